This is an optimization exercise on Yosys and OpenROAD, whose aim is small area, not a production implementation.
RTL that was checked went through simulation tests only; none was proved equivalent to the original.
Runs are listed by start time; runs that overlapped did not see each other's results, and the first one shown may already differ from the original design.
Not every run is shown, and edits may drop behaviour that the tests do not exercise.
Function not checked in runs 1 and 3 to 9: the RTL went through the layout flow alone.
In runs 18 and 19 the design's own scripts or RTL, not TritonCTS, make the clock network.
The clock input has no modelled driver; a real chip could not lean on it and would need a root buffer or a full tree.

--- design.v ---
`timescale 1ns / 1ps
module bin2bcd(CLK,RESET,ENABLE,  BIN ,BCD_o);
parameter INPUT_SIZE = 32 ;  
parameter OUTPUT_SIZE = 10 ;  
parameter COUNT_SIZE = 6   ; 
integer k ;
output	reg	[OUTPUT_SIZE * 4 -1:0]  BCD_o ;
input					CLK;
input		[INPUT_SIZE-1:0]	BIN;
input   				ENABLE;
input   				RESET;
	reg	[OUTPUT_SIZE * 4 -1:0]  BCD ;
	reg	[COUNT_SIZE:0]		CNT ;
	reg	[3:0]			BCD_t ; 
	reg	[INPUT_SIZE-1:0]	BIN_INPUT;
function       [3:0]   CORRECT;
input   [3:0]   DECADE;
begin
	CORRECT = (DECADE >= 5)?(DECADE+3):(DECADE);
end
endfunction
always @ (posedge CLK or posedge RESET) begin
	if(RESET) begin 
		CNT = INPUT_SIZE+1;
		BCD = 0 ;
		BIN_INPUT = 0 ;
	end else begin 
		if(ENABLE) begin
			if(CNT == INPUT_SIZE + 1 ) begin
				BIN_INPUT = BIN;
				CNT = CNT -1;
			end else begin
				if (CNT == 0) begin
					BCD_o = BCD ;	
				end else begin
					for(k = 1 ; k <= OUTPUT_SIZE ; k = k + 1) begin
						BCD_t[0] = BCD[(k-1)* 4] ;
						BCD_t[1] = BCD[(k-1)* 4 + 1];
						BCD_t[2] = BCD[(k-1)* 4 + 2] ;
						BCD_t[3] = BCD[(k-1)* 4 + 3] ;
						BCD_t[3:0] = CORRECT(BCD_t[3:0]) ;
						BCD[(k-1)* 4]  = BCD_t[0];    				
                                        	BCD[(k-1)* 4 + 1] = BCD_t[1]	;
						BCD[(k-1)* 4 + 2] = BCD_t[2]	;
						BCD[(k-1)* 4 + 3] = BCD_t[3]	;
					end 
					CNT = CNT -1; 
					BCD = (BCD<<1); 
					BCD[0] = BIN_INPUT[INPUT_SIZE - 1]; 
					BIN_INPUT = BIN_INPUT<<1; 
				end
			end
		end
	end
end
endmodule
--- run.sh ---
#!/bin/bash
# synth_recipe.tcl (not shown) runs the flow's synth.tcl, then flattens the netlist and writes it again
# the make line also repeats each setting of config.mk as NAME=value (left out here)
make -C /OpenROAD-flow-scripts/flow DESIGN_CONFIG=/design/flow/config.mk WORK_HOME=/design/flow/orfs CLKGATE_MAP_FILE= SYNTH_SCRIPT=/design/flow/synth_recipe.tcl finish
--- config.mk ---
export PLATFORM = sky130hd
export DESIGN_NAME = bin2bcd
export DESIGN_NICKNAME = bin2bcd
export VERILOG_FILES = /design/flow/design.v
export SDC_FILE = /design/flow/constraint.sdc
export NUM_CORES = 4
export LEC_CHECK = 0
export CAP_MARGIN = 20
export CORE_MARGIN = 2
export CORE_UTILIZATION = 40
export SLEW_MARGIN = 20
--- constraint.sdc ---
create_clock -name core_clock -period 10.0 [get_ports {CLK}]
set_input_delay 2.0000 -clock core_clock [delete_from_list [all_inputs] [get_ports {CLK}]]
set_output_delay 2.0000 -clock core_clock [all_outputs]
set_load 0.01 [all_outputs]
==> results of run 1 <==
==> flip-flops by register name, summed over array words and instances, names as in the netlist <==
name	count
BCD	40
BIN_INPUT	32
BCD_o	40
CNT	7
==> synth_stat cells (4+ instances only) <==
cell type	number	share of area, %
o21ai_0	106	9.8
dfrtp_1	77	36
nand2_1	43	3.0
edfxtp_1	40	22
mux2i_1	32	5.9
inv_1	25	1.7
ha_1	23	5.3
a21oi_1	19	1.8
nor2_1	14	0.97
clkbuf_1	11	0.76
xnor2_1	11	1.8
mux2_2	10	2.1
nand2b_1	10	1.2
o31ai_1	10	1.4
nor3b_1	9	1.2
buf_2	5	0.46
buf_4	4	0.56
xor2_1	4	0.65
==> area by class of cell <==
cell class | count | area, um2
sequential | 119 | 3180
timing repair buffer | 78 | 782
clock inverter | 12 | 86.3
tap | 176 | 220
fill | 1166 | 6410
multi-input combinational | 304 | 2020
clock buffer | 20 | 447
inverter | 25 | 95.1
==> kinds of logic (layout without fill, tap and decap cells) <==
logic type | count (synthesis) | in the layout | synth area share (%)
buf+inv | 48 | 135 | 3.79
fa+ha+maj | 23 | 23 | 5.32
flops | 119 | 119 | 58.8
mux | 44 | 44 | 8.42
compound gates | 138 | 138 | 13.7
xor+xnor | 15 | 15 | 2.43
simple gates | 84 | 84 | 7.49
==> path summary, 6_finish.rpt <==
| kind | slack (ps) | to | cells after the start |
|---|---|---|---|
| worst min register to register | 470 | CNT[4] | 1 |
| max in group asynchronous | 7420 | BCD[7] | 3 |
| worst max-delay path | 5930 | BCD_o[38] | 4 |
| min in group asynchronous | 2110 | BIN_INPUT[0] | 3 |
| worst min-delay path | 470 | CNT[4] | 1 |
| worst max register to register | 7450 | BCD[0] | 4 |
==> stage by stage <==
step / util, % / area, um2 / worst slack (ps)
detailed placement: 47.4 / 6280 / 5160
global route: 51.6 / 6840 / 5700
global placement: 47.4 / 6280 / 5200
floorplan: - / 5410 / 4650
CTS: 51.5 / 6820 / 5610
finish: 51.6 / 6840 / 5930
==> worst max-delay path, stage by stage <==
cell,delay [ps]
clkdlybuf4s50_1,410
clkinv_2,50
buf_6,560
and4_2,1050
==> per-layer routing <==
layer | track usage, % | share of wire (%) | up-vias | wire [um]
li1 | - | - | 1808 | -
met1 | 18.7 | 47 | 1691 | 4620
met2 | 22.1 | 44 | 75 | 4340
met3 | 5.47 | 5.7 | 19 | 554
met4 | 7.92 | 2.5 | 0 | 248
met5 | 0 | 0 | - | 0
==> summary.txt, run 1 <==
Floorplan
  – Die Y: 120 um
  – Core ar.: 0.0132 mm2
  – Number of I/O pins: 75
  – Starting Density: 40.8%
  – FP Rows: 42
  – Die X: 120 um
  – Die Footprint: 0.0145 mm2

Worst setup path
  – Setup crit end kind: flop
  – CP Class: in -> reg
  – Largest fanout on the critical path: 80
  – Worst Path Required: 10030 ps
  – CP Launch Point: RESET
  – Startpoint types: input port
  – Arr. time, crit path: 4100 ps
  – Worst R2R Start: CNT[2]

Routing
  – Initial DRC Count: 243
  – Routed wire length: 9.76 mm
  – Routed len/inst: 13.3 um
  – DR vias: 3593
  – Pre-Repair DR Iteration Count: 4
  – Post-DRT Antenna Nets: 0
  – Residual DRC: 0
  – Via density per instance: 4.90

Synthesis
  – Post-synthesis sequential area ratio: 58.8%
  – Post-synth EDFFs: 40
  – Cells after Synth: 471
  – Cell variety after synth: 30
  – Yosys reg bits: 119
  – Mapped Area: 0.00541 mm2
  – Async SR Flop Fraction: 66.4%
  – Synth Flop Type: dfrtp_1
  – Mean Syn Cell Area: 11.5 um2
  – Yosys warnings: 1

Clocking
  – Clock Sinks: 119
  – CTS tree: built
  – CTS H-tree lvls: 4
  – CTS Buffer Depth: 2
  – Clk root buf: clkbuf_16
  – Hold-fix buffers, CTS: 0
  – CTS resizes: 0
  – CTS Buf Count: 17
  – Clk slew on worst S/H paths: 50 ps
  – Post-CTS Setup Inserts: 0
  – Clock latency on the worst-skew pair: 420 ps

Layout
  – Proportion of layout cells with a drive suffix above 1: 8.96%
  – Commonest non-fill, non-tap cell in the layout: o21ai_0
  – Synth-to-layout area growth: 26.4%
  – N_diodes: 0
  – Most frequent cells in the layout: 106 x o21ai_0, 77 x dfrtp_1, 74 x clkdlybuf4s50_1
  – Post-Layout Cell Count: 734
  – # nets final: 603

STA
  – Slew HR: 34.8%
  – Final setup viols: 0
  – Max-slew violations: 0
  – Total count of hold-check failures in the final report: 0
  – Hold WS: 468 ps
  – Clock skew: 5.72 ps
  – FMAX: 246 MHz
  – Slew @ Worst Pin: 978 ps
  – RSZ-0062 raised after global routing: false
  – Final period utilization: 40.7%
  – Final worst path period need: 4070 ps
  – Sum Neg Setup Slack: 0 ps

Run status
  – Status: finished clean

GRT
  – Largest net degree at the start of global routing: 109
  – Initial antenna violation count: 0
  – Vias in the first global route: 3595
  – Gr ovfl total: 0
  – Gr usage total: 14.8%
  – First-pass GRT wire length: 16.8 mm

Placed design
  – IO Port Bufs: 74
  – Placed cells: 701
  – Gpl congestion: 0.797
  – Placed wire-length estimate: 5.98 mm

Job
  – Max-cap violations: 0

Hold path
  – Worst Hold Class: reg -> reg
  – Min-delay src: CNT[4]
Power of run 1 is not shown: the default activity estimate is doubtful for this run.
==> run 2: changes to the inputs <==
==> design.v (replaced) <==
module bin2bcd(CLK,RESET,ENABLE,  BIN ,BCD_o);
output	reg	[39:0]  BCD_o ;
input			CLK;
input		[31:0]	BIN;
input			ENABLE;
input			RESET;
	localparam W = 39;
	reg	[5:0]	c ;
	reg	[W-1:0]	R ;
	wire idle = c[5] & c[1];
	wire run  = ~c[5];
	wire copy = c[5] & ~c[0];
	wire done = c[5] & c[0] & ~c[1];
	wire [8:0] en;
	assign en[0] = 1'b1;
	assign en[1] = c[4] | c[3] | c[2];			 
	assign en[2] = c[4] | c[3];				 
	assign en[3] = c[4] | (c[3] & c[2]);			 
	assign en[4] = c[4];					 
	assign en[5] = c[4] & (c[3] | c[2] | c[1]);		 
	assign en[6] = c[4] & (c[3] | (c[2] & c[1]));		 
	assign en[7] = c[4] & c[3] & (c[2] | c[1]);		 
	assign en[8] = c[4] & c[3] & c[2] & (c[1] | c[0]);	 
	function [3:0] CORRECT;
	input [3:0] d;
	input       e;
	reg g;
	begin
		g = e & (d[3] | (d[2] & (d[1] | d[0])));
		CORRECT[0] = d[0] ^ g;
		CORRECT[1] = g ? ~(d[1] ^ d[0]) : d[1];
		CORRECT[2] = g ? (d[0] & ~d[2]) : d[2];
		CORRECT[3] = d[3] | g;
	end
	endfunction
	function integer POS;	 
	input integer d;
	input integer k;
	begin
		POS = (32 + 4*d + k) % W;
	end
	endfunction
	reg [W-1:0] C;	 
	reg [3:0]   t;
	integer d, k;
	always @* begin
		C = R;
		for (d = 0; d < 9; d = d + 1) begin
			for (k = 0; k < 4; k = k + 1) t[k] = R[POS(d,k)];
			t = CORRECT(t, en[d]);
			for (k = 0; k < 4; k = k + 1) C[POS(d,k)] = t[k];
		end
	end
	wire [W-1:0] step = {C[W-2:0], C[W-1]};
	wire [W-1:0] load = {{(W-32){1'b0}}, BIN};
	wire sl = idle;
	wire ss = ENABLE & run;
	wire sh = ~(sl | ss);
	wire [W-1:0] Rn = ({W{sl}} & load) | ({W{ss}} & step) | ({W{sh}} & R);
	always @(posedge CLK or posedge RESET) begin
		if (RESET)
			c <= 6'd63;
		else if (ENABLE && !done)
			c <= c + 6'd1;
	end
	always @(posedge CLK)
		R <= Rn;
	always @(posedge CLK) begin
		if (ENABLE && copy) begin
			for (d = 0; d < 10; d = d + 1)
				for (k = 0; k < 4; k = k + 1)
					if (4*d+k < 39)
						BCD_o[4*d+k] <= R[POS(d,k)];
			BCD_o[39] <= 1'b0;
		end
	end
endmodule
--- a/config.mk
+++ b/config.mk
@@ -5,6 +5,7 @@
 export SDC_FILE = /design/flow/constraint.sdc
 export NUM_CORES = 4
 export LEC_CHECK = 0
+export ABC_AREA = 1
 export CAP_MARGIN = 20
 export CORE_MARGIN = 2
 export CORE_UTILIZATION = 40
==> summary.txt, run 2 <==
Run status
  – Status: finished clean

STA
  – Max-slew violations: 0
  – Final worst path period need: 3470 ps
  – Final period utilization: 34.7%
  – Sum Neg Setup Slack: 0 ps
  – Total count of hold-check failures in the final report: 0
  – Clock skew: 13.1 ps
  – Final setup viols: 0
  – Setup WS post-layout: 6530 ps
  – FMAX: 289 MHz
  – RSZ-0062 raised after global routing: false

Clocking
  – Clock Sinks: 84
  – CTS Buf Count: 9
  – Hold-fix buffers, CTS: 0
  – CTS Buffer Depth: 2
  – Post-CTS Setup Inserts: 0
  – CTS H-tree lvls: 3
  – Clock latency on the worst-skew pair: 350 ps
  – Clk slew on worst S/H paths: 80 ps
  – CTS tree: built
  – Clk root buf: clkbuf_8
  – CTS resizes: 0

GRT
  – GR met3 Demand/Resource: 2.87%
  – First-pass GRT wire length: 13.3 mm
  – Routing usage on met2: 26.9%
  – Gr busiest metal: met2
  – Vias in the first global route: 2919
  – Largest net degree at the start of global routing: 41
  – Gr usage total: 16.5%
  – Initial antenna violation count: 0
  – Met1 Use GR: 21.2%
  – Gr ovfl total: 0

Synthesis
  – Yosys warnings: 1
  – Cells after Synth: 450
  – Mean Syn Cell Area: 8.56 um2
  – Mapped Area: 0.00385 mm2
  – Yosys top cell area share: 30.4%
  – Async SR Flop Fraction: 7.14%
  – Post-synthesis sequential area ratio: 54.8%
  – Post-synth EDFFs: 39
  – Synth area leaders: edfxtp_1 30%, dfxtp_1 20%, nand2_1 15%, inv_1 6.9%, nand3_1 6.1%
  – Synth Flop Type: edfxtp_1
  – Cell variety after synth: 28
  – Area leader, netlist: edfxtp_1
  – Synth top cells by count: 153 x nand2_1, 71 x inv_1, 47 x nand3_1
  – Yosys reg bits: 84
  – Most frequent cell after synthesis: nand2_1

Floorplan
  – FP Rows: 35
  – Die X: 102 um
  – Starting Density: 41.5%
  – Number of I/O pins: 75
  – Core ar.: 0.00928 mm2
  – Die Footprint: 0.0104 mm2
  – Die Y: 102 um

Hold path
  – Worst Hold Class: reg -> reg

Worst setup path
  – Worst Path Required: 10240 ps
  – Largest fanout on the critical path: 40
  – Setup crit end kind: flop
  – CP Class: in -> reg
  – Startpoint types: input port
  – Arr. time, crit path: 3710 ps
  – Worst reg2reg setup slack: 8220 ps

Placed design
  – Worst slack, placed: 6060 ps
  – Gpl congestion: 0.803
  – Post-DP Area: 0.00468 mm2
  – Placed wire-length estimate: 5.57 mm
  – IO Port Bufs: 73

Routing
  – DR vias: 3079
  – Via density per instance: 4.68
  – Post-DRT Antenna Nets: 0
  – Routed len/inst: 12.3 um
  – Initial DRC Count: 136
  – Routed wire length: 8.06 mm
  – Pre-Repair DR Iteration Count: 4
  – Residual DRC: 0

Layout
  – Multi-input logic area: 0.00138 mm2
  – Most frequent cells in the layout: 153 x nand2_1, 73 x clkdlybuf4s50_1, 71 x inv_1
  – Synth-to-layout area growth: 28.1%
  – Commonest non-fill, non-tap cell in the layout: nand2_1
  – N_diodes: 0
  – Final-layout fill cell count: 855
  – # nets final: 570
  – Register area: 0.00211 mm2
  – Proportion of layout cells with a drive suffix above 1: 7.75%
  – Final instance area: 0.00493 mm2

Job
  – Max-cap violations: 0
run 2: critical path, cell delays in order:
cell and delay (ps):
clkdlybuf4s50_1 530, inv_2 70, nor2_4 70, buf_4 390
nor2_8 130, inv_6 250, o21ai_0 130, inv_1 60
nand2_1 40
run 2: routing by layer:
layer / share of wire [%] / vias up
met5: 0 / -
met4: 1.7 / 0
li1: - / 1589
met3: 5.1 / 12
met1: 47 / 1391
met2: 47 / 87
run 2: area by class of cell:
class,instances,area share [%]
flip-flops and latches,84,42.7
multi-input cells,280,28.0
repair buffers,75,15.4
inverters,74,5.78
well taps,129,3.27
clock buffers,10,2.59
clock inverters,6,2.26
run 2: worst paths after layout:
kind                         from        end  cells after the start
setup / recovery           ENABLE      R[12]                      9
hold / removal              R[10]  BCD_o[17]                      0
setup reg to reg             c[5]      R[12]                      7
hold reg to reg             R[10]  BCD_o[17]                      0
max in group asynchronous   RESET       c[2]                      2
min in group asynchronous   RESET       c[0]                      2
run 2: logic make-up after synthesis:
group,share of synthesized area [%]
other,0.0973
AND/OR/NAND/NOR,24.4
buffers and inverters,9.58
XOR/XNOR,0.909
AO/OA/AOI/OAI,6.72
adder cells (fa/ha/maj),3.57
flip-flops,54.8
run 2: through the flow:
stage,hold WS [ps],instances,utilization (%)
floorplan,408,450,-
global placement,415,641,50.4
detailed placement,414,641,50.4
CTS,435,657,52.9
global route,444,658,53.2
finish,431,658,53.2
Power of run 2 is not shown: the default activity estimate is doubtful for this run.
==> run 3: changes to the inputs <==
--- a/design.v
+++ b/design.v
@@ -64,7 +64,7 @@
 			c <= c + 6'd1;
 	end
 	always @(posedge CLK)
-		R <= Rn;
+		if (sl) R <= load; else if (ss) R <= step;
 	always @(posedge CLK) begin
 		if (ENABLE && copy) begin
 			for (d = 0; d < 10; d = d + 1)
==> flow/run.sh (new file) <==
#!/bin/bash
# Layout: the standard ORFS flow, with settings that keep cell area down:
# unit-size port buffers, ABC's buffers removed at floorplan, small clock
# buffers without dummy loads, and power recovery (downsizing of cells on
# paths with slack) after global routing.
set -euo pipefail
bash standard.sh \
  "BUFFER_PORTS_ARGS=-buffer_cell sky130_fd_sc_hd__buf_1" \
  "REMOVE_ABC_BUFFERS=1" \
  "RECOVER_POWER=100" \
  "CTS_ARGS=-sink_clustering_enable -repair_clock_nets -dont_use_dummy_load -buf_list {sky130_fd_sc_hd__clkbuf_2 sky130_fd_sc_hd__clkbuf_4 sky130_fd_sc_hd__clkbuf_8}" \
  finish > flow.log 2>&1
==> standard.sh (new file) <==
#!/bin/bash
# synth_recipe.tcl (not shown) runs the flow's synth.tcl, then flattens the netlist and writes it again
# the make line also repeats each setting of config.mk as NAME=value (left out here)
make -C /OpenROAD-flow-scripts/flow DESIGN_CONFIG=/design/flow/config.mk WORK_HOME=/design/flow/orfs CLKGATE_MAP_FILE= SYNTH_SCRIPT=/design/flow/synth_recipe.tcl "${@:-finish}"
removed: run.sh
==> summary.txt, run 3 <==
STA
  – RSZ-0062 raised after global routing: false
  – Total count of hold-check failures in the final report: 0
  – Final worst path period need: 3500 ps
  – Final setup viols: 0
  – Clock skew: 17.8 ps
  – FMAX: 286 MHz
  – Slew @ Worst Pin: 1550 ps
  – Setup WS post-layout: 6500 ps
  – Slew HR: -3.57%
  – Sum Neg Setup Slack: 0 ps
  – Final period utilization: 35.0%
  – Max-slew violations: 40

Placed design
  – Gpl congestion: 0.816
  – Worst slack, placed: 6620 ps
  – Post-DP Area: 0.00422 mm2
  – Placed wire-length estimate: 5.12 mm
  – IO Port Bufs: 73

Layout
  – # nets final: 494
  – Multi-input logic area: 0.00112 mm2
  – N_diodes: 0
  – Synth-to-layout area growth: 12.9%
  – Final-layout fill cell count: 892
  – Proportion of layout cells with a drive suffix above 1: 5.38%
  – Register area: 0.00243 mm2
  – Most frequent cells in the layout: 113 x nand2_1, 73 x buf_1, 71 x edfxtp_1
  – Commonest non-fill, non-tap cell in the layout: nand2_1
  – Final instance area: 0.00431 mm2

Worst setup path
  – CP Class: reg -> reg
  – Worst reg2reg setup slack: 6500 ps
  – Setup crit end kind: flop
  – Arr. time, crit path: 3440 ps
  – Worst R2R Start: c[1]
  – Startpoint types: flop
  – CP Launch Point: c[1]
  – Largest fanout on the critical path: 42
  – Worst Path Required: 9940 ps

Clocking
  – CTS H-tree lvls: 3
  – CTS tree: built
  – Clock Sinks: 84
  – Clk slew on worst S/H paths: 70 ps
  – Clk root buf: clkbuf_8
  – CTS Buffer Depth: 2
  – CTS Buf Count: 9
  – Clock latency on the worst-skew pair: 350 ps
  – Hold-fix buffers, CTS: 0
  – Post-CTS Setup Inserts: 0
  – CTS resizes: 0

Routing
  – Via density per instance: 4.71
  – Routed wire length: 7.29 mm
  – DR vias: 2707
  – Post-DRT Antenna Nets: 0
  – Pre-Repair DR Iteration Count: 4
  – Routed len/inst: 12.7 um
  – Initial DRC Count: 108
  – Residual DRC: 0

Synthesis
  – Async SR Flop Fraction: 7.14%
  – Area leader, netlist: edfxtp_1
  – Cell variety after synth: 27
  – Synth Flop Type: edfxtp_1
  – Yosys warnings: 1
  – Synth top cells by count: 112 x nand2_1, 71 x edfxtp_1, 51 x inv_1
  – Yosys reg bits: 84
  – Most frequent cell after synthesis: nand2_1
  – Post-synthesis sequential area ratio: 63.6%
  – Synth area leaders: edfxtp_1 56%, nand2_1 11%, nand3_1 5.9%, inv_1 5.0%, dfstp_2 4.1%
  – Post-synth EDFFs: 71
  – Mean Syn Cell Area: 10.3 um2
  – Mapped Area: 0.00382 mm2
  – Cells after Synth: 370
  – Yosys top cell area share: 55.8%

Floorplan
  – Die X: 102 um
  – Die Footprint: 0.0103 mm2
  – Core ar.: 0.00924 mm2
  – Starting Density: 41.3%
  – FP Rows: 35
  – Number of I/O pins: 75
  – Die Y: 102 um

GRT
  – First-pass GRT wire length: 11.8 mm
  – Gr usage total: 15.2%
  – Vias in the first global route: 2511
  – Gr ovfl total: 0
  – Largest net degree at the start of global routing: 43
  – Initial antenna violation count: 0

Run status
  – Status: failed layout checks
  – Layout check fault list: capacitance limit, slew limit

Hold path
  – Min-delay src: R[35]
  – Worst Hold Class: reg -> reg

Job
  – Max-cap violations: 2
[run 3: changes by cell type after synthesis, sizes merged, moves of 4 or more]
cell / before / now
edfxtp: 39 / 71
inv: 74 / 53
a31oi: 0 / 8
dfxtp: 39 / 7
nand2: 154 / 116
buf: 11 / 7
o21ai: 39 / 16
[run 3: worst paths after layout]
path | depth (start not counted) | to
max in group asynchronous | 2 | c[0]
max | 2 | R[15]
max reg2reg | 2 | R[15]
min | 0 | BCD_o[3]
min in group asynchronous | 2 | c[5]
min reg2reg | 0 | BCD_o[3]
[run 3: critical path, stage by stage (launching register included)]
cell	delay, ps
dfstp_1	620
nand2_1	890
nand2_1	1580
[run 3: cell families (layout without fill, tap and decap cells)]
group / Yosys count / count (layout) / synth area share [%]
other cells: 1 / 1 / 0.0982
flops: 84 / 84 / 63.6
simple gates: 182 / 182 / 20.5
compound gates: 27 / 27 / 4.45
fa+ha+maj: 11 / 11 / 3.60
buf+inv: 61 / 137 / 6.81
xor+xnor: 4 / 4 / 0.917
[run 3: layout make-up]
class / instances / share of cell area (%)
timing repair buffer: 75 / 6.53
inverter: 53 / 4.67
clock buffer: 9 / 2.87
sequential: 84 / 56.3
multi-input combinational: 225 / 25.9
tap: 129 / 3.74
[run 3: metrics by stage]
step           utilization, %  std cells  hold WS, ps
2_1_floorplan               -        362          408
3_3_place_gp             45.7        566          424
3_5_place_dp             45.7        566          425
4_1_cts                  47.0        575          451
5_1_grt                  46.7        575          463
6_report                 46.7        575          447
[run 3: routing by layer]
metal | vias up | track usage, % | share of wire, %
li1 | 1387 | - | -
met1 | 1255 | 20.2 | 47
met2 | 59 | 23.2 | 48
met3 | 6 | 2.90 | 4.2
met4 | 0 | 8.84 | 1.1
met5 | - | 0 | 0
Power of run 3 is not shown: the default activity estimate is doubtful for this run.
==> run 4: changes to the inputs <==
==> flow/run.sh (replaced) <==
#!/bin/bash
# Layout: the standard ORFS flow, with settings that keep cell area down:
# unit-size port buffers, ABC's buffers removed at floorplan, small clock
# buffers without dummy loads,.
set -euo pipefail
bash standard.sh \
  "BUFFER_PORTS_ARGS=-buffer_cell sky130_fd_sc_hd__buf_1" \
  "REMOVE_ABC_BUFFERS=1" \
  "CTS_ARGS=-sink_clustering_enable -repair_clock_nets -dont_use_dummy_load -buf_list {sky130_fd_sc_hd__clkbuf_2 sky130_fd_sc_hd__clkbuf_4 sky130_fd_sc_hd__clkbuf_8}" \
  finish > flow.log 2>&1
==> summary.txt, run 4 <==
Clocking
  – CTS Buf Count: 9
  – Hold-fix buffers, CTS: 0
  – CTS H-tree lvls: 3
  – CTS Buffer Depth: 2
  – CTS tree: built
  – Clock Sinks: 84
  – Post-CTS Setup Inserts: 0
  – Clk root buf: clkbuf_8
  – Clk slew on worst S/H paths: 70 ps
  – Clock latency on the worst-skew pair: 350 ps
  – CTS resizes: 0

Routing
  – Post-DRT Antenna Nets: 0
  – Pre-Repair DR Iteration Count: 4
  – Via density per instance: 4.69
  – Residual DRC: 0
  – Routed wire length: 7.33 mm
  – Initial DRC Count: 123
  – Routed len/inst: 12.7 um
  – DR vias: 2695

Worst setup path
  – CP Class: in -> reg
  – Worst Path Required: 9960 ps
  – Setup crit end kind: flop
  – Startpoint types: input port
  – CP Cell Sequence: buf_1, nand2_1, nand2_2
  – Reg-to-reg critical path endpoint: R[26]
  – Worst R2R Start: c[1]
  – Arr. time, crit path: 2980 ps
  – CP bufs+invs: 1
  – Crit path max-delay family: simple AND/OR/NAND/NOR gates
  – Worst R2R Path Depth: 2
  – CP max stage delay: 670 ps
  – Largest fanout on the critical path: 39
  – Worst reg2reg setup slack: 7620 ps
  – Critical-path top delay cell: nand2_2

GRT
  – Largest net degree at the start of global routing: 43
  – First-pass GRT wire length: 11.8 mm
  – Vias in the first global route: 2511
  – Gr usage total: 15.2%
  – Initial antenna violation count: 0
  – Gr ovfl total: 0

Floorplan
  – Core ar.: 0.00924 mm2
  – FP Rows: 35
  – Die Y: 102 um
  – Starting Density: 41.3%
  – Die X: 102 um
  – Die Footprint: 0.0103 mm2
  – Number of I/O pins: 75

Hold path
  – WHS Endpoint: BCD_o[3]
  – Worst Hold Class: reg -> reg
  – Min-delay src: R[35]
  – Hold depth: 0

STA
  – Final setup viols: 0
  – Slew HR: 40.4%
  – Final worst path period need: 3020 ps
  – Max-slew violations: 0
  – RSZ-0062 raised after global routing: false
  – FMAX: 331 MHz
  – Sum Neg Setup Slack: 0 ps
  – Final period utilization: 30.2%
  – Slew @ Worst Pin: 891 ps
  – Total count of hold-check failures in the final report: 0
  – Clock skew: 19.1 ps

Synthesis
  – Cell variety after synth: 27
  – Area leader, netlist: edfxtp_1
  – Yosys top cell area share: 55.8%
  – Post-synthesis sequential area ratio: 63.6%
  – Yosys reg bits: 84
  – Synth top cells by count: 112 x nand2_1, 71 x edfxtp_1, 51 x inv_1
  – Synth area leaders: edfxtp_1 56%, nand2_1 11%, nand3_1 5.9%, inv_1 5.0%, dfstp_2 4.1%
  – Async SR Flop Fraction: 7.14%
  – Yosys warnings: 1
  – Post-synth EDFFs: 71
  – Mean Syn Cell Area: 10.3 um2
  – Cells after Synth: 370
  – Mapped Area: 0.00382 mm2
  – Most frequent cell after synthesis: nand2_1
  – Synth Flop Type: edfxtp_1

Layout
  – Synth-to-layout area growth: 13.7%
  – N_diodes: 0
  – # nets final: 494
  – Final-layout fill cell count: 890
  – Most frequent cells in the layout: 111 x nand2_1, 73 x buf_1, 71 x edfxtp_1
  – Commonest non-fill, non-tap cell in the layout: nand2_1
  – Proportion of layout cells with a drive suffix above 1: 6.95%

Run status
  – Status: finished clean

Placed design
  – Placed wire-length estimate: 5.12 mm
  – Gpl congestion: 0.816
  – IO Port Bufs: 73

Job
  – Max-cap violations: 0
==> run 4: cell counts after synthesis <==
Identical to the previous run, type by type.
==> run 4: layout make-up <==
class	count	area [um2]	area share (%)
Timing Repair Buffer	75	289	6.66
Clock buffer	9	124	2.85
Multi-Input combinational cell	225	1140	26.2
Sequential cell	84	2430	55.9
Tap cell	129	161	3.72
Inverter	53	201	4.64
==> run 4: through the flow <==
step / instances / utilization, % / area (um2) / worst slack (ps) / hold WS (ps)
after global placement: 566 / 45.7 / 4220 / 6640 / 424
after floorplan: 362 / - / 3760 / 4780 / 408
final: 575 / 47.0 / 4340 / 6980 / 443
after CTS: 575 / 47.0 / 4340 / 6980 / 451
after detailed placement: 566 / 45.7 / 4220 / 6620 / 425
after global routing: 575 / 47.0 / 4340 / 6900 / 463
==> run 4: worst max path at each step <==
stage | startpoint | endpoint | slack, ps | cells after the start
2_1_floorplan | ENABLE | BCD_o[0] | 4780 | 2
3_3_place_gp | ENABLE | R[19] | 6640 | 3
3_5_place_dp | ENABLE | R[8] | 6620 | 3
4_1_cts | ENABLE | R[4] | 6980 | 3
5_1_grt | ENABLE | R[3] | 6900 | 3
6_report | ENABLE | R[26] | 6980 | 3
==> run 4: kinds of logic (layout without fill, tap and decap cells) <==
logic type               count (synthesis)  count (layout)  share of synthesized area (%)
AND/OR/NAND/NOR                        182             182                           20.5
buffers and inverters                   61             137                           6.81
other                                    1               1                         0.0982
adder cells (fa/ha/maj)                 11              11                           3.60
flip-flops                              84              84                           63.6
AO/OA/AOI/OAI                           27              27                           4.45
XOR/XNOR                                 4               4                          0.917
==> run 4: worst register-to-register path, delay by kind of cell, from the launching register on <==
family | cells | cell delay (ps)
AND/OR/NAND/NOR | 2 | 1400
flip-flops | 1 | 590
==> run 4: metal layers <==
metal  global-route usage, %  vias up  wire, um
met3                    2.90        7       353
li1                        -     1387         -
met4                    8.84        0       104
met5                       0        -         0
met2                    23.2       62      3540
met1                    20.2     1239      3340
Power of run 4 is not shown: the default activity estimate is doubtful for this run.
==> run 5: changes to the inputs <==
--- a/config.mk
+++ b/config.mk
@@ -5,7 +5,6 @@
 export SDC_FILE = /design/flow/constraint.sdc
 export NUM_CORES = 4
 export LEC_CHECK = 0
-export ABC_AREA = 1
 export CAP_MARGIN = 20
 export CORE_MARGIN = 2
 export CORE_UTILIZATION = 40
==> summary.txt, run 5 <==
Run status
  – Status: finished clean

Worst setup path
  – Startpoint types: input port
  – Arr. time, crit path: 3110 ps
  – CP Cell Sequence: buf_1, and3_2
  – CP bufs+invs: 1
  – Critical-path top delay cell: and3_2
  – Setup crit end kind: flop
  – CP max stage delay: 850 ps
  – Crit path max-delay family: simple AND/OR/NAND/NOR gates
  – Largest fanout on the critical path: 39
  – CP Class: in -> reg
  – Worst Path Required: 9950 ps

GRT
  – Largest net degree at the start of global routing: 45
  – Initial antenna violation count: 0
  – Gr ovfl total: 0
  – Gr usage total: 14.7%
  – First-pass GRT wire length: 11.3 mm
  – Vias in the first global route: 2320

Clocking
  – CTS Buffer Depth: 2
  – CTS tree: built
  – Clk slew on worst S/H paths: 70 ps
  – Post-CTS Setup Inserts: 0
  – CTS Buf Count: 9
  – Clk root buf: clkbuf_8
  – Clock latency on the worst-skew pair: 340 ps
  – Hold-fix buffers, CTS: 0
  – CTS H-tree lvls: 3
  – CTS resizes: 0
  – Clock Sinks: 84

Routing
  – DR vias: 2328
  – Via density per instance: 4.91
  – Post-DRT Antenna Nets: 0
  – Routed len/inst: 14.4 um
  – Initial DRC Count: 66
  – Routed wire length: 6.85 mm
  – Pre-Repair DR Iteration Count: 4
  – Residual DRC: 0

Layout
  – # nets final: 414
  – Final-layout fill cell count: 833
  – Proportion of layout cells with a drive suffix above 1: 6.56%
  – N_diodes: 0
  – Commonest non-fill, non-tap cell in the layout: buf_1
  – Register area: 0.00243 mm2
  – Synth-to-layout area growth: 13.3%
  – Multi-input logic area: 0.00110 mm2
  – Most frequent cells in the layout: 73 x buf_1, 71 x edfxtp_1, 33 x nand2_1

STA
  – Clock skew: 21.0 ps
  – Final setup viols: 0
  – Max-slew violations: 0
  – Slew HR: 35.8%
  – Slew @ Worst Pin: 961 ps
  – Sum Neg Setup Slack: 0 ps
  – Total count of hold-check failures in the final report: 0
  – Final worst path period need: 3170 ps
  – Final period utilization: 31.7%
  – FMAX: 316 MHz
  – RSZ-0062 raised after global routing: false

Floorplan
  – Die X: 99.9 um
  – FP Rows: 34
  – Core ar.: 0.00881 mm2
  – Die Y: 99.9 um
  – Die Footprint: 0.00997 mm2
  – Number of I/O pins: 75
  – Starting Density: 41.7%

Synthesis
  – Yosys warnings: 1
  – Mapped Area: 0.00368 mm2
  – Cell variety after synth: 42
  – Most frequent cell after synthesis: edfxtp_1
  – Synth Flop Type: edfxtp_1
  – Cells after Synth: 293
  – Async SR Flop Fraction: 7.14%
  – Mean Syn Cell Area: 12.5 um2
  – Area leader, netlist: edfxtp_1
  – Yosys reg bits: 84
  – Yosys top cell area share: 58.0%
  – Synth top cells by count: 71 x edfxtp_1, 33 x nand2_1, 25 x nor2_1
  – Post-synthesis sequential area ratio: 66.1%
  – Post-synth EDFFs: 71
  – Synth area leaders: edfxtp_1 58%, dfstp_2 4.3%, dfxtp_1 3.8%, ha_1 3.7%, nand2_1 3.4%

Hold path
  – Worst Hold Class: reg -> reg

Job
  – Max-cap violations: 0

Placed design
  – Placed wire-length estimate: 4.60 mm
  – IO Port Bufs: 73
  – Gpl congestion: 0.770
[run 5: cell types whose count changed after synthesis, sizes merged, moves of 10 or more]
| cell | delta |
|---|---|
| nand3 | -39 |
| nand2 | -83 |
| nor2 | +13 |
| inv | -29 |
| xnor2 | +13 |
| a21oi | +10 |
[run 5: final timing paths]
path,start,to,slack [ps],depth (start not counted)
worst min-delay path,R[37],BCD_o[5],440,0
worst max-delay path,ENABLE,BCD_o[30],6830,2
worst max register to register,c[1],R[28],8050,6
worst min register to register,R[37],BCD_o[5],440,0
min in group asynchronous,RESET,c[4],1790,2
max in group asynchronous,RESET,c[3],8170,2
[run 5: logic make-up (layout without fill, tap and decap cells)]
logic type | count (synthesis) | count (layout) | share of synthesized area [%]
adders and majority gates | 11 | 11 | 3.74
DFF | 84 | 84 | 66.1
AOI/OAI and AO/OA | 55 | 55 | 9.80
muxes | 8 | 8 | 2.38
xor gates and xnor gates | 13 | 13 | 3.10
and+or+nand+nor | 86 | 86 | 10.7
buffers and inverters | 35 | 108 | 4.08
other | 1 | 1 | 0.102
[run 5: stage by stage]
stage          cells  setup slack [ps]  hold WS [ps]  area, um2  util [%]
2_1_floorplan    282              6600           408       3620         -
3_3_place_gp     465              6520           422       4040      45.9
3_5_place_dp     465              6460           421       4040      45.9
4_1_cts          474              6820           440       4170      47.3
5_1_grt          474              6720           459       4170      47.3
6_report         474              6830           441       4170      47.3
[run 5: cell type report]
type | instances | share of cell area [%]
Timing Repair Buffer | 75 | 6.94
Inverter | 24 | 2.16
Clock buffer | 9 | 2.97
Sequential cell | 84 | 58.3
Tap cell | 108 | 3.24
Multi-Input combinational cell | 174 | 26.3
[run 5: layer usage]
metal / part of all wire, % / global-route usage [%] / vias up
li1: - / - / 1186
met1: 47 / 19.6 / 1080
met2: 47 / 23.5 / 55
met3: 3.6 / 2.44 / 7
met4: 1.8 / 7.06 / 0
met5: 0 / 0 / -
Power of run 5 is not shown: the default activity estimate is doubtful for this run.
==> run 6: changes to the inputs <==
==> flow/run.sh (replaced) <==
#!/bin/bash
# Layout: the standard ORFS flow, with settings that keep cell area down:
# unit-size port buffers, ABC's buffers removed at floorplan, small clock
# buffers without dummy loads,.
set -euo pipefail
bash standard.sh \
  "BUFFER_PORTS_ARGS=-buffer_cell sky130_fd_sc_hd__buf_1" \
  "REMOVE_ABC_BUFFERS=1" \
  "CTS_ARGS=-sink_clustering_enable -repair_clock_nets -dont_use_dummy_load -buf_list sky130_fd_sc_hd__clkbuf_4 -root_buf sky130_fd_sc_hd__clkbuf_8" \
  finish > flow.log 2>&1
==> summary.txt, run 6 <==
GRT
  – Gr ovfl total: 0
  – Initial antenna violation count: 0
  – Gr usage total: 14.7%
  – First-pass GRT wire length: 11.3 mm
  – Largest net degree at the start of global routing: 45
  – Vias in the first global route: 2320

Worst setup path
  – Worst Path Required: 9950 ps
  – Worst reg2reg setup slack: 8050 ps
  – Setup crit end kind: flop
  – CP Cell Sequence: buf_1, and3_2
  – CP Class: in -> reg
  – CP bufs+invs: 1
  – Startpoint types: input port
  – Critical-path top delay cell: and3_2
  – Largest fanout on the critical path: 39
  – Crit path max-delay family: simple AND/OR/NAND/NOR gates
  – CP max stage delay: 850 ps
  – Arr. time, crit path: 3110 ps

STA
  – Slew HR: 35.8%
  – Max-slew violations: 0
  – Final period utilization: 31.7%
  – RSZ-0062 raised after global routing: false
  – Hold WS: 441 ps
  – Final worst path period need: 3170 ps
  – Clock skew: 21.0 ps
  – Final setup viols: 0
  – Total count of hold-check failures in the final report: 0
  – Slew @ Worst Pin: 961 ps
  – FMAX: 316 MHz
  – Sum Neg Setup Slack: 0 ps

Run status
  – Status: finished clean

Clocking
  – Clk root buf: clkbuf_8
  – Clock latency on the worst-skew pair: 340 ps
  – CTS tree: built
  – Clk slew on worst S/H paths: 70 ps
  – CTS Buf Count: 9
  – CTS Buffer Depth: 2
  – CTS resizes: 0
  – Clock Sinks: 84
  – Hold-fix buffers, CTS: 0
  – Post-CTS Setup Inserts: 0
  – CTS H-tree lvls: 3

Routing
  – Initial DRC Count: 66
  – Residual DRC: 0
  – Via density per instance: 4.91
  – Post-DRT Antenna Nets: 0
  – Routed wire length: 6.85 mm
  – DR vias: 2328
  – Routed len/inst: 14.4 um
  – Pre-Repair DR Iteration Count: 4

Floorplan
  – Die X: 99.9 um
  – Die Y: 99.9 um
  – Starting Density: 41.7%
  – Die Footprint: 0.00997 mm2
  – FP Rows: 34
  – Number of I/O pins: 75
  – Core ar.: 0.00881 mm2

Synthesis
  – Mean Syn Cell Area: 12.5 um2
  – Cells after Synth: 293
  – Async SR Flop Fraction: 7.14%
  – Synth Flop Type: edfxtp_1
  – Synth area leaders: edfxtp_1 58%, dfstp_2 4.3%, dfxtp_1 3.8%, ha_1 3.7%, nand2_1 3.4%
  – Yosys reg bits: 84
  – Yosys warnings: 1
  – Yosys top cell area share: 58.0%
  – Mapped Area: 0.00368 mm2
  – Post-synth EDFFs: 71
  – Cell variety after synth: 42
  – Area leader, netlist: edfxtp_1
  – Post-synthesis sequential area ratio: 66.1%
  – Most frequent cell after synthesis: edfxtp_1
  – Synth top cells by count: 71 x edfxtp_1, 33 x nand2_1, 25 x nor2_1

Layout
  – N_diodes: 0
  – # nets final: 414
  – Commonest non-fill, non-tap cell in the layout: buf_1
  – Most frequent cells in the layout: 73 x buf_1, 71 x edfxtp_1, 33 x nand2_1
  – Synth-to-layout area growth: 13.3%
  – Proportion of layout cells with a drive suffix above 1: 6.56%

Placed design
  – IO Port Bufs: 73
  – Gpl congestion: 0.770
  – Placed wire-length estimate: 4.60 mm

Job
  – Max-cap violations: 0

Hold path
  – Worst Hold Class: reg -> reg
run 6: cells by family (layout without fill, tap and decap cells):
kind of cell	after synthesis	in the layout	share of synthesized area (%)
buf+inv	35	108	4.08
simple gates	86	86	10.7
other cells	1	1	0.102
compound gates	55	55	9.80
flops	84	84	66.1
mux	8	8	2.38
xor+xnor	13	13	3.10
fa+ha+maj	11	11	3.74
run 6: metal layers:
metal / GRT usage (%) / vias to the layer above / wire length [um]
li1: - / 1186 / -
met1: 19.6 / 1080 / 3240
met2: 23.5 / 55 / 3240
met3: 2.44 / 7 / 246
met4: 7.06 / 0 / 122
met5: 0 / - / 0
run 6: path summary, 6_finish.rpt:
path                        start   endpoint  cells past startpoint
setup / recovery           ENABLE  BCD_o[30]                      2
hold / removal              R[37]   BCD_o[5]                      0
setup reg to reg             c[1]      R[28]                      6
hold reg to reg             R[37]   BCD_o[5]                      0
max in group asynchronous   RESET       c[3]                      2
min in group asynchronous   RESET       c[4]                      2
run 6: final cells by class:
type | instances | area, um2
Sequential cell | 84 | 2430
Multi-Input combinational cell | 174 | 1100
Timing Repair Buffer | 75 | 289
Tap cell | 108 | 135
Clock buffer | 9 | 124
Fill cell | 833 | 4640
Inverter | 24 | 90.1
run 6: metrics by stage:
step	setup WS (ps)	instances	util (%)	area, um2
after floorplan	6600	282	-	3620
after global placement	6520	465	45.9	4040
after detailed placement	6460	465	45.9	4040
after CTS	6820	474	47.3	4170
after global routing	6720	474	47.3	4170
final	6830	474	47.3	4170
Power of run 6 is not shown: the default activity estimate is doubtful for this run.
==> run 7: changes to the inputs <==
==> flow/run.sh (replaced) <==
#!/bin/bash
# Layout: the standard ORFS flow, with settings that keep cell area down:
# unit-size port buffers, ABC's buffers removed at floorplan, combinational
# cells set to their smallest size before the placement repair (which then
# buffers or resizes only where needed), and small clock buffers without
# dummy loads.
set -euo pipefail
bash standard.sh \
  "BUFFER_PORTS_ARGS=-buffer_cell sky130_fd_sc_hd__buf_1" \
  "REMOVE_ABC_BUFFERS=1" \
  "PRE_RESIZE_TCL=$PWD/flow/downsize.tcl" \
  "CTS_ARGS=-sink_clustering_enable -repair_clock_nets -dont_use_dummy_load -buf_list sky130_fd_sc_hd__clkbuf_4 -root_buf sky130_fd_sc_hd__clkbuf_8" \
  finish > flow.log 2>&1
==> flow/downsize.tcl (new file) <==
# Before the placement-stage repair_design: set every combinational cell to
# the smallest drive strength of its kind. repair_design, which runs next,
# then fixes slew and capacitance where a small cell is not enough.
set db [ord::get_db]
set n 0
foreach inst [[ord::get_db_block] getInsts] {
  set m [$inst getMaster]
  set name [$m getName]
  if {![regexp {^(sky130_fd_sc_hd__(\w+))_(\d+)$} $name -> base kind drive]} { continue }
  # leave registers, clock cells, tie cells and physical cells alone
  if {[regexp {^(df|edf|sdf|dl|clk|conb|tap|fill|decap|diode)} $kind]} { continue }
  set best $m
  set best_area [expr {[$m getWidth] * [$m getHeight]}]
  foreach d {0 1 2} {
    set c [$db findMaster ${base}_$d]
    if {$c eq "NULL" || $c eq ""} { continue }
    set a [expr {[$c getWidth] * [$c getHeight]}]
    if {$a < $best_area} { set best $c; set best_area $a }
  }
  if {$best ne $m} {
    $inst swapMaster $best
    incr n
  }
}
puts "downsize.tcl: resized $n instances to a smaller drive strength"
==> summary.txt, run 7 <==
Run status
  – Status: finished clean

Layout
  – Util after Layout: 47.8%
  – Most frequent cells in the layout: 73 x buf_1, 71 x edfxtp_1, 33 x nand2_1
  – N_diodes: 0
  – # nets final: 417
  – Commonest non-fill, non-tap cell in the layout: buf_1
  – Synth-to-layout area growth: 14.6%
  – Proportion of layout cells with a drive suffix above 1: 6.23%

GRT
  – Vias in the first global route: 2389
  – Initial antenna violation count: 0
  – Largest net degree at the start of global routing: 25
  – First-pass GRT wire length: 11.6 mm
  – Gr ovfl total: 0
  – Gr usage total: 14.9%

Synthesis
  – Post-synthesis sequential area ratio: 66.1%
  – Post-Synth XOR/XNOR Area: 3.10%
  – Post-synth EDFFs: 71
  – Async SR Flop Fraction: 7.14%
  – Mapped Area: 0.00368 mm2
  – Cells after Synth: 293
  – Cell variety after synth: 42
  – Synth area leaders: edfxtp_1 58%, dfstp_2 4.3%, dfxtp_1 3.8%, ha_1 3.7%, nand2_1 3.4%
  – Mux contribution to synthesized area: 2.38%
  – Area leader, netlist: edfxtp_1
  – Post-synthesis adder-cell area fraction: 3.74%
  – Yosys top cell area share: 58.0%
  – Complex-gate fraction of the synthesized area: 9.80%
  – Most frequent cell after synthesis: edfxtp_1
  – Yosys warnings: 1
  – Post-synthesis simple-gate area fraction: 10.7%
  – Yosys reg bits: 84
  – Mean Syn Cell Area: 12.5 um2
  – Synth top cells by count: 71 x edfxtp_1, 33 x nand2_1, 25 x nor2_1
  – Main combinational cell family by area after synthesis: simple AND/OR/NAND/NOR gates
  – Synth Flop Type: edfxtp_1

Clocking
  – Hold-fix buffers, CTS: 0
  – Clock latency on the worst-skew pair: 340 ps
  – CTS Buffer Depth: 2
  – CTS Buf Count: 9
  – Clock Sinks: 84
  – CTS H-tree lvls: 3
  – Clk slew on worst S/H paths: 70 ps
  – CTS tree: built
  – Clk root buf: clkbuf_8
  – CTS resizes: 0
  – Post-CTS Setup Inserts: 0

Hold path
  – Hold depth: 0
  – Worst Hold Class: reg -> reg

Floorplan
  – Core ar.: 0.00881 mm2
  – Starting Density: 41.7%
  – Die Y: 99.9 um
  – Die X: 99.9 um
  – FP Rows: 34
  – Die Footprint: 0.00997 mm2
  – Number of I/O pins: 75

Worst setup path
  – Startpoint types: input port
  – Worst Path Required: 10040 ps
  – Setup crit end kind: flop
  – Arr. time, crit path: 3300 ps
  – CP Class: in -> reg
  – Worst R2R Path Depth: 6
  – Largest fanout on the critical path: 19

STA
  – Total count of hold-check failures in the final report: 0
  – Clock skew: 19.9 ps
  – Slew HR: 35.8%
  – Final period utilization: 32.5%
  – RSZ-0062 raised after global routing: false
  – Max-slew violations: 0
  – Final setup viols: 0
  – FMAX: 307 MHz
  – Slew @ Worst Pin: 961 ps
  – Final worst path period need: 3250 ps
  – Sum Neg Setup Slack: 0 ps

Routing
  – DR vias: 2356
  – Pre-Repair DR Iteration Count: 4
  – Initial DRC Count: 105
  – Via density per instance: 4.94
  – Post-DRT Antenna Nets: 0
  – Routed len/inst: 14.8 um
  – Residual DRC: 0
  – Routed wire length: 7.07 mm

Placed design
  – Gpl congestion: 0.770
  – IO Port Bufs: 73
  – Placed wire-length estimate: 4.89 mm

Job
  – Max-cap violations: 0
-- run 7: cell count changes in the layout (fill, tap and decap cells not counted), sizes merged --
cell,change
buf,+3
-- run 7: area by class of cell --
cell class	instances	area, um2
Fill cell	850	4590
Clock buffer	9	124
Sequential cell	84	2430
Tap cell	108	135
Timing Repair Buffer	78	367
Inverter	24	90.1
Multi-Input combinational cell	174	1070
-- run 7: cell families (layout without fill, tap and decap cells) --
family                   count (synthesis)  count (layout)
AO/OA/AOI/OAI                           55              55
XOR/XNOR                                13              13
adder cells (fa/ha/maj)                 11              11
buffers and inverters                   35             111
flip-flops                              84              84
multiplexers                             8               8
other                                    1               1
AND/OR/NAND/NOR                         86              86
-- run 7: metrics by stage --
stage          hold slack, ps  worst slack (ps)  instances  cell area, um2
2_1_floorplan             408              6600        282            3620
3_3_place_gp              422              6520        465            4040
3_5_place_dp              424              6390        468            4090
4_1_cts                   441              6730        477            4210
5_1_grt                   455              6630        477            4210
6_report                  441              6750        477            4210
-- run 7: worst paths after layout --
| kind | endpoint | slack, ps | startpoint |
|---|---|---|---|
| min in group asynchronous | c[4] | 1790 | RESET |
| setup reg to reg | R[28] | 8000 | c[1] |
| setup / recovery | R[14] | 6750 | ENABLE |
| max in group asynchronous | c[1] | 8180 | RESET |
| hold reg to reg | BCD_o[5] | 440 | R[37] |
| hold / removal | BCD_o[5] | 440 | R[37] |
-- run 7: critical path, stage by stage --
cell and delay, ps:
buf_1 220, nor2b_1 270, nor2_1 110, inv_1 60, buf_2 400, buf_16 220
-- run 7: layer usage --
metal  track usage, %  vias up  wire (um)
li1                 -     1190          -
met1             19.7     1096       3280
met2             23.6       60       3350
met3             2.92       10        317
met4             7.38        0        125
met5                0        -          0
Power of run 7 is not shown: the default activity estimate is doubtful for this run.
==> run 8: changes to the inputs <==
==> flow/run.sh (replaced) <==
#!/bin/bash
# Layout: the standard ORFS flow, with settings that keep cell area down:
# unit-size port buffers, ABC's buffers removed at floorplan, small clock
# buffers without dummy loads,.
set -euo pipefail
bash standard.sh \
  "BUFFER_PORTS_ARGS=-buffer_cell sky130_fd_sc_hd__buf_1" \
  "REMOVE_ABC_BUFFERS=1" \
  "CTS_ARGS=-sink_clustering_enable -dont_use_dummy_load -buf_list sky130_fd_sc_hd__clkbuf_4 -root_buf sky130_fd_sc_hd__clkbuf_8" \
  finish > flow.log 2>&1
--- a/config.mk
+++ b/config.mk
@@ -7,5 +7,6 @@
 export LEC_CHECK = 0
 export CAP_MARGIN = 20
 export CORE_MARGIN = 2
-export CORE_UTILIZATION = 40
+export CORE_UTILIZATION = 70
+export PLACE_DENSITY = 0.75
 export SLEW_MARGIN = 20
removed: flow/downsize.tcl
==> summary.txt, run 8 <==
Placed design
  – IO Port Bufs: 73
  – Placed wire-length estimate: 4.38 mm
  – Gpl congestion: 0.802

Routing
  – Residual DRC: 0
  – Pre-Repair DR Iteration Count: 4
  – Routed wire length: 6.57 mm
  – Via density per instance: 5.55
  – DR vias: 2418
  – Initial DRC Count: 153
  – Routed len/inst: 15.1 um
  – Post-DRT Antenna Nets: 0

Worst setup path
  – Setup crit end kind: flop
  – Arr. time, crit path: 3480 ps
  – Worst R2R Start: c[1]
  – Reg-to-reg critical path endpoint: R[28]
  – Largest fanout on the critical path: 21
  – Worst R2R Path Depth: 6
  – CP Class: in -> reg
  – CP max stage delay: 480 ps
  – Startpoint types: input port
  – CP Cell Sequence: buf_1, nor2b_1, nor2_1, inv_1, buf_4
  – Critical-path top delay cell: inv_1
  – Worst reg2reg setup slack: 7920 ps
  – Worst Path Required: 10000 ps

GRT
  – Vias in the first global route: 2332
  – Gr busiest metal: met2
  – Largest net degree at the start of global routing: 45
  – Gr usage total: 23.3%
  – Gr ovfl total: 0
  – Met1 Use GR: 30.3%
  – Initial antenna violation count: 0
  – Routing usage on met2: 37.2%
  – GR met3 Demand/Resource: 3.91%
  – First-pass GRT wire length: 10.5 mm

Hold path
  – Min-delay src: R[37]
  – Hold depth: 0
  – WHS Endpoint: BCD_o[5]
  – Worst Hold Class: reg -> reg

Synthesis
  – Synth Flop Type: edfxtp_1
  – Synth top cells by count: 71 x edfxtp_1, 33 x nand2_1, 25 x nor2_1
  – Post-synth EDFFs: 71
  – Post-synthesis sequential area ratio: 66.1%
  – Area leader, netlist: edfxtp_1
  – Async SR Flop Fraction: 7.14%
  – Cells after Synth: 293
  – Mean Syn Cell Area: 12.5 um2
  – Yosys reg bits: 84
  – Yosys warnings: 1
  – Cell variety after synth: 42
  – Mapped Area: 0.00368 mm2
  – Synth area leaders: edfxtp_1 58%, dfstp_2 4.3%, dfxtp_1 3.8%, ha_1 3.7%, nand2_1 3.4%
  – Yosys top cell area share: 58.0%
  – Most frequent cell after synthesis: edfxtp_1

STA
  – Final setup viols: 0
  – RSZ-0062 raised after global routing: false
  – Total count of hold-check failures in the final report: 0
  – Final period utilization: 34.8%
  – Final worst path period need: 3480 ps
  – Slew HR: 36.9%
  – FMAX: 287 MHz
  – Max-slew violations: 0
  – Slew @ Worst Pin: 944 ps
  – Clock skew: 18.7 ps
  – Sum Neg Setup Slack: 0 ps

Clocking
  – CTS H-tree lvls: 3
  – CTS Buf Count: 9
  – Clock latency on the worst-skew pair: 330 ps
  – Clock Sinks: 84
  – CTS resizes: 0
  – CTS tree: built
  – CTS Buffer Depth: 2
  – Clk slew on worst S/H paths: 80 ps
  – Hold-fix buffers, CTS: 0
  – Clk root buf: clkbuf_8
  – Post-CTS Setup Inserts: 0

Layout
  – Final-layout fill cell count: 313
  – Synth-to-layout area growth: 12.0%
  – # nets final: 414
  – N_diodes: 0
  – Proportion of layout cells with a drive suffix above 1: 6.56%
  – Commonest non-fill, non-tap cell in the layout: buf_1
  – Most frequent cells in the layout: 73 x buf_1, 71 x edfxtp_1, 33 x nand2_1

Floorplan
  – Die Footprint: 0.00585 mm2
  – FP Rows: 26
  – Starting Density: 72.4%
  – Die X: 76.5 um
  – Die Y: 76.5 um
  – Number of I/O pins: 75
  – Core ar.: 0.00507 mm2

Run status
  – Status: finished clean

Job
  – Max-cap violations: 0
==> run 8: final cells by class <==
cell class / count / area (um2) / share of cell area [%]
clock buffer: 9 / 124 / 3.01
inverter: 24 / 90.1 / 2.19
multi-input combinational: 174 / 1100 / 26.6
sequential: 84 / 2430 / 59.0
tap: 70 / 87.6 / 2.13
timing repair buffer: 75 / 289 / 7.02
==> run 8: cell families (layout without fill, tap and decap cells) <==
kind of cell / count (synthesis) / after routing / synth area share, %
xor+xnor: 13 / 13 / 3.10
buf+inv: 35 / 108 / 4.08
fa+ha+maj: 11 / 11 / 3.74
simple gates: 86 / 86 / 10.7
compound gates: 55 / 55 / 9.80
mux: 8 / 8 / 2.38
flops: 84 / 84 / 66.1
other cells: 1 / 1 / 0.102
==> run 8: worst max path at each step <==
| stage | startpoint | to | slack [ps] | cells after the start |
|---|---|---|---|---|
| after floorplan | ENABLE | R[0] | 6600 | 3 |
| after global placement | ENABLE | R[14] | 6280 | 5 |
| after detailed placement | ENABLE | R[19] | 6190 | 5 |
| after CTS | ENABLE | R[17] | 6530 | 5 |
| after global routing | ENABLE | R[17] | 6390 | 5 |
| final | ENABLE | R[20] | 6520 | 5 |
==> run 8: worst max-delay path: cells and delay by family <==
family / cells / cell delay [ps]
and+or+nand+nor: 2 / 380
buffers and inverters: 3 / 1100
==> run 8: layer usage <==
metal  up-vias  routed length (um)  share of wire (%)
met5         -                   0                  0
met4         0                 122                1.9
met3        11                 288                4.4
met2        75                3320                 51
met1      1142                2830                 43
li1       1190                   -                  -
==> run 8: per-stage QoR <==
stage	std cells	setup WS, ps	hold slack (ps)	cell area (um2)	util, %
after floorplan	282	6600	408	3620	-
after global placement	427	6280	424	3990	78.7
after detailed placement	427	6190	423	3990	78.7
after CTS	436	6530	437	4120	81.1
after global routing	436	6390	458	4120	81.1
final	436	6520	433	4120	81.1
Power of run 8 is not shown: the default activity estimate is doubtful for this run.
==> run 9: changes to the inputs <==
--- a/flow/run.sh
+++ b/flow/run.sh
@@ -6,5 +6,5 @@
 bash standard.sh \
   "BUFFER_PORTS_ARGS=-buffer_cell sky130_fd_sc_hd__buf_1" \
   "REMOVE_ABC_BUFFERS=1" \
-  "CTS_ARGS=-sink_clustering_enable -dont_use_dummy_load -buf_list sky130_fd_sc_hd__clkbuf_4 -root_buf sky130_fd_sc_hd__clkbuf_8" \
+  "CTS_ARGS=-sink_clustering_enable -dont_use_dummy_load -buf_list sky130_fd_sc_hd__clkbuf_4 -root_buf sky130_fd_sc_hd__clkbuf_8 -sink_clustering_max_diameter 40 -sink_clustering_size 12" \
   finish > flow.log 2>&1
--- a/config.mk
+++ b/config.mk
@@ -7,6 +7,5 @@
 export LEC_CHECK = 0
 export CAP_MARGIN = 20
 export CORE_MARGIN = 2
-export CORE_UTILIZATION = 70
-export PLACE_DENSITY = 0.75
+export CORE_UTILIZATION = 40
 export SLEW_MARGIN = 20
==> summary.txt, run 9 <==
Synthesis
  – Yosys warnings: 1
  – Post-synthesis sequential area ratio: 66.1%
  – Area leader, netlist: edfxtp_1
  – Cell variety after synth: 42
  – Synth top cells by count: 71 x edfxtp_1, 33 x nand2_1, 25 x nor2_1
  – Mapped Area: 0.00368 mm2
  – Async SR Flop Fraction: 7.14%
  – Post-synth EDFFs: 71
  – Yosys top cell area share: 58.0%
  – Synth Flop Type: edfxtp_1
  – Mean Syn Cell Area: 12.5 um2
  – Cells after Synth: 293
  – Yosys reg bits: 84
  – Most frequent cell after synthesis: edfxtp_1
  – Synth area leaders: edfxtp_1 58%, dfstp_2 4.3%, dfxtp_1 3.8%, ha_1 3.7%, nand2_1 3.4%

Clocking
  – Hold-fix buffers, CTS: 0
  – CTS tree: built
  – Clock latency on the worst-skew pair: 340 ps
  – Post-CTS Setup Inserts: 0
  – CTS H-tree lvls: 3
  – Clk root buf: clkbuf_8
  – Clock Sinks: 84
  – Clk slew on worst S/H paths: 70 ps
  – CTS Buffer Depth: 2
  – CTS resizes: 0
  – CTS Buf Count: 9

Layout
  – Proportion of layout cells with a drive suffix above 1: 6.56%
  – Register area: 0.00243 mm2
  – Multi-input logic area: 0.00110 mm2
  – Synth-to-layout area growth: 13.3%
  – Commonest non-fill, non-tap cell in the layout: buf_1
  – Final-layout fill cell count: 833
  – Util after Layout: 47.3%
  – Most frequent cells in the layout: 73 x buf_1, 71 x edfxtp_1, 33 x nand2_1
  – # nets final: 414
  – N_diodes: 0

Routing
  – Initial DRC Count: 66
  – Residual DRC: 0
  – Routed len/inst: 14.4 um
  – Routed wire length: 6.85 mm
  – DR vias: 2328
  – Via density per instance: 4.91
  – Pre-Repair DR Iteration Count: 4
  – Post-DRT Antenna Nets: 0

GRT
  – First-pass GRT wire length: 11.3 mm
  – Largest net degree at the start of global routing: 45
  – Vias in the first global route: 2320
  – Initial antenna violation count: 0
  – Gr ovfl total: 0
  – Gr usage total: 14.7%

STA
  – Final period utilization: 31.7%
  – Sum Neg Setup Slack: 0 ps
  – Clock skew: 21.0 ps
  – RSZ-0062 raised after global routing: false
  – Max-slew violations: 0
  – Final worst path period need: 3170 ps
  – Final setup viols: 0
  – Setup WS post-layout: 6830 ps
  – Hold WS: 441 ps
  – FMAX: 316 MHz
  – Slew HR: 35.8%
  – Slew @ Worst Pin: 961 ps
  – Total count of hold-check failures in the final report: 0

Placed design
  – Placed wire-length estimate: 4.60 mm
  – Worst slack, placed: 6460 ps
  – Gpl congestion: 0.770
  – IO Port Bufs: 73

Worst setup path
  – Reg-to-reg critical path endpoint: R[28]
  – Worst Setup EP: BCD_o[30]
  – Worst reg2reg setup slack: 8050 ps
  – Worst R2R Path Depth: 6
  – Worst R2R Start: c[1]
  – CP Cell Sequence: buf_1, and3_2
  – CP max stage delay: 850 ps
  – Arr. time, crit path: 3110 ps
  – Startpoint types: input port
  – Largest fanout on the critical path: 39
  – CP bufs+invs: 1
  – Setup crit end kind: flop
  – CP Class: in -> reg
  – Worst Path Required: 9950 ps
  – Critical-path top delay cell: and3_2
  – Instance count on the critical path: 2
  – Crit path max-delay family: simple AND/OR/NAND/NOR gates
  – CP Launch Point: ENABLE

Floorplan
  – FP Rows: 34
  – Number of I/O pins: 75
  – Die X: 99.9 um
  – Core ar.: 0.00881 mm2
  – Die Y: 99.9 um
  – Starting Density: 41.7%
  – Die Footprint: 0.00997 mm2

Run status
  – Status: finished clean

Hold path
  – Worst Hold Class: reg -> reg

Job
  – Max-cap violations: 0
-- run 9: cell counts after synthesis --
No cell type changed its count.
-- run 9: area by class of cell --
| type | count | share of cell area [%] |
|---|---|---|
| Multi-Input combinational cell | 174 | 26.3 |
| Sequential cell | 84 | 58.3 |
| Inverter | 24 | 2.16 |
| Tap cell | 108 | 3.24 |
| Timing Repair Buffer | 75 | 6.94 |
| Clock buffer | 9 | 2.97 |
-- run 9: per-layer routing --
metal | vias to the layer above | global-route usage, % | wire length, um
met5 | - | 0 | 0
met1 | 1080 | 19.6 | 3240
li1 | 1186 | - | -
met4 | 0 | 7.06 | 122
met2 | 55 | 23.5 | 3240
met3 | 7 | 2.44 | 246
-- run 9: cell families (layout without fill, tap and decap cells) --
| logic type | count (synthesis) | after routing | synth area share (%) |
|---|---|---|---|
| buffers and inverters | 35 | 108 | 4.08 |
| XOR/XNOR | 13 | 13 | 3.10 |
| flip-flops | 84 | 84 | 66.1 |
| adder cells (fa/ha/maj) | 11 | 11 | 3.74 |
| AO/OA/AOI/OAI | 55 | 55 | 9.80 |
| multiplexers | 8 | 8 | 2.38 |
| AND/OR/NAND/NOR | 86 | 86 | 10.7 |
| other | 1 | 1 | 0.102 |
-- run 9: worst min path at each step --
stage / end / slack [ps] / start / cells after the start
after global routing: BCD_o[5] / 460 / R[37] / 0
after floorplan: BCD_o[0] / 410 / R[32] / 0
final: BCD_o[5] / 440 / R[37] / 0
after global placement: BCD_o[1] / 420 / R[33] / 0
after detailed placement: BCD_o[5] / 420 / R[37] / 0
after CTS: BCD_o[5] / 440 / R[37] / 0
-- run 9: metrics by stage --
step	std cells	area, um2
floorplan	282	3620
global placement	465	4040
detailed placement	465	4040
CTS	474	4170
global route	474	4170
finish	474	4170
Power of run 9 is not shown: the default activity estimate is doubtful for this run.
==> run 10: changes to the inputs <==
--- a/design.v
+++ b/design.v
@@ -7,20 +7,20 @@
 	localparam W = 39;
 	reg	[5:0]	c ;
 	reg	[W-1:0]	R ;
-	wire idle = c[5] & c[1];
-	wire run  = ~c[5];
-	wire copy = c[5] & ~c[0];
-	wire done = c[5] & c[0] & ~c[1];
+	wire idle = ~(c[5] | c[4] | c[3] | c[2] | c[0]);
+	wire copy = c[5] & c[1] & c[0];
+	wire done = c[5] & c[2];
+	wire run  = ~(idle | copy | done);
 	wire [8:0] en;
 	assign en[0] = 1'b1;
-	assign en[1] = c[4] | c[3] | c[2];			 
-	assign en[2] = c[4] | c[3];				 
-	assign en[3] = c[4] | (c[3] & c[2]);			 
-	assign en[4] = c[4];					 
-	assign en[5] = c[4] & (c[3] | c[2] | c[1]);		 
-	assign en[6] = c[4] & (c[3] | (c[2] & c[1]));		 
-	assign en[7] = c[4] & c[3] & (c[2] | c[1]);		 
-	assign en[8] = c[4] & c[3] & c[2] & (c[1] | c[0]);	 
+	assign en[1] = c[5] | c[4] | c[3];			 
+	assign en[2] = c[5] | c[4] | c[3];			 
+	assign en[3] = c[5] | c[4];				 
+	assign en[4] = c[5] | c[4];				 
+	assign en[5] = c[5] | (c[4] & (c[3] | c[2]));		 
+	assign en[6] = c[5] | (c[4] & c[3]);			 
+	assign en[7] = c[5] | (c[4] & c[3] & c[2]);		 
+	assign en[8] = c[5];					 
 	function [3:0] CORRECT;
 	input [3:0] d;
 	input       e;
@@ -28,8 +28,8 @@
 	begin
 		g = e & (d[3] | (d[2] & (d[1] | d[0])));
 		CORRECT[0] = d[0] ^ g;
-		CORRECT[1] = g ? ~(d[1] ^ d[0]) : d[1];
-		CORRECT[2] = g ? (d[0] & ~d[2]) : d[2];
+		CORRECT[1] = d[1] ^ (g & ~d[0]);
+		CORRECT[2] = d[2] ^ (g & (d[2] | d[0]));
 		CORRECT[3] = d[3] | g;
 	end
 	endfunction
@@ -59,7 +59,7 @@
 	wire [W-1:0] Rn = ({W{sl}} & load) | ({W{ss}} & step) | ({W{sh}} & R);
 	always @(posedge CLK or posedge RESET) begin
 		if (RESET)
-			c <= 6'd63;
+			c <= 6'd2;
 		else if (ENABLE && !done)
 			c <= c + 6'd1;
 	end
==> flow/run.sh (replaced) <==
#!/bin/bash
# Layout: the standard ORFS flow (standard.sh), with settings that keep
# cell area down:
# - synthesis is the standard synthesis (synth_recipe.tcl), but ABC maps
#   the logic with flow/abc_area.script (area-oriented amap) through
#   flow/my_synth.tcl; registers and their names are unchanged;
# - port buffers are buf_1 instead of the resizer's default choice;
# - the buffers ABC inserted are removed at floorplan;
# - CTS without dummy loads, clkbuf_8 root, and leaf buffers that drive at
#   most 10 flip-flops set to clkbuf_4 afterwards (flow/clkleaf.tcl).
# ORFS writes each step's full log under orfs/logs; make's output is in
# flow.log.
set -euo pipefail
export FLOW_SYNTH_TCL=$PWD/synth_recipe.tcl
export MY_ABC_SCRIPT=$PWD/flow/abc_area.script
bash standard.sh \
  "SYNTH_SCRIPT=$PWD/flow/my_synth.tcl" \
  "BUFFER_PORTS_ARGS=-buffer_cell sky130_fd_sc_hd__buf_1" \
  "REMOVE_ABC_BUFFERS=1" \
  "CTS_ARGS=-sink_clustering_enable -dont_use_dummy_load -buf_list sky130_fd_sc_hd__clkbuf_4 -root_buf sky130_fd_sc_hd__clkbuf_8" \
  "POST_CTS_TCL=$PWD/flow/clkleaf.tcl" \
  finish > flow.log 2>&1
==> flow/abc_area.script (new file) <==
strash
dch -f
amap
topo
stime -c
buffer -c
upsize -c
dnsize -c
==> flow/clkleaf.tcl (new file) <==
set db [ord::get_db]
set small [$db findMaster sky130_fd_sc_hd__clkbuf_4]
set n 0
foreach inst [[ord::get_db_block] getInsts] {
  if {[[$inst getMaster] getName] ne "sky130_fd_sc_hd__clkbuf_8"} { continue }
  set in_net [[$inst findITerm A] getNet]
  if {$in_net eq "NULL" || [$in_net getName] eq "CLK"} { continue }
  set out_net [[$inst findITerm X] getNet]
  if {$out_net eq "NULL"} { continue }
  set fanout [expr {[llength [$out_net getITerms]] - 1}]
  if {$fanout > 10} { continue }
  $inst swapMaster $small
  incr n
}
puts "clkleaf.tcl: $n leaf clock buffers set to clkbuf_4"
==> flow/my_synth.tcl (new file) <==
# The standard synthesis (synth_recipe.tcl), with ABC run on a script of this
# flow's own (MY_ABC_SCRIPT) in place of ORFS's: only the mapping of the
# logic between registers changes.
proc abc {args} {
  set i [lsearch -exact $args -script]
  if {$i >= 0} { lset args [expr {$i + 1}] $::env(MY_ABC_SCRIPT) }
  yosys abc {*}$args
}
source $::env(FLOW_SYNTH_TCL)
==> summary.txt, run 10 <==
Synthesis
  – Complex-gate fraction of the synthesized area: 15.8%
  – Post-synth EDFFs: 71
  – Yosys warnings: 1
  – Mapped Area: 0.00346 mm2
  – Cell variety after synth: 29
  – Post-synthesis simple-gate area fraction: 6.69%
  – Async SR Flop Fraction: 7.14%
  – Post-Synth XOR/XNOR Area: 0%
  – Cells after Synth: 269
  – Yosys reg bits: 84
  – Most frequent cell after synthesis: edfxtp_1
  – Synth Flop Type: edfxtp_1
  – Mux contribution to synthesized area: 0%
  – Mean Syn Cell Area: 12.9 um2
  – Post-synthesis adder-cell area fraction: 3.62%
  – Synth area leaders: edfxtp_1 62%, o21ai_0 6.4%, dfxtp_1 4.0%, dfrtp_1 3.6%, ha_1 3.6%
  – Area leader, netlist: edfxtp_1
  – Yosys top cell area share: 61.6%
  – Main combinational cell family by area after synthesis: compound AO/OA/AOI/OAI gates
  – Post-synthesis sequential area ratio: 70.0%
  – Synth top cells by count: 71 x edfxtp_1, 44 x o21ai_0, 31 x nand2_1

Worst setup path
  – Largest fanout on the critical path: 39
  – Startpoint types: input port
  – Arr. time, crit path: 3440 ps
  – Setup crit end kind: flop
  – Worst Path Required: 9950 ps
  – CP Class: in -> reg

Routing
  – Uppermost layer routed: met4
  – Initial DRC Count: 138
  – Routed len/inst: 15.0 um
  – Metal3 WL: 339 um
  – DR vias: 2257
  – DRT met1 WL: 3.09 mm
  – Routed wire length: 6.77 mm
  – Pre-Repair DR Iteration Count: 5
  – Residual DRC: 0
  – Post-DRT Antenna Nets: 0
  – Routed wl met2: 3.21 mm
  – Via density per instance: 5.02

Layout
  – Synth-to-layout area growth: 14.0%
  – Util after Layout: 47.5%
  – Proportion of layout cells with a drive suffix above 1: 6.09%
  – Most frequent cells in the layout: 73 x buf_1, 71 x edfxtp_1, 44 x o21ai_0
  – N_diodes: 0
  – Final-layout fill cell count: 774
  – # nets final: 392
  – Commonest non-fill, non-tap cell in the layout: buf_1

STA
  – Slew HR: 35.8%
  – Slew @ Worst Pin: 959 ps
  – Final setup viols: 0
  – RSZ-0062 raised after global routing: false
  – Total count of hold-check failures in the final report: 0
  – Max-slew violations: 0
  – Clock skew: 40.0 ps
  – Final worst path period need: 3490 ps
  – Final period utilization: 34.9%
  – Sum Neg Setup Slack: 0 ps
  – FMAX: 287 MHz

Placed design
  – Gpl congestion: 0.806
  – Placed wire-length estimate: 4.59 mm
  – IO Port Bufs: 73

Run status
  – Status: finished clean

Floorplan
  – Die Footprint: 0.00941 mm2
  – Die X: 97.0 um
  – Core ar.: 0.00830 mm2
  – FP Rows: 33
  – Die Y: 97.0 um
  – Number of I/O pins: 75
  – Starting Density: 41.7%

GRT
  – First-pass GRT wire length: 10.8 mm
  – Gr ovfl total: 0
  – Largest net degree at the start of global routing: 40
  – Gr usage total: 14.8%
  – Vias in the first global route: 2228
  – Initial antenna violation count: 0

Clocking
  – Clock latency on the worst-skew pair: 360 ps
  – Clk slew on worst S/H paths: 80 ps
  – CTS tree: built
  – Clock Sinks: 84

Job
  – Max-cap violations: 0

Hold path
  – Worst Hold Class: reg -> reg
run 10: cell type report:
cell class / count / area, um2 / area share, %
Clock buffer: 9 / 105 / 2.66
Inverter: 25 / 93.8 / 2.38
Multi-Input combinational cell: 153 / 908 / 23.0
Sequential cell: 84 / 2420 / 61.5
Tap cell: 105 / 131 / 3.33
Timing Repair Buffer: 74 / 282 / 7.14
run 10: cell families (layout without fill, tap and decap cells):
family / Yosys count / after routing
buffers and inverters: 32 / 108
AO/OA/AOI/OAI: 90 / 90
AND/OR/NAND/NOR: 52 / 52
other: 1 / 1
adder cells (fa/ha/maj): 10 / 10
flip-flops: 84 / 84
run 10: per-stage QoR:
| stage | hold WS, ps | instance area [um2] | std cells | setup slack, ps |
|---|---|---|---|---|
| after global placement | 419 | 3840 | 441 | 6290 |
| final | 449 | 3940 | 450 | 6510 |
| after detailed placement | 438 | 3840 | 441 | 6190 |
| after global routing | 462 | 3940 | 450 | 6360 |
| after floorplan | 408 | 3420 | 262 | 6650 |
run 10: critical path, stage by stage:
cell and delay, ps:
buf_1 140, o21ai_2 120, nor3_2 310, inv_2 120
nand2_2 710
run 10: path summary, 6_finish.rpt:
kind                              from  endpoint  slack (ps)  cells after the start
min in group asynchronous        RESET      c[0]        1530                      2
worst max-delay path            ENABLE      R[8]        6510                      5
max in group asynchronous        RESET      c[1]        8220                      2
worst max register to register    c[5]      R[8]        6860                      6
worst min-delay path             R[34]  BCD_o[2]         450                      0
worst min register to register   R[34]  BCD_o[2]         450                      0
run 10: routing by layer:
metal  up-vias  GRT usage, %
met1      1044          19.2
met3         8          3.03
met5         -             0
met2        65          23.2
met4         0          8.67
li1       1140             -
Power of run 10 is not shown: the default activity estimate is doubtful for this run.
==> run 11: changes to the inputs <==
==> flow/run.sh (replaced) <==
#!/bin/bash
# Layout: the standard ORFS flow (standard.sh), with settings that keep
# cell area down:
# - port buffers are buf_1 instead of the resizer's default choice;
# - the buffers ABC inserted are removed at floorplan;
# - CTS without dummy loads, clkbuf_8 root, and leaf buffers that drive at
#   most 10 flip-flops set to clkbuf_4 afterwards (flow/clkleaf.tcl).
# ORFS writes each step's full log under orfs/logs; make's output is in
# flow.log.
set -euo pipefail
bash standard.sh \
  "BUFFER_PORTS_ARGS=-buffer_cell sky130_fd_sc_hd__buf_1" \
  "REMOVE_ABC_BUFFERS=1" \
  "CTS_ARGS=-sink_clustering_enable -dont_use_dummy_load -buf_list sky130_fd_sc_hd__clkbuf_4 -root_buf sky130_fd_sc_hd__clkbuf_8" \
  "POST_CTS_TCL=$PWD/flow/clkleaf.tcl" \
  finish > flow.log 2>&1
removed: flow/abc_area.script
removed: flow/my_synth.tcl
==> summary.txt, run 11 <==
Synthesis
  – Synth Flop Type: edfxtp_1
  – Mean Syn Cell Area: 12.6 um2
  – Post-synth EDFFs: 71
  – Most frequent cell after synthesis: edfxtp_1
  – Synth area leaders: edfxtp_1 59%, dfxtp_1 3.9%, dfrtp_1 3.5%, ha_1 3.5%, o21ai_0 3.1%
  – Yosys reg bits: 84
  – Synth top cells by count: 71 x edfxtp_1, 29 x nand2_1, 26 x nor2_1
  – Async SR Flop Fraction: 7.14%
  – Yosys warnings: 1
  – Yosys top cell area share: 59.5%
  – Post-synthesis sequential area ratio: 67.6%
  – Cell variety after synth: 37
  – Area leader, netlist: edfxtp_1
  – Mapped Area: 0.00358 mm2
  – Cells after Synth: 284

STA
  – Sum Neg Setup Slack: 0 ps
  – Final period utilization: 33.9%
  – Final worst path period need: 3390 ps
  – Clock skew: 19.5 ps
  – FMAX: 295 MHz
  – RSZ-0062 raised after global routing: false
  – Slew HR: 46.4%
  – Hold WS: 459 ps
  – Slew @ Worst Pin: 805 ps
  – Total count of hold-check failures in the final report: 0
  – Max-slew violations: 0
  – Final setup viols: 0

GRT
  – Vias in the first global route: 2070
  – Gr ovfl total: 0
  – Initial antenna violation count: 0
  – Gr usage total: 13.9%
  – Largest net degree at the start of global routing: 40
  – First-pass GRT wire length: 10.4 mm

Clocking
  – Clock latency on the worst-skew pair: 340 ps
  – Clk slew on worst S/H paths: 90 ps
  – Clock Sinks: 84
  – CTS tree: built

Worst setup path
  – CP Cell Sequence: buf_1, o21a_1, or2_2
  – Critical-path top delay cell: or2_2
  – Largest fanout on the critical path: 32
  – Startpoint types: input port
  – Worst reg2reg setup slack: 7390 ps
  – Worst Path Required: 9960 ps
  – CP max stage delay: 740 ps
  – Worst R2R Start: c[5]
  – Instance count on the critical path: 3
  – Worst Setup EP: R[1]
  – Setup crit end kind: flop
  – CP bufs+invs: 1
  – Crit path max-delay family: simple AND/OR/NAND/NOR gates
  – Arr. time, crit path: 3350 ps
  – Worst R2R Path Depth: 4
  – CP Launch Point: ENABLE
  – CP Class: in -> reg
  – Reg-to-reg critical path endpoint: R[1]

Layout
  – Proportion of layout cells with a drive suffix above 1: 6.21%
  – # nets final: 401
  – Synth-to-layout area growth: 13.1%
  – Most frequent cells in the layout: 73 x buf_1, 71 x edfxtp_1, 29 x nand2_1
  – N_diodes: 0
  – Post-Layout Cell Count: 462
  – Commonest non-fill, non-tap cell in the layout: buf_1

Floorplan
  – Die Y: 98.7 um
  – Core ar.: 0.00872 mm2
  – FP Rows: 34
  – Die X: 98.7 um
  – Starting Density: 41.1%
  – Die Footprint: 0.00973 mm2
  – Number of I/O pins: 75

Run status
  – Status: finished clean

Routing
  – Residual DRC: 0
  – Initial DRC Count: 77
  – Routed len/inst: 14.8 um
  – Post-DRT Antenna Nets: 0
  – Via density per instance: 4.97
  – DR vias: 2296
  – Routed wire length: 6.84 mm
  – Pre-Repair DR Iteration Count: 5

Placed design
  – Placed cells: 452
  – Placed wire-length estimate: 4.68 mm
  – IO Port Bufs: 73
  – Gpl congestion: 0.780

Hold path
  – Worst Hold Class: reg -> reg
  – Min-delay src: R[30]

Job
  – Max-cap violations: 0
-- run 11: cell count changes in the layout (fill, tap and decap cells not counted), sizes merged, moves of 4 or more --
cell    previous run  this run
nor2              13        26
o21ai             47        22
mux2               0         4
or4                0         4
xnor2              0         9
o32a               8         0
a211oi             0         4
nand2b             0         4
a21oi             12        17
o22a               4         0
nand3              1         5
inv               25        17
o22ai              8         1
a31oi              0         5
-- run 11: kinds of logic (layout without fill, tap and decap cells) --
kind of cell / Yosys count / count (layout) / synth area share, %
mux: 6 / 6 / 1.82
compound gates: 63 / 63 / 10.4
other cells: 1 / 1 / 0.105
buf+inv: 32 / 102 / 4.05
flops: 84 / 84 / 67.6
simple gates: 76 / 76 / 9.57
xor+xnor: 12 / 12 / 2.93
fa+ha+maj: 10 / 10 / 3.49
-- run 11: how the worst min path moves through the flow --
| stage | to | slack (ps) | depth (start not counted) |
|---|---|---|---|
| 2_1_floorplan | BCD_o[38] | 430 | 0 |
| 3_3_place_gp | BCD_o[37] | 440 | 0 |
| 3_5_place_dp | BCD_o[37] | 440 | 0 |
| 5_1_grt | BCD_o[37] | 480 | 0 |
| 6_report | BCD_o[37] | 460 | 0 |
-- run 11: final cells by class --
type | instances | area (um2)
clock buffers | 9 | 86.3
fillers | 820 | 4670
inverters | 17 | 63.8
multi-input cells | 168 | 1030
flip-flops and latches | 84 | 2420
well taps | 108 | 135
repair buffers | 76 | 317
-- run 11: worst register-to-register path, cell delays in order, from the launching register on --
cell and delay, ps:
dfrtp_1 510, or3_1 490, nor3_4 140, buf_4 350, or2_2 730
-- run 11: per-layer routing --
metal,vias to the layer above,global-route usage [%],share of wire (%)
li1,1149,-,-
met4,0,6.95,1.9
met5,-,0,0
met3,10,2.62,3.9
met1,1088,19.4,47
met2,49,21.1,48
-- run 11: metrics by stage --
| step | setup WS, ps | utilization [%] | cell area [um2] |
|---|---|---|---|
| 2_1_floorplan | 5800 | - | 3500 |
| 3_3_place_gp | 6300 | 45.2 | 3940 |
| 3_5_place_dp | 6240 | 45.2 | 3940 |
| 5_1_grt | 6470 | 46.5 | 4050 |
| 6_report | 6610 | 46.5 | 4050 |
Power of run 11 is not shown: the default activity estimate is doubtful for this run.
==> run 12: changes to the inputs <==
--- a/flow/run.sh
+++ b/flow/run.sh
@@ -1,6 +1,9 @@
 #!/bin/bash
 # Layout: the standard ORFS flow (standard.sh), with settings that keep
 # cell area down:
+# - synthesis is the standard synthesis (synth_recipe.tcl), but ABC maps
+#   the logic with flow/abc_area.script (area-oriented amap) through
+#   flow/my_synth.tcl; registers and their names are unchanged;
 # - port buffers are buf_1 instead of the resizer's default choice;
 # - the buffers ABC inserted are removed at floorplan;
 # - CTS without dummy loads, clkbuf_8 root, and leaf buffers that drive at
@@ -8,7 +11,10 @@
 # ORFS writes each step's full log under orfs/logs; make's output is in
 # flow.log.
 set -euo pipefail
+export FLOW_SYNTH_TCL=$PWD/synth_recipe.tcl
+export MY_ABC_SCRIPT=$PWD/flow/abc_area.script
 bash standard.sh \
+  "SYNTH_SCRIPT=$PWD/flow/my_synth.tcl" \
   "BUFFER_PORTS_ARGS=-buffer_cell sky130_fd_sc_hd__buf_1" \
   "REMOVE_ABC_BUFFERS=1" \
   "CTS_ARGS=-sink_clustering_enable -dont_use_dummy_load -buf_list sky130_fd_sc_hd__clkbuf_4 -root_buf sky130_fd_sc_hd__clkbuf_8" \
==> flow/abc_area.script (new file) <==
strash
dch -f
amap
==> flow/my_synth.tcl (new file) <==
# The standard synthesis (synth_recipe.tcl), with ABC run on a script of this
# flow's own (MY_ABC_SCRIPT) in place of ORFS's: only the mapping of the
# logic between registers changes.
proc abc {args} {
  set i [lsearch -exact $args -script]
  if {$i >= 0} { lset args [expr {$i + 1}] $::env(MY_ABC_SCRIPT) }
  yosys abc {*}$args
}
source $::env(FLOW_SYNTH_TCL)
==> summary.txt, run 12 <==
Run status
  – Status: finished clean

Layout
  – Final-layout fill cell count: 772
  – Commonest non-fill, non-tap cell in the layout: buf_1
  – Util after Layout: 47.7%
  – N_diodes: 0
  – Most frequent cells in the layout: 73 x buf_1, 71 x edfxtp_1, 47 x o21ai_0
  – # nets final: 392
  – Multi-input logic area: 888 um2
  – Post-Layout Cell Count: 450
  – Proportion of layout cells with a drive suffix above 1: 4.06%
  – Final instance area: 0.00392 mm2
  – Register area: 0.00242 mm2
  – Synth-to-layout area growth: 15.1%

Worst setup path
  – Setup crit end kind: flop
  – Worst reg2reg setup slack: 6940 ps
  – Arr. time, crit path: 3760 ps
  – Startpoint types: input port
  – CP Class: in -> reg
  – Worst R2R Path Depth: 5
  – Largest fanout on the critical path: 39
  – Worst Path Required: 9950 ps

Synthesis
  – Synth area leaders: edfxtp_1 63%, o21ai_0 6.9%, dfxtp_1 4.1%, dfrtp_1 3.7%, ha_1 3.7%
  – Area leader, netlist: edfxtp_1
  – Yosys reg bits: 84
  – Yosys top cell area share: 62.6%
  – Cell variety after synth: 21
  – Cells after Synth: 263
  – Async SR Flop Fraction: 7.14%
  – Mean Syn Cell Area: 12.9 um2
  – Most frequent cell after synthesis: edfxtp_1
  – Mapped Area: 0.00340 mm2
  – Post-synthesis sequential area ratio: 71.2%
  – Post-synth EDFFs: 71
  – Synth top cells by count: 71 x edfxtp_1, 47 x o21ai_0, 32 x nand2_1
  – Synth Flop Type: edfxtp_1
  – Yosys warnings: 1

Placed design
  – Gpl congestion: 0.830
  – Placed cells: 441
  – Post-DP Area: 0.00382 mm2
  – IO Port Bufs: 73
  – Placed wire-length estimate: 4.47 mm

GRT
  – Largest net degree at the start of global routing: 42
  – Vias in the first global route: 2104
  – Gr usage total: 14.9%
  – Gr ovfl total: 0
  – First-pass GRT wire length: 10.1 mm
  – Initial antenna violation count: 0

STA
  – Slew @ Worst Pin: 925 ps
  – Slew HR: 38.1%
  – Total count of hold-check failures in the final report: 0
  – Sum Neg Setup Slack: 0 ps
  – Final worst path period need: 3800 ps
  – RSZ-0062 raised after global routing: false
  – Clock skew: 27.4 ps
  – FMAX: 263 MHz
  – Max-slew violations: 0
  – Final period utilization: 38.0%
  – Final setup viols: 0

Floorplan
  – FP Rows: 33
  – Die Y: 96.3 um
  – Core ar.: 0.00822 mm2
  – Number of I/O pins: 75
  – Die X: 96.3 um
  – Starting Density: 41.4%
  – Die Footprint: 0.00927 mm2

Clocking
  – CTS tree: built
  – Clk slew on worst S/H paths: 70 ps
  – Clock Sinks: 84
  – Clock latency on the worst-skew pair: 350 ps

Routing
  – Initial DRC Count: 102
  – Pre-Repair DR Iteration Count: 4
  – DR vias: 2262
  – Via density per instance: 5.03
  – Post-DRT Antenna Nets: 0
  – Routed wire length: 6.46 mm
  – Residual DRC: 0
  – Routed len/inst: 14.3 um

Hold path
  – Worst Hold Class: reg -> reg
  – Hold depth: 0

Job
  – Max-cap violations: 0
## run 12: through the flow
stage	worst slack [ps]	hold slack (ps)
3_5_place_dp	5830	444
2_1_floorplan	4650	416
6_report	6200	456
3_3_place_gp	5940	436
5_1_grt	6010	477
## run 12: area by class of cell
type | count | area share, %
Inverter | 25 | 2.40
Multi-Input combinational cell | 153 | 22.7
Timing Repair Buffer | 74 | 7.19
Sequential cell | 84 | 61.9
Tap cell | 105 | 3.35
Clock buffer | 9 | 2.52
## run 12: final timing paths
| kind | from | end |
|---|---|---|
| max | ENABLE | R[26] |
| min | R[34] | BCD_o[2] |
| max reg2reg | c[5] | R[26] |
| min reg2reg | R[34] | BCD_o[2] |
| max in group asynchronous | RESET | c[1] |
| min in group asynchronous | RESET | c[2] |
## run 12: kinds of logic after synthesis
family                   share of synthesized area [%]
AND/OR/NAND/NOR                                   6.10
AO/OA/AOI/OAI                                     16.0
other                                            0.110
adder cells (fa/ha/maj)                           3.68
buffers and inverters                             2.98
flip-flops                                        71.2
## run 12: per-layer routing
layer	share of wire (%)	wire, um	vias up	GRT usage [%]
met2	45	2920	72	21.9
met3	5.7	368	14	3.37
li1	-	-	1142	-
met5	0	0	-	0
met1	46	2990	1034	20.0
met4	2.7	172	0	9.05
## run 12: worst max-delay path: stages
cell	delay [ps]
buf_1	100
o21ai_0	220
nor3_1	420
clkinv_1	270
nand2_2	720
Power of run 12 is not shown: the default activity estimate is doubtful for this run.
==> run 13: changes to the inputs <==
--- a/design.v
+++ b/design.v
@@ -64,7 +64,7 @@
 			c <= c + 6'd1;
 	end
 	always @(posedge CLK)
-		if (sl) R <= load; else if (ss) R <= step;
+		R <= ({W{sl}} & load) | ({W{ss}} & step) | ({W{~(sl|ss)}} & R);
 	always @(posedge CLK) begin
 		if (ENABLE && copy) begin
 			for (d = 0; d < 10; d = d + 1)
==> summary.txt, run 13 <==
Placed design
  – Placed wire-length estimate: 4.46 mm
  – IO Port Bufs: 73
  – Gpl congestion: 0.813
  – Post-DP Area: 0.00365 mm2
  – Worst slack, placed: 5220 ps

Routing
  – Pre-Repair DR Iteration Count: 4
  – Via density per instance: 5.19
  – DR vias: 2351
  – Initial DRC Count: 98
  – Post-DRT Antenna Nets: 0
  – Routed wire length: 6.60 mm
  – Residual DRC: 0
  – Routed len/inst: 14.6 um

Layout
  – Proportion of layout cells with a drive suffix above 1: 4.27%
  – Commonest non-fill, non-tap cell in the layout: buf_1
  – Most frequent cells in the layout: 73 x buf_1, 39 x edfxtp_1, 39 x dfxtp_1
  – Synth-to-layout area growth: 16.0%
  – # nets final: 398
  – N_diodes: 0
  – Final instance area: 0.00375 mm2

Synthesis
  – Async SR Flop Fraction: 7.14%
  – Yosys top cell area share: 36.3%
  – Cell variety after synth: 24
  – Synth Flop Type: edfxtp_1
  – Yosys reg bits: 84
  – Post-synth EDFFs: 39
  – Mean Syn Cell Area: 12.0 um2
  – Cells after Synth: 268
  – Synth area leaders: edfxtp_1 36%, dfxtp_1 24%, a221o_1 5.0%, dfrtp_1 3.9%, ha_1 3.9%
  – Synth top cells by count: 39 x dfxtp_1, 39 x edfxtp_1, 27 x clkinv_1
  – Area leader, netlist: edfxtp_1
  – Post-synthesis sequential area ratio: 65.1%
  – Mapped Area: 0.00323 mm2
  – Yosys warnings: 1

GRT
  – Gr ovfl total: 0
  – Gr usage total: 16.0%
  – First-pass GRT wire length: 10.7 mm
  – Largest net degree at the start of global routing: 40
  – Vias in the first global route: 2186
  – Initial antenna violation count: 0

Worst setup path
  – Worst Path Required: 10280 ps
  – Largest fanout on the critical path: 34
  – Reg-to-reg critical path endpoint: R[8]
  – Worst reg2reg setup slack: 6720 ps
  – CP bufs+invs: 2
  – CP Launch Point: ENABLE
  – Worst R2R Start: c[5]
  – Worst R2R Path Depth: 6
  – Setup crit end kind: flop
  – CP Cell Sequence: buf_1, o21ai_0, nor3_1, clkinv_1, a211oi_1, a221o_1
  – Arr. time, crit path: 4680 ps
  – Startpoint types: input port
  – CP max stage delay: 1020 ps
  – CP Class: in -> reg
  – Crit path max-delay family: buffers and inverters
  – Critical-path top delay cell: clkinv_1

STA
  – Sum Neg Setup Slack: 0 ps
  – Slew HR: 33.0%
  – Total count of hold-check failures in the final report: 0
  – Slew @ Worst Pin: 999 ps
  – Setup WS post-layout: 5600 ps
  – Final period utilization: 44.0%
  – Hold WS: 442 ps
  – FMAX: 227 MHz
  – Max-slew violations: 0
  – Final setup viols: 0
  – RSZ-0062 raised after global routing: false
  – Clock skew: 32.0 ps
  – Final worst path period need: 4400 ps

Floorplan
  – Die Y: 93.9 um
  – Die X: 93.9 um
  – Number of I/O pins: 75
  – Die Footprint: 0.00881 mm2
  – FP Rows: 32
  – Starting Density: 41.6%
  – Core ar.: 0.00777 mm2

Hold path
  – WHS Endpoint: BCD_o[2]
  – Hold depth: 0
  – Min-delay src: R[34]
  – Worst Hold Class: reg -> reg

Clocking
  – Clock Sinks: 84
  – CTS tree: built
  – Clock latency on the worst-skew pair: 360 ps
  – Clk slew on worst S/H paths: 70 ps

Job
  – Max-cap violations: 0

Run status
  – Status: finished clean
-- run 13: cells by family after synthesis --
logic type | after synthesis | share of synthesized area [%]
DFF | 84 | 65.1
other | 1 | 0.116
and+or+nand+nor | 48 | 5.93
buffers and inverters | 28 | 3.37
AOI/OAI and AO/OA | 97 | 21.6
adders and majority gates | 10 | 3.87
-- run 13: per-stage QoR --
| step | cells | util (%) |
|---|---|---|
| floorplan | 267 | - |
| global placement | 444 | 47.0 |
| detailed placement | 444 | 47.0 |
| global route | 453 | 48.2 |
| finish | 453 | 48.2 |
-- run 13: how the worst max path moves through the flow --
stage,end,slack (ps),cells past startpoint
after global placement,R[11],5350,6
after detailed placement,R[19],5220,6
after global routing,R[19],5110,6
after floorplan,R[37],5370,7
final,R[8],5600,6
-- run 13: final cells by class --
class / count / area (um2)
Sequential cell: 84 / 2100
Clock buffer: 9 / 98.8
Fill cell: 771 / 4020
Timing Repair Buffer: 75 / 289
Multi-Input combinational cell: 156 / 1030
Tap cell: 102 / 128
Inverter: 27 / 101
-- run 13: routing by layer --
layer	share of wire [%]	wire [um]	GRT usage [%]	vias up
met1	47	3080	21.0	1085
met4	2.2	142	7.73	0
met5	0	0	0	-
met2	46	3010	24.6	64
li1	-	-	-	1191
met3	5.5	364	4.01	11
-- run 13: worst reg2reg max path: cells and delay by family, from the launching register on --
family / cells / cell delay [ps]
AND/OR/NAND/NOR: 1 / 710
AO/OA/AOI/OAI: 3 / 890
flip-flops: 1 / 430
buffers and inverters: 2 / 1180
Power of run 13 is not shown: the default activity estimate is doubtful for this run.
==> run 14: changes to the inputs <==
--- a/flow/clkleaf.tcl
+++ b/flow/clkleaf.tcl
@@ -8,7 +8,7 @@
   set out_net [[$inst findITerm X] getNet]
   if {$out_net eq "NULL"} { continue }
   set fanout [expr {[llength [$out_net getITerms]] - 1}]
-  if {$fanout > 10} { continue }
+  if {$fanout > 16} { continue }
   $inst swapMaster $small
   incr n
 }
--- a/config.mk
+++ b/config.mk
@@ -7,5 +7,6 @@
 export LEC_CHECK = 0
 export CAP_MARGIN = 20
 export CORE_MARGIN = 2
-export CORE_UTILIZATION = 40
+export CORE_UTILIZATION = 70
+export PLACE_DENSITY = 0.75
 export SLEW_MARGIN = 20
==> summary.txt, run 14 <==
Routing
  – Post-DRT Antenna Nets: 0
  – Routed len/inst: 16.1 um
  – Initial DRC Count: 339
  – DR vias: 2470
  – Via density per instance: 6.13
  – Routed wire length: 6.51 mm
  – Residual DRC: 0
  – Pre-Repair DR Iteration Count: 5

Worst setup path
  – CP Class: in -> reg
  – Critical-path top delay cell: clkinv_1
  – CP Cell Sequence: buf_1, o21ai_0, nor3_1, clkinv_1, a211oi_1, a221o_1
  – Largest fanout on the critical path: 34
  – Arr. time, crit path: 4690 ps
  – Startpoint types: input port
  – Worst Path Required: 10300 ps
  – CP max stage delay: 970 ps
  – Setup crit end kind: flop
  – Worst R2R Path Depth: 6

STA
  – Max-slew violations: 0
  – RSZ-0062 raised after global routing: false
  – Slew HR: 37.5%
  – FMAX: 228 MHz
  – Slew @ Worst Pin: 932 ps
  – Final worst path period need: 4390 ps
  – Total count of hold-check failures in the final report: 0
  – Clock skew: 17.9 ps
  – Hold WS: 452 ps
  – Sum Neg Setup Slack: 0 ps
  – Final period utilization: 43.9%
  – Final setup viols: 0

Synthesis
  – Post-synthesis sequential area ratio: 65.1%
  – Synth Flop Type: edfxtp_1
  – Cell variety after synth: 24
  – Mean Syn Cell Area: 12.0 um2
  – Mux contribution to synthesized area: 0%
  – Synth top cells by count: 39 x dfxtp_1, 39 x edfxtp_1, 27 x clkinv_1
  – Yosys reg bits: 84
  – Complex-gate fraction of the synthesized area: 21.6%
  – Post-synth EDFFs: 39
  – Cells after Synth: 268
  – Main combinational cell family by area after synthesis: compound AO/OA/AOI/OAI gates
  – Post-synthesis simple-gate area fraction: 5.93%
  – Mapped Area: 0.00323 mm2
  – Async SR Flop Fraction: 7.14%
  – Yosys warnings: 1
  – Post-synthesis adder-cell area fraction: 3.87%
  – Synth area leaders: edfxtp_1 36%, dfxtp_1 24%, a221o_1 5.0%, dfrtp_1 3.9%, ha_1 3.9%
  – Area leader, netlist: edfxtp_1
  – Yosys top cell area share: 36.3%
  – Post-Synth XOR/XNOR Area: 0%

Layout
  – # nets final: 398
  – Register area: 0.00210 mm2
  – Most frequent cells in the layout: 73 x buf_1, 39 x edfxtp_1, 39 x dfxtp_1
  – Final instance area: 0.00366 mm2
  – Final-layout fill cell count: 262
  – N_diodes: 0
  – Multi-input logic area: 0.00103 mm2
  – Commonest non-fill, non-tap cell in the layout: buf_1
  – Util after Layout: 82.9%
  – Proportion of layout cells with a drive suffix above 1: 4.27%
  – Synth-to-layout area growth: 13.3%

GRT
  – Gr usage total: 26.6%
  – Initial antenna violation count: 0
  – Met1 Use GR: 34.6%
  – Gr ovfl total: 0
  – Routing usage on met2: 42.9%
  – First-pass GRT wire length: 10.3 mm
  – GR met3 Demand/Resource: 5.28%
  – Gr busiest metal: met2
  – Largest net degree at the start of global routing: 40
  – Vias in the first global route: 2250

Clocking
  – Clock Sinks: 84
  – Clock latency on the worst-skew pair: 350 ps
  – Clk slew on worst S/H paths: 110 ps
  – CTS tree: built

Job
  – Max-cap violations: 0

Run status
  – Status: finished clean

Hold path
  – Hold depth: 0
  – Worst Hold Class: reg -> reg

Placed design
  – Gpl congestion: 0.796
  – Placed wire-length estimate: 4.40 mm
  – IO Port Bufs: 73
  – Post-DP Area: 0.00358 mm2

Floorplan
  – Die Footprint: 0.00517 mm2
  – Starting Density: 73.2%
  – Number of I/O pins: 75
  – Die Y: 71.9 um
  – Die X: 71.9 um
  – Core ar.: 0.00441 mm2
  – FP Rows: 24
[run 14: cell counts after synthesis]
Identical to the previous run, type by type.
[run 14: final cells by class]
cell class                      count  area share [%]
Tap cell                           52            1.78
Sequential cell                    84            57.5
Timing Repair Buffer               75            7.90
Inverter                           27            2.77
Multi-Input combinational cell    156            28.0
Clock buffer                        9            2.02
[run 14: worst paths after layout]
kind	start	end	slack [ps]
max	ENABLE	R[15]	5610
min	R[34]	BCD_o[2]	450
max reg2reg	c[5]	R[15]	6780
min reg2reg	R[34]	BCD_o[2]	450
max in group asynchronous	RESET	c[1]	8260
min in group asynchronous	RESET	c[4]	1490
[run 14: critical path: cells and delay by family]
kind / cells / cell delay (ps)
buf+inv: 2 / 1070
compound gates: 3 / 910
simple gates: 1 / 700
[run 14: routing by layer]
metal | share of wire, % | vias to the layer above
met5 | 0 | -
met4 | 2.1 | 0
met3 | 7.5 | 13
met2 | 48 | 118
met1 | 42 | 1141
li1 | - | 1198
[run 14: through the flow]
stage,instances,worst slack [ps]
2_1_floorplan,267,5370
3_5_place_dp,394,5360
6_report,403,5610
5_1_grt,403,5260
3_3_place_gp,394,5440
[run 14: cells by family after synthesis]
family	Yosys count
AND/OR/NAND/NOR	48
AO/OA/AOI/OAI	97
buffers and inverters	28
other	1
adder cells (fa/ha/maj)	10
flip-flops	84
Power of run 14 is not shown: the default activity estimate is doubtful for this run.
==> run 15: changes to the inputs <==
--- a/flow/run.sh
+++ b/flow/run.sh
@@ -2,8 +2,9 @@
 # Layout: the standard ORFS flow (standard.sh), with settings that keep
 # cell area down:
 # - synthesis is the standard synthesis (synth_recipe.tcl), but ABC maps
-#   the logic with flow/abc_area.script (area-oriented amap) through
-#   flow/my_synth.tcl; registers and their names are unchanged;
+#   the logic with flow/abc_area.script (area-oriented amap, no upsizing) through
+#   flow/my_synth.tcl, and without the half/full adder extraction
+#   (ADDER_MAP_FILE empty); registers and their names are unchanged;
 # - port buffers are buf_1 instead of the resizer's default choice;
 # - the buffers ABC inserted are removed at floorplan;
 # - CTS without dummy loads, clkbuf_8 root, and leaf buffers that drive at
@@ -15,6 +16,7 @@
 export MY_ABC_SCRIPT=$PWD/flow/abc_area.script
 bash standard.sh \
   "SYNTH_SCRIPT=$PWD/flow/my_synth.tcl" \
+  "ADDER_MAP_FILE=" \
   "BUFFER_PORTS_ARGS=-buffer_cell sky130_fd_sc_hd__buf_1" \
   "REMOVE_ABC_BUFFERS=1" \
   "CTS_ARGS=-sink_clustering_enable -dont_use_dummy_load -buf_list sky130_fd_sc_hd__clkbuf_4 -root_buf sky130_fd_sc_hd__clkbuf_8" \
--- a/flow/clkleaf.tcl
+++ b/flow/clkleaf.tcl
@@ -8,7 +8,7 @@
   set out_net [[$inst findITerm X] getNet]
   if {$out_net eq "NULL"} { continue }
   set fanout [expr {[llength [$out_net getITerms]] - 1}]
-  if {$fanout > 16} { continue }
+  if {$fanout > 10} { continue }
   $inst swapMaster $small
   incr n
 }
--- a/config.mk
+++ b/config.mk
@@ -7,6 +7,5 @@
 export LEC_CHECK = 0
 export CAP_MARGIN = 20
 export CORE_MARGIN = 2
-export CORE_UTILIZATION = 70
-export PLACE_DENSITY = 0.75
+export CORE_UTILIZATION = 40
 export SLEW_MARGIN = 20
==> summary.txt, run 15 <==
Floorplan
  – Core ar.: 0.00773 mm2
  – Die Y: 93.5 um
  – FP Rows: 32
  – Starting Density: 41.4%
  – Number of I/O pins: 75
  – Die X: 93.5 um
  – Die Footprint: 0.00873 mm2

Layout
  – Post-Layout Cell Count: 469
  – # nets final: 404
  – Commonest non-fill, non-tap cell in the layout: buf_1
  – N_diodes: 0
  – Most frequent cells in the layout: 73 x buf_1, 48 x nor2_1, 39 x edfxtp_1, 39 x dfxtp_1, 32 x clkinv_1
  – Proportion of layout cells with a drive suffix above 1: 4.63%
  – Synth-to-layout area growth: 17.2%

Placed design
  – IO Port Bufs: 73
  – Gpl congestion: 0.832
  – Placed wire-length estimate: 4.57 mm
  – Placed cells: 459

Synthesis
  – Main combinational cell family by area after synthesis: compound AO/OA/AOI/OAI gates
  – Mean Syn Cell Area: 11.3 um2
  – Complex-gate fraction of the synthesized area: 21.8%
  – Post-synthesis adder-cell area fraction: 0%
  – Yosys warnings: 1
  – Post-synth EDFFs: 39
  – Yosys reg bits: 84
  – Synth area leaders: edfxtp_1 37%, dfxtp_1 24%, nor2_1 5.7%, a221o_1 4.7%, dfrtp_1 3.9%
  – Post-synthesis sequential area ratio: 65.7%
  – Post-Synth XOR/XNOR Area: 0%
  – Synth Flop Type: edfxtp_1
  – Synth top cells by count: 49 x nor2_1, 39 x dfxtp_1, 39 x edfxtp_1
  – Area leader, netlist: edfxtp_1
  – Most frequent cell after synthesis: nor2_1
  – Cell variety after synth: 26
  – Cells after Synth: 282
  – Mapped Area: 0.00320 mm2
  – Async SR Flop Fraction: 7.14%
  – Mux contribution to synthesized area: 0%
  – Yosys top cell area share: 36.6%
  – Post-synthesis simple-gate area fraction: 8.41%

GRT
  – Vias in the first global route: 2236
  – First-pass GRT wire length: 10.8 mm
  – Initial antenna violation count: 0
  – Largest net degree at the start of global routing: 40
  – Gr ovfl total: 0
  – Gr usage total: 16.1%

STA
  – Final setup viols: 0
  – Slew HR: 45.3%
  – Total count of hold-check failures in the final report: 0
  – Final worst path period need: 3760 ps
  – Final period utilization: 37.6%
  – Sum Neg Setup Slack: 0 ps
  – FMAX: 266 MHz
  – Clock skew: 31.9 ps
  – RSZ-0062 raised after global routing: false
  – Max-slew violations: 0
  – Slew @ Worst Pin: 815 ps

Clocking
  – Clk slew on worst S/H paths: 110 ps
  – CTS tree: built
  – Clock Sinks: 84
  – Clock latency on the worst-skew pair: 350 ps

Routing
  – Post-DRT Antenna Nets: 0
  – Pre-Repair DR Iteration Count: 4
  – DR vias: 2395
  – Routed wire length: 6.70 mm
  – Routed len/inst: 14.3 um
  – Via density per instance: 5.11
  – Initial DRC Count: 135
  – Residual DRC: 0

Worst setup path
  – Startpoint types: input port
  – Critical-path top delay cell: clkinv_1
  – CP Cell Sequence: buf_1, o21a_1, nand2_1, nor2_1, buf_4, clkinv_1, a2111oi_0, a221o_1
  – CP Class: in -> reg
  – CP max stage delay: 670 ps
  – CP bufs+invs: 3
  – Setup crit end kind: flop
  – Arr. time, crit path: 4060 ps
  – Worst Path Required: 10300 ps
  – Largest fanout on the critical path: 29
  – Crit path max-delay family: buffers and inverters

Hold path
  – Worst Hold Class: reg -> reg

Job
  – Max-cap violations: 0

Run status
  – Status: finished clean
-- run 15: cell types whose count changed after synthesis, moves of 2 or more --
cell	change
a21oi_1	-7
o21ai_0	+4
nor2_1	+24
nand2_1	-5
ha_1	-10
clkinv_1	+5
o32ai_1	+3
nor2b_1	+2
o22a_1	-2
-- run 15: cell families after synthesis --
group / count (synthesis)
and+or+nand+nor: 68
buffers and inverters: 33
other: 1
AOI/OAI and AO/OA: 96
DFF: 84
-- run 15: final cells by class --
cell class	instances	area, um2
clock buffer	9	92.6
timing repair buffer	77	324
multi-input combinational	165	985
tap	102	128
sequential	84	2100
fill	772	3980
inverter	32	120
-- run 15: worst reg2reg max path, delay by kind of cell, from the launching register on --
kind / cells / cell delay [ps]
compound gates: 2 / 770
buf+inv: 3 / 1050
flops: 1 / 480
simple gates: 3 / 380
-- run 15: stage by stage --
step / utilization, % / setup slack, ps / hold slack, ps / instance area, um2
2_1_floorplan: - / 5170 / 416 / 3190
3_3_place_gp: 47.0 / 5910 / 422 / 3630
3_5_place_dp: 47.0 / 5880 / 427 / 3630
5_1_grt: 48.6 / 6040 / 455 / 3750
6_report: 48.6 / 6240 / 442 / 3750
-- run 15: worst paths after layout --
kind	startpoint	to	slack [ps]	cells past startpoint
max in group asynchronous	RESET	c[1]	8270	2
hold reg to reg	R[38]	BCD_o[6]	440	0
min in group asynchronous	RESET	c[4]	1490	2
hold / removal	R[38]	BCD_o[6]	440	0
setup / recovery	ENABLE	R[0]	6240	8
setup reg to reg	c[5]	R[0]	7300	8
-- run 15: per-layer routing --
layer | GRT usage (%) | wire [um]
met5 | 0 | 0
met4 | 6.25 | 63
met3 | 3.22 | 345
met2 | 24.3 | 3130
met1 | 22.7 | 3160
Power of run 15 is not shown: the default activity estimate is doubtful for this run.
==> run 16: changes to the inputs <==
--- a/flow/run.sh
+++ b/flow/run.sh
@@ -7,8 +7,10 @@
 #   (ADDER_MAP_FILE empty); registers and their names are unchanged;
 # - port buffers are buf_1 instead of the resizer's default choice;
 # - the buffers ABC inserted are removed at floorplan;
+# - repair of slew and capacitance may not use cells of drive 4 and up
+#   other than buf_4 (flow/small_cells.tcl);
 # - CTS without dummy loads, clkbuf_8 root, and leaf buffers that drive at
-#   most 10 flip-flops set to clkbuf_4 afterwards (flow/clkleaf.tcl).
+#   most 16 flip-flops set to clkbuf_4 afterwards (flow/clkleaf.tcl).
 # ORFS writes each step's full log under orfs/logs; make's output is in
 # flow.log.
 set -euo pipefail
@@ -21,4 +23,8 @@
   "REMOVE_ABC_BUFFERS=1" \
   "CTS_ARGS=-sink_clustering_enable -dont_use_dummy_load -buf_list sky130_fd_sc_hd__clkbuf_4 -root_buf sky130_fd_sc_hd__clkbuf_8" \
   "POST_CTS_TCL=$PWD/flow/clkleaf.tcl" \
+  "PRE_GLOBAL_PLACE_TCL=$PWD/flow/small_cells.tcl" \
+  "PRE_RESIZE_TCL=$PWD/flow/small_cells.tcl" \
+  "PRE_CTS_TCL=$PWD/flow/small_cells.tcl" \
+  "PRE_GLOBAL_ROUTE_TCL=$PWD/flow/small_cells.tcl" \
   finish > flow.log 2>&1
--- a/flow/clkleaf.tcl
+++ b/flow/clkleaf.tcl
@@ -8,7 +8,7 @@
   set out_net [[$inst findITerm X] getNet]
   if {$out_net eq "NULL"} { continue }
   set fanout [expr {[llength [$out_net getITerms]] - 1}]
-  if {$fanout > 10} { continue }
+  if {$fanout > 16} { continue }
   $inst swapMaster $small
   incr n
 }
==> flow/small_cells.tcl (new file) <==
# Before each step that repairs slew and capacitance: keep the repair from
# reaching for very large cells. Cells of drive strength 4 and above are left
# out, except buf_4 and the clock buffers CTS uses. This only narrows the
# platform's own cell list.
set skip {}
foreach cell [get_lib_cells sky130_fd_sc_hd__*] {
  set name [get_name $cell]
  if {![regexp {_(\d+)$} $name -> drive]} { continue }
  if {$drive < 4} { continue }
  if {[lsearch -exact {sky130_fd_sc_hd__buf_4 sky130_fd_sc_hd__clkbuf_4 sky130_fd_sc_hd__clkbuf_8} $name] >= 0} { continue }
  if {[regexp {^sky130_fd_sc_hd__(fill|decap|tap|diode)} $name]} { continue }
  lappend skip $cell
}
set_dont_use $skip
puts "small_cells.tcl: [llength $skip] cells of drive 4 and above left out of repair"
--- a/config.mk
+++ b/config.mk
@@ -7,5 +7,6 @@
 export LEC_CHECK = 0
 export CAP_MARGIN = 20
 export CORE_MARGIN = 2
-export CORE_UTILIZATION = 40
+export CORE_UTILIZATION = 70
+export PLACE_DENSITY = 0.75
 export SLEW_MARGIN = 20
==> summary.txt, run 16 <==
Run status
  – Status: finished clean

Routing
  – Via density per instance: 6.23
  – Routed wl met2: 3.34 mm
  – Post-DRT Antenna Nets: 0
  – DRT met1 WL: 2.70 mm
  – Pre-Repair DR Iteration Count: 5
  – Initial DRC Count: 277
  – DR vias: 2611
  – Routed len/inst: 16.2 um
  – Uppermost layer routed: met4
  – Residual DRC: 0
  – Routed wire length: 6.80 mm
  – Metal3 WL: 593 um

STA
  – Clock skew: 29.7 ps
  – Final setup viols: 0
  – Slew HR: 41.5%
  – Final worst path period need: 4410 ps
  – Sum Neg Setup Slack: 0 ps
  – FMAX: 227 MHz
  – Max-slew violations: 0
  – RSZ-0062 raised after global routing: false
  – Slew @ Worst Pin: 878 ps
  – Final period utilization: 44.1%
  – Total count of hold-check failures in the final report: 0

Clocking
  – Clk slew on worst S/H paths: 100 ps
  – Clock Sinks: 84
  – Clock latency on the worst-skew pair: 350 ps
  – CTS tree: built

GRT
  – Gr ovfl total: 0
  – Gr usage total: 28.4%
  – Initial antenna violation count: 0
  – First-pass GRT wire length: 11.0 mm
  – Vias in the first global route: 2394
  – Largest net degree at the start of global routing: 34

Floorplan
  – Core ar.: 0.00438 mm2
  – Die Footprint: 0.00513 mm2
  – Starting Density: 73.0%
  – Number of I/O pins: 75
  – Die Y: 71.6 um
  – FP Rows: 24
  – Die X: 71.6 um

Worst setup path
  – Setup crit end kind: flop
  – Worst R2R Start: c[5]
  – Worst Path Required: 10290 ps
  – CP Launch Point: ENABLE
  – CP Class: in -> reg
  – Arr. time, crit path: 4700 ps
  – Largest fanout on the critical path: 29
  – Startpoint types: input port

Layout
  – Commonest non-fill, non-tap cell in the layout: buf_1
  – Most frequent cells in the layout: 75 x buf_1, 48 x nor2_1, 39 x edfxtp_1, 39 x dfxtp_1, 32 x clkinv_1
  – Synth-to-layout area growth: 13.5%
  – Proportion of layout cells with a drive suffix above 1: 4.09%
  – # nets final: 404
  – N_diodes: 0

Synthesis
  – Post-synthesis sequential area ratio: 65.7%
  – Cells after Synth: 282
  – Cell variety after synth: 26
  – Area leader, netlist: edfxtp_1
  – Yosys top cell area share: 36.6%
  – Yosys warnings: 1
  – Mapped Area: 0.00320 mm2
  – Synth Flop Type: edfxtp_1
  – Yosys reg bits: 84
  – Async SR Flop Fraction: 7.14%
  – Most frequent cell after synthesis: nor2_1
  – Mean Syn Cell Area: 11.3 um2
  – Post-synth EDFFs: 39
  – Synth top cells by count: 49 x nor2_1, 39 x dfxtp_1, 39 x edfxtp_1
  – Synth area leaders: edfxtp_1 37%, dfxtp_1 24%, nor2_1 5.7%, a221o_1 4.7%, dfrtp_1 3.9%

Placed design
  – Gpl congestion: 0.844
  – Placed wire-length estimate: 4.56 mm
  – IO Port Bufs: 73

Hold path
  – Worst Hold Class: reg -> reg
  – Min-delay src: R[35]

Job
  – Max-cap violations: 0
-- run 16: cell counts after synthesis --
Identical to the previous run, type by type.
-- run 16: kinds of logic (layout without fill, tap and decap cells) --
family | count (synthesis) | in the layout | synth area share [%]
buffers and inverters | 33 | 118 | 3.99
other | 1 | 1 | 0.117
and+or+nand+nor | 68 | 68 | 8.41
DFF | 84 | 84 | 65.7
AOI/OAI and AO/OA | 96 | 96 | 21.8
-- run 16: per-stage QoR --
stage          hold WS [ps]  cells  utilization [%]  worst slack [ps]  area [um2]
2_1_floorplan           416    281                -              5170        3190
3_3_place_gp            422    410             81.2              5440        3560
3_5_place_dp            427    410             81.2              5370        3560
5_1_grt                 477    419             82.9              5440        3630
6_report                463    419             82.9              5590        3630
-- run 16: final timing paths --
check	cells past startpoint	to	slack [ps]
setup reg to reg	8	R[0]	6560
min in group asynchronous	2	c[0]	1490
hold / removal	0	BCD_o[3]	460
max in group asynchronous	2	c[1]	8260
hold reg to reg	0	BCD_o[3]	460
setup / recovery	8	R[0]	5590
-- run 16: cell type report --
type | instances | area, um2
repair buffers | 77 | 292
well taps | 52 | 65.1
flip-flops and latches | 84 | 2100
fillers | 289 | 751
inverters | 32 | 120
multi-input cells | 165 | 980
clock buffers | 9 | 73.8
-- run 16: per-layer routing --
layer / track usage (%) / up-vias
met5: 0 / -
met2: 45.1 / 130
met3: 7.45 / 22
met1: 37.4 / 1226
met4: 11.7 / 0
li1: - / 1233
-- run 16: critical path, cell delays in order --
cell and delay (ps):
buf_1 90, o21a_1 160, nand2_1 70, nor2_1 80, buf_1 590, clkinv_1 920, a2111oi_0 610, a221o_1 170
Power of run 16 is not shown: the default activity estimate is doubtful for this run.
==> run 17: changes to the inputs <==
--- a/flow/run.sh
+++ b/flow/run.sh
@@ -10,7 +10,7 @@
 # - repair of slew and capacitance may not use cells of drive 4 and up
 #   other than buf_4 (flow/small_cells.tcl);
 # - CTS without dummy loads, clkbuf_8 root, and leaf buffers that drive at
-#   most 16 flip-flops set to clkbuf_4 afterwards (flow/clkleaf.tcl).
+#   most 12 flip-flops set to clkbuf_4 afterwards (flow/clkleaf.tcl).
 # ORFS writes each step's full log under orfs/logs; make's output is in
 # flow.log.
 set -euo pipefail
--- a/flow/clkleaf.tcl
+++ b/flow/clkleaf.tcl
@@ -8,7 +8,7 @@
   set out_net [[$inst findITerm X] getNet]
   if {$out_net eq "NULL"} { continue }
   set fanout [expr {[llength [$out_net getITerms]] - 1}]
-  if {$fanout > 16} { continue }
+  if {$fanout > 12} { continue }
   $inst swapMaster $small
   incr n
 }
==> summary.txt, run 17 <==
Worst setup path
  – Largest fanout on the critical path: 29
  – Setup crit end kind: flop
  – CP max stage delay: 900 ps
  – CP Cell Sequence: buf_1, o21a_1, nand2_1, nor2_1, buf_1, clkinv_1, a2111oi_0, a221o_1
  – Startpoint types: input port
  – Crit path max-delay family: buffers and inverters
  – Critical-path top delay cell: clkinv_1
  – Arr. time, crit path: 4650 ps
  – Worst Path Required: 10290 ps
  – CP bufs+invs: 3
  – CP Class: in -> reg
  – Most used cell, CP: buf_1

Clocking
  – Clock Sinks: 84
  – Clk slew on worst S/H paths: 100 ps
  – Clock latency on the worst-skew pair: 340 ps
  – CTS tree: built

Hold path
  – Worst Hold Class: reg -> reg

Synthesis
  – Synth Flop Type: edfxtp_1
  – Yosys warnings: 1
  – Post-synth EDFFs: 39
  – Cells after Synth: 282
  – Post-synthesis sequential area ratio: 65.7%
  – Synth top cells by count: 49 x nor2_1, 39 x dfxtp_1, 39 x edfxtp_1
  – Most frequent cell after synthesis: nor2_1
  – Mean Syn Cell Area: 11.3 um2
  – Async SR Flop Fraction: 7.14%
  – Area leader, netlist: edfxtp_1
  – Mapped Area: 0.00320 mm2
  – Yosys top cell area share: 36.6%
  – Yosys reg bits: 84
  – Cell variety after synth: 26
  – Synth area leaders: edfxtp_1 37%, dfxtp_1 24%, nor2_1 5.7%, a221o_1 4.7%, dfrtp_1 3.9%

STA
  – Final period utilization: 43.6%
  – RSZ-0062 raised after global routing: false
  – Slew HR: 41.9%
  – Max-slew violations: 0
  – Clock skew: 29.9 ps
  – Sum Neg Setup Slack: 0 ps
  – Hold WS: 463 ps
  – Final setup viols: 0
  – FMAX: 229 MHz
  – Slew @ Worst Pin: 872 ps
  – Total count of hold-check failures in the final report: 0
  – Final worst path period need: 4360 ps

Layout
  – # nets final: 404
  – N_diodes: 0
  – Proportion of layout cells with a drive suffix above 1: 4.09%
  – Final-layout fill cell count: 287
  – Synth-to-layout area growth: 13.7%
  – Final instance area: 0.00364 mm2
  – Util after Layout: 83.0%
  – Commonest non-fill, non-tap cell in the layout: buf_1
  – Most frequent cells in the layout: 75 x buf_1, 48 x nor2_1, 39 x edfxtp_1, 39 x dfxtp_1, 32 x clkinv_1

Routing
  – Initial DRC Count: 304
  – Via density per instance: 6.14
  – Pre-Repair DR Iteration Count: 7
  – Routed len/inst: 16.1 um
  – Post-DRT Antenna Nets: 0
  – Routed wire length: 6.76 mm
  – Residual DRC: 0
  – DR vias: 2574

Floorplan
  – Starting Density: 73.0%
  – Number of I/O pins: 75
  – Core ar.: 0.00438 mm2
  – Die X: 71.6 um
  – Die Y: 71.6 um
  – FP Rows: 24
  – Die Footprint: 0.00513 mm2

Job
  – Max-cap violations: 0

GRT
  – Gr busiest metal: met2
  – Initial antenna violation count: 0
  – Gr ovfl total: 0
  – Met1 Use GR: 37.2%
  – Routing usage on met2: 45.2%
  – GR met3 Demand/Resource: 7.45%
  – Largest net degree at the start of global routing: 34
  – Vias in the first global route: 2394
  – First-pass GRT wire length: 11.0 mm
  – Gr usage total: 28.3%

Placed design
  – Post-DP Area: 0.00356 mm2
  – Gpl congestion: 0.844
  – Placed wire-length estimate: 4.56 mm
  – IO Port Bufs: 73

Run status
  – Status: finished clean
==> run 17: cell types whose count changed in the layout (fill, tap and decap cells not counted) <==
cell,previous run,this run
clkbuf_8,1,2
clkbuf_4,8,7
==> run 17: logic make-up (layout without fill, tap and decap cells) <==
| kind of cell | count (synthesis) | in the layout | share of synthesized area, % |
|---|---|---|---|
| AND/OR/NAND/NOR | 68 | 68 | 8.41 |
| AO/OA/AOI/OAI | 96 | 96 | 21.8 |
| flip-flops | 84 | 84 | 65.7 |
| other | 1 | 1 | 0.117 |
| buffers and inverters | 33 | 118 | 3.99 |
==> run 17: worst reg2reg max path, cell delays in order, from the launching register on <==
cell	delay, ps
dfrtp_1	490
clkinv_1	190
nand3_1	240
nor3_2	80
nor2_1	100
buf_1	560
clkinv_1	900
a2111oi_0	630
a221o_1	170
==> run 17: metrics by stage <==
step / worst slack (ps) / instances
after global placement: 5440 / 410
final: 5640 / 419
after detailed placement: 5370 / 410
after floorplan: 5170 / 281
after global routing: 5440 / 419
==> run 17: layout make-up <==
| cell class | count | area (um2) | area share [%] |
|---|---|---|---|
| multi-input cells | 165 | 980 | 26.9 |
| inverters | 32 | 120 | 3.30 |
| repair buffers | 77 | 292 | 8.01 |
| well taps | 52 | 65.1 | 1.79 |
| clock buffers | 9 | 80.1 | 2.20 |
| flip-flops and latches | 84 | 2100 | 57.8 |
==> run 17: layer usage <==
layer  share of wire [%]  wire length (um)
met3                 7.8               524
met5                   0                 0
met4                 2.0               133
met1                  40              2740
met2                  50              3370
==> run 17: worst paths after layout <==
path,slack [ps],to,cells after the start,start
max reg2reg,6600,R[0],8,c[5]
max in group asynchronous,8260,c[1],2,RESET
max,5640,R[0],8,ENABLE
min reg2reg,460,BCD_o[3],0,R[35]
min,460,BCD_o[3],0,R[35]
min in group asynchronous,1490,c[0],2,RESET
Power of run 17 is not shown: the default activity estimate is doubtful for this run.
==> run 18: changes to the inputs <==
--- a/flow/run.sh
+++ b/flow/run.sh
@@ -16,13 +16,14 @@
 set -euo pipefail
 export FLOW_SYNTH_TCL=$PWD/synth_recipe.tcl
 export MY_ABC_SCRIPT=$PWD/flow/abc_area.script
+export CLKTREE_N=4 CLKTREE_CELL=sky130_fd_sc_hd__clkbuf_8
 bash standard.sh \
   "SYNTH_SCRIPT=$PWD/flow/my_synth.tcl" \
   "ADDER_MAP_FILE=" \
   "BUFFER_PORTS_ARGS=-buffer_cell sky130_fd_sc_hd__buf_1" \
   "REMOVE_ABC_BUFFERS=1" \
   "CTS_ARGS=-sink_clustering_enable -dont_use_dummy_load -buf_list sky130_fd_sc_hd__clkbuf_4 -root_buf sky130_fd_sc_hd__clkbuf_8" \
-  "POST_CTS_TCL=$PWD/flow/clkleaf.tcl" \
+  "POST_CTS_TCL=$PWD/flow/clktree.tcl" \
   "PRE_GLOBAL_PLACE_TCL=$PWD/flow/small_cells.tcl" \
   "PRE_RESIZE_TCL=$PWD/flow/small_cells.tcl" \
   "PRE_CTS_TCL=$PWD/flow/small_cells.tcl" \
==> flow/clktree.tcl (new file) <==
set db [ord::get_db]
set block [ord::get_db_block]
set nbuf $::env(CLKTREE_N)
set master [$db findMaster $::env(CLKTREE_CELL)]
set clk_net [$block findNet CLK]

# the flip-flop clock pins
set sinks {}
foreach inst [$block getInsts] {
  if {![regexp {^sky130_fd_sc_hd__(df|edf)} [[$inst getMaster] getName]]} { continue }
  lappend sinks [$inst findITerm CLK]
}
# remove the clock buffers CTS made, and their nets
foreach inst [$block getInsts] {
  if {![string match "sky130_fd_sc_hd__clkbuf_*" [[$inst getMaster] getName]]} { continue }
  set out [[$inst findITerm X] getNet]
  foreach it [$inst getITerms] { if {[$it getNet] ne "NULL"} { $it disconnect } }
  odb::dbInst_destroy $inst
  if {$out ne "NULL" && $out ne $clk_net} { odb::dbNet_destroy $out }
}
foreach it $sinks { if {[$it getNet] ne "NULL"} { $it disconnect } }

proc xy {it} {
  set b [[$it getInst] getBBox]
  return [list [expr {([$b xMin] + [$b xMax]) / 2}] [expr {([$b yMin] + [$b yMax]) / 2}]]
}
proc split_at_median {items axis} {
  set s [lsort -integer -index $axis $items]
  set h [expr {[llength $s] / 2}]
  return [list [lrange $s 0 [expr {$h - 1}]] [lrange $s $h end]]
}
set items {}
foreach it $sinks { lappend items [concat [xy $it] [list $it]] }
if {$nbuf == 1} {
  set groups [list $items]
} elseif {$nbuf == 2} {
  set groups [split_at_median $items 0]
} else {
  set groups {}
  foreach half [split_at_median $items 0] { foreach q [split_at_median $half 1] { lappend groups $q } }
}
set k 0
foreach g $groups {
  set sx 0; set sy 0
  foreach e $g { incr sx [lindex $e 0]; incr sy [lindex $e 1] }
  set n [llength $g]
  set inst [odb::dbInst_create $block $master clkbuf_leaf_$k]
  set net [odb::dbNet_create $block clknet_leaf_$k]
  $net setSigType CLOCK
  $inst setLocation [expr {$sx / $n}] [expr {$sy / $n}]
  $inst setPlacementStatus PLACED
  [$inst findITerm A] connect $clk_net
  [$inst findITerm X] connect $net
  foreach e $g { [lindex $e 2] connect $net }
  puts "clktree.tcl: [$inst getName] ([$master getName]) drives $n flip-flops"
  incr k
}
detailed_placement
check_placement
estimate_parasitics -placement
report_check_types -max_slew -max_capacitance
removed: flow/clkleaf.tcl
==> summary.txt, run 18 <==
Run status
  – Status: finished clean

GRT
  – Gr ovfl total: 0
  – First-pass GRT wire length: 10.9 mm
  – Vias in the first global route: 2344
  – Initial antenna violation count: 0
  – Gr usage total: 27.7%
  – Largest net degree at the start of global routing: 34

Synthesis
  – Synth area leaders: edfxtp_1 37%, dfxtp_1 24%, nor2_1 5.7%, a221o_1 4.7%, dfrtp_1 3.9%
  – Yosys reg bits: 84
  – Synth Flop Type: edfxtp_1
  – Async SR Flop Fraction: 7.14%
  – Synth top cells by count: 49 x nor2_1, 39 x dfxtp_1, 39 x edfxtp_1
  – Yosys warnings: 1
  – Cells after Synth: 282
  – Cell variety after synth: 26
  – Post-synth EDFFs: 39
  – Area leader, netlist: edfxtp_1
  – Post-synthesis sequential area ratio: 65.7%
  – Mean Syn Cell Area: 11.3 um2
  – Most frequent cell after synthesis: nor2_1
  – Mapped Area: 0.00320 mm2
  – Yosys top cell area share: 36.6%

STA
  – RSZ-0062 raised after global routing: false
  – Final period utilization: 45.3%
  – Slew @ Worst Pin: 872 ps
  – FMAX: 221 MHz
  – Final worst path period need: 4530 ps
  – Clock skew: 11.4 ps
  – Total count of hold-check failures in the final report: 0
  – Slew HR: 41.9%
  – Max-slew violations: 0
  – Sum Neg Setup Slack: 0 ps
  – Final setup viols: 0
  – Setup WS post-layout: 5470 ps

Floorplan
  – Die X: 71.6 um
  – Starting Density: 73.0%
  – Number of I/O pins: 75
  – Die Footprint: 0.00513 mm2
  – Core ar.: 0.00438 mm2
  – Die Y: 71.6 um
  – FP Rows: 24

Placed design
  – Post-DP Area: 0.00356 mm2
  – Placed wire-length estimate: 4.56 mm
  – Gpl congestion: 0.844
  – IO Port Bufs: 73
  – Worst slack, placed: 5370 ps

Layout
  – Final instance area: 0.00361 mm2
  – Synth-to-layout area growth: 12.9%
  – Util after Layout: 82.4%
  – Proportion of layout cells with a drive suffix above 1: 2.76%
  – N_diodes: 0
  – # nets final: 399
  – Commonest non-fill, non-tap cell in the layout: buf_1
  – Most frequent cells in the layout: 75 x buf_1, 48 x nor2_1, 39 x edfxtp_1, 39 x dfxtp_1, 32 x clkinv_1

Worst setup path
  – Worst Path Required: 10120 ps
  – Arr. time, crit path: 4650 ps
  – CP Class: in -> reg
  – Largest fanout on the critical path: 29
  – Setup crit end kind: flop
  – Startpoint types: input port

Routing
  – Pre-Repair DR Iteration Count: 4
  – Initial DRC Count: 290
  – Residual DRC: 0
  – Via density per instance: 6.18
  – Post-DRT Antenna Nets: 0
  – Routed wire length: 6.76 mm
  – Routed len/inst: 16.3 um
  – DR vias: 2559

Clocking
  – Clock latency on the worst-skew pair: 170 ps
  – Clk slew on worst S/H paths: 120 ps
  – Clock Sinks: 84

Job
  – Max-cap violations: 0

Hold path
  – Worst Hold Class: reg -> reg
run 18: final timing paths:
| kind | from | to | slack [ps] | cells past startpoint |
|---|---|---|---|---|
| setup / recovery | ENABLE | R[0] | 5470 | 8 |
| hold / removal | R[38] | BCD_o[6] | 460 | 0 |
| setup reg to reg | c[5] | R[0] | 6580 | 8 |
| hold reg to reg | R[38] | BCD_o[6] | 460 | 0 |
| max in group asynchronous | RESET | c[1] | 8120 | 2 |
| min in group asynchronous | RESET | c[0] | 1660 | 2 |
run 18: cells by family after synthesis:
| group | Yosys count | share of synthesized area (%) |
|---|---|---|
| other cells | 1 | 0.117 |
| simple gates | 68 | 8.41 |
| compound gates | 96 | 21.8 |
| flops | 84 | 65.7 |
| buf+inv | 33 | 3.99 |
run 18: metal layers:
metal	vias to the layer above	global-route usage, %	part of all wire [%]
met3	13	5.77	7.6
li1	1219	-	-
met1	1205	37.4	41
met4	0	8.39	1.6
met2	122	45.8	50
met5	-	0	0
run 18: per-stage QoR:
| stage | std cells | hold WS (ps) |
|---|---|---|
| 5_1_grt | 414 | 478 |
| 2_1_floorplan | 281 | 416 |
| 3_3_place_gp | 410 | 422 |
| 6_report | 414 | 456 |
| 3_5_place_dp | 410 | 427 |
run 18: worst max-delay path: stages:
cell       delay (ps)
buf_1              90
o21a_1            160
nand2_1            70
nor2_1             80
buf_1             560
clkinv_1          900
a2111oi_0         620
a221o_1           170
run 18: cell type report:
class | instances | area (um2)
Fill cell | 280 | 769
Multi-Input combinational cell | 165 | 980
Timing Repair Buffer | 77 | 292
Sequential cell | 84 | 2100
Buffer | 4 | 55.1
Inverter | 32 | 120
Tap cell | 52 | 65.1
Power of run 18 is not shown: the default activity estimate is doubtful for this run.
==> run 19: changes to the inputs <==
--- a/flow/run.sh
+++ b/flow/run.sh
@@ -9,8 +9,9 @@
 # - the buffers ABC inserted are removed at floorplan;
 # - repair of slew and capacitance may not use cells of drive 4 and up
 #   other than buf_4 (flow/small_cells.tcl);
-# - CTS without dummy loads, clkbuf_8 root, and leaf buffers that drive at
-#   most 12 flip-flops set to clkbuf_4 afterwards (flow/clkleaf.tcl).
+# - CTS runs, then its tree is replaced (flow/clktree.tcl) by 4 clkbuf_8
+#   driven straight from the clock port, each driving one quarter of the
+#   flip-flops (split at the median x, then each half at the median y).
 # ORFS writes each step's full log under orfs/logs; make's output is in
 # flow.log.
 set -euo pipefail
==> summary.txt, run 19 <==
Synthesis
  – Mean Syn Cell Area: 11.3 um2
  – Post-Synth XOR/XNOR Area: 0%
  – Yosys reg bits: 84
  – Post-synth EDFFs: 39
  – Mapped Area: 0.00320 mm2
  – Most frequent cell after synthesis: nor2_1
  – Cell variety after synth: 26
  – Cells after Synth: 282
  – Synth area leaders: edfxtp_1 37%, dfxtp_1 24%, nor2_1 5.7%, a221o_1 4.7%, dfrtp_1 3.9%
  – Post-synthesis adder-cell area fraction: 0%
  – Async SR Flop Fraction: 7.14%
  – Yosys top cell area share: 36.6%
  – Synth top cells by count: 49 x nor2_1, 39 x dfxtp_1, 39 x edfxtp_1
  – Mux contribution to synthesized area: 0%
  – Yosys warnings: 1
  – Main combinational cell family by area after synthesis: compound AO/OA/AOI/OAI gates
  – Area leader, netlist: edfxtp_1
  – Post-synthesis simple-gate area fraction: 8.41%
  – Complex-gate fraction of the synthesized area: 21.8%
  – Post-synthesis sequential area ratio: 65.7%
  – Synth Flop Type: edfxtp_1

Worst setup path
  – Worst R2R Start: c[5]
  – Worst reg2reg setup slack: 6580 ps
  – Setup crit end kind: flop
  – Worst R2R Path Depth: 8
  – CP bufs+invs: 3
  – Crit path max-delay family: buffers and inverters
  – CP Class: in -> reg
  – Critical-path top delay cell: clkinv_1
  – CP max stage delay: 900 ps
  – CP Cell Sequence: buf_1, o21a_1, nand2_1, nor2_1, buf_1, clkinv_1, a2111oi_0, a221o_1
  – Worst Path Required: 10120 ps
  – Arr. time, crit path: 4650 ps
  – Most used cell, CP: buf_1
  – Reg-to-reg critical path endpoint: R[0]
  – Startpoint types: input port
  – Largest fanout on the critical path: 29

Routing
  – Pre-Repair DR Iteration Count: 4
  – Uppermost layer routed: met4
  – Metal3 WL: 514 um
  – Routed wire length: 6.76 mm
  – DRT met1 WL: 2.76 mm
  – Routed wl met2: 3.38 mm
  – Routed len/inst: 16.3 um
  – Residual DRC: 0
  – Post-DRT Antenna Nets: 0
  – Initial DRC Count: 290
  – DR vias: 2559
  – Via density per instance: 6.18

STA
  – Final setup viols: 0
  – Slew HR: 41.9%
  – Clock skew: 11.4 ps
  – Final period utilization: 45.3%
  – Final worst path period need: 4530 ps
  – Max-slew violations: 0
  – FMAX: 221 MHz
  – Sum Neg Setup Slack: 0 ps
  – RSZ-0062 raised after global routing: false
  – Slew @ Worst Pin: 872 ps
  – Total count of hold-check failures in the final report: 0
  – Hold WS: 456 ps

Layout
  – Commonest non-fill, non-tap cell in the layout: buf_1
  – Synth-to-layout area growth: 12.9%
  – Most frequent cells in the layout: 75 x buf_1, 48 x nor2_1, 39 x edfxtp_1, 39 x dfxtp_1, 32 x clkinv_1
  – Util after Layout: 82.4%
  – Proportion of layout cells with a drive suffix above 1: 2.76%
  – N_diodes: 0
  – Post-Layout Cell Count: 414
  – # nets final: 399
  – Final-layout fill cell count: 280

Hold path
  – Hold depth: 0
  – WHS Endpoint: BCD_o[6]
  – Worst Hold Class: reg -> reg
  – Min-delay src: R[38]

GRT
  – Gr ovfl total: 0
  – First-pass GRT wire length: 10.9 mm
  – Initial antenna violation count: 0
  – Vias in the first global route: 2344
  – Gr usage total: 27.7%
  – Largest net degree at the start of global routing: 34

Floorplan
  – FP Rows: 24
  – Number of I/O pins: 75
  – Die Footprint: 0.00513 mm2
  – Die X: 71.6 um
  – Core ar.: 0.00438 mm2
  – Die Y: 71.6 um
  – Starting Density: 73.0%

Clocking
  – Clk slew on worst S/H paths: 120 ps
  – Clock latency on the worst-skew pair: 170 ps
  – Clock Sinks: 84

Placed design
  – Placed wire-length estimate: 4.56 mm
  – Placed cells: 410
  – Gpl congestion: 0.844
  – IO Port Bufs: 73

Run status
  – Status: finished clean

Job
  – Max-cap violations: 0
## run 19: per-stage QoR
| step | worst slack [ps] | cell area (um2) |
|---|---|---|
| 2_1_floorplan | 5170 | 3190 |
| 5_1_grt | 5250 | 3610 |
| 3_5_place_dp | 5370 | 3560 |
| 6_report | 5470 | 3610 |
| 3_3_place_gp | 5440 | 3560 |
## run 19: how the worst max path moves through the flow
stage          slack (ps)     to  cells after the start   start
2_1_floorplan        5170  R[13]                      7    c[5]
3_3_place_gp         5440   R[0]                      8  ENABLE
3_5_place_dp         5370   R[0]                      8  ENABLE
5_1_grt              5250   R[0]                      8  ENABLE
6_report             5470   R[0]                      8  ENABLE
## run 19: worst reg2reg max path, cell delays in order, from the launching register on
cell and delay [ps]:
dfrtp_1 510, clkinv_1 200, nand3_1 240, nor3_2 80, nor2_1 100, buf_1 560
clkinv_1 900, a2111oi_0 620, a221o_1 170
## run 19: area by class of cell
class	count	area, um2	share of cell area, %
inverter	32	120	3.32
timing repair buffer	77	292	8.07
multi-input combinational	165	980	27.1
buffer	4	55.1	1.52
tap	52	65.1	1.80
sequential	84	2100	58.2
## run 19: cell families after synthesis
logic type,after synthesis
AO/OA/AOI/OAI,96
flip-flops,84
AND/OR/NAND/NOR,68
buffers and inverters,33
other,1
## run 19: per-layer routing
metal / global-route usage (%) / up-vias
li1: - / 1219
met1: 37.4 / 1205
met2: 45.8 / 122
met3: 5.77 / 13
met4: 8.39 / 0
met5: 0 / -
Power of run 19 is not shown: the default activity estimate is doubtful for this run.

-- separate check: timing with driven ports --
The results above use ideal ports. As a check the final layouts listed here were re-extracted and re-timed, cells and wires unchanged. Step 1 assumes that a clkbuf_16 drives the clock port and a buf_2 every other input. Step 2, shift: input delay + t, output delay - t, t = (earliest + latest rising clock arrival at the registers) / 2. This alone moves slack from input paths to output paths. Slacks: ideal / step 1 / step 2; pairs: ideal / step 1.
run	shift t [ns]	setup WS [ns]	worst setup path after step 2
run 1	0.453	5.929 / 5.949 / 5.496	input to register
run 2	0.380	6.534 / 6.543 / 6.163	input to register
run 3	0.371	6.502 / 6.502 / 6.152	input to register
run 4	0.373	6.982 / 6.975 / 6.602	input to register
run 5	0.360	6.835 / 6.842 / 6.482	input to register
run 6	0.360	6.835 / 6.842 / 6.482	input to register
run 7	0.359	6.748 / 6.752 / 6.393	input to register
run 8	0.354	6.516 / 6.515 / 6.161	input to register
run 9	0.360	6.835 / 6.842 / 6.482	input to register
run 10	0.369	6.511 / 6.518 / 6.149	input to register
run 11	0.367	6.614 / 6.625 / 6.257	input to register
run 12	0.366	6.195 / 6.191 / 5.825	input to register
run 13	0.374	5.595 / 5.600 / 5.226	input to register
run 14	0.372	5.613 / 5.620 / 5.248	input to register
run 15	0.359	6.243 / 6.248 / 5.889	input to register
run 16	0.362	5.590 / 5.596 / 5.234	input to register
run 17	0.360	5.639 / 5.646 / 5.286	input to register
run 18	0.225	5.473 / 5.510 / 5.285	input to register
run 19	0.225	5.473 / 5.510 / 5.285	input to register
For run 1, which loses most, drivers alone change the setup slack by +0.020 ns; drivers and shift together by -0.433 ns.
